This design comes from an exercise in tuning for small area, a short achievable clock period and few clock cycles on the open sky130 flow, not from production work. The RTL was checked by simulation tests, not by an equivalence proof against the original design. Runs are listed by start time; runs that overlapped did not see each other's results, and the first one shown may already differ from the original design. Not every run is shown, and edits may drop behaviour that the tests do not exercise. Power is estimated from default activity; no workload was simulated.

$ cat config.mk
export PLATFORM = sky130hd
export DESIGN_NAME = kianv_core
export DESIGN_NICKNAME = kianv_core
export VERILOG_FILES = /design/flow/design.v
export SDC_FILE = /design/flow/constraint.sdc
export NUM_CORES = 4
export LEC_CHECK = 0
export CAP_MARGIN = 20
export CORE_MARGIN = 2
export CORE_UTILIZATION = 30
export SLEW_MARGIN = 20
$ cat constraint.sdc
create_clock -name core_clock -period 12.0 [get_ports {clk}]
set_input_delay 2.4000 -clock core_clock [delete_from_list [all_inputs] [get_ports {clk}]]
set_output_delay 2.4000 -clock core_clock [all_outputs]
set_load 0.01 [all_outputs]
$ cat design.v
/*verilator lint_off MULTITOP*/
module mux2 #(
    parameter WIDTH = 32
) (
    input  wire [WIDTH -1:0] d0,
    d1,
    input  wire              s,
    output wire [WIDTH -1:0] y
);
  assign y = s ? d1 : d0;
endmodule
module mux3 #(
    parameter WIDTH = 32
) (
    input  wire [WIDTH -1:0] d0,
    d1,
    d2,
    input  wire [       1:0] s,
    output wire [WIDTH -1:0] y
);
  assign y = s[1] ? d2 : (s[0] ? d1 : d0);
endmodule
module mux4 #(
    parameter WIDTH = 32
) (
    input  wire [WIDTH -1:0] d0,
    d1,
    d2,
    d3,
    input  wire [       1:0] s,
    output wire [WIDTH -1:0] y
);
  wire [WIDTH -1:0] low, high;
  mux2 lowmux (
      d0,
      d1,
      s[0],
      low
  );
  mux2 highmux (
      d2,
      d3,
      s[0],
      high
  );
  mux2 finalmux (
      low,
      high,
      s[1],
      y
  );
endmodule
module mux5 #(
    parameter WIDTH = 32
) (
    input  wire [WIDTH -1:0] d0,
    d1,
    d2,
    d3,
    d4,
    input  wire [       2:0] s,
    output wire [WIDTH -1:0] y
);
  assign y = (s == 0) ? d0 : (s == 1) ? d1 : (s == 2) ? d2 : (s == 3) ? d3 : d4;
endmodule
module latch #(
    parameter WIDTH = 32
) (
    input wire clk,
    input wire [WIDTH -1:0] d,
    output reg [WIDTH -1:0] q
);
  always @(posedge clk) q <= d;
endmodule
module dflop_rsync #(
    parameter WIDTH  = 32,
    parameter PRESET = 0
) (
    input wire resetn,
    input wire clk,
    input wire en,
    input wire [WIDTH -1:0] d,
    output reg [WIDTH -1:0] q
);
  always @(posedge clk)
    if (!resetn) q <= PRESET;
    else if (en) q <= d;
endmodule
module counter #(
    parameter WIDTH = 32
) (
    input wire resetn,
    input wire clk,
    input wire inc,
    output reg [WIDTH -1:0] q
);
  always @(posedge clk)
    if (!resetn) q <= 0;
    else if (inc) q <= q + 1;
endmodule
/*verilator lint_on MULTITOP*/
module extend (
    input  wire [31:7] instr,
    input  wire [ 2:0] immsrc,
    output reg  [31:0] immext
);
  always @(*) begin
    case (immsrc)
      3'b 000: immext = {{20{instr[31]}}, instr[31:20]};
      3'b 001: immext = {{20{instr[31]}}, instr[31:25], instr[11:7]};
      3'b 010: immext = {{20{instr[31]}}, instr[7:7], instr[30:25], instr[11:8], 1'b0};
      3'b 011: immext = {{12{instr[31]}}, instr[19:12], instr[20], instr[30:21], 1'b0};
      3'b 100: immext = {instr[31:12], 12'b0};
      default:       immext = 32'bx;
    endcase
  end
endmodule
module load_alignment (
    input  wire [                 1:0] addr,
    input  wire [$clog2(5)  -1:0] LOADop,
    input  wire [                31:0] data,
    output reg  [                31:0] result
);
  wire is_lb = 0 == LOADop;
  wire is_lbu = 1 == LOADop;
  wire is_lh = 2 == LOADop;
  wire is_lhu = 3 == LOADop;
  wire is_lw = 4 == LOADop;
  always @* begin
    result = 'hx;
    if (is_lb | is_lbu) begin
      result[7:0] =
                  addr[1:0] == 2'b00 ? data[7  :0] :
                  addr[1:0] == 2'b01 ? data[15 :8] :
                  addr[1:0] == 2'b10 ? data[23:16] :
                  addr[1:0] == 2'b11 ? data[31:24] : 8'hx;
      result = {is_lbu ? 24'b0 : {24{result[7]}}, result[7:0]};
    end
    if (is_lh | is_lhu) begin
      result[15:0] = ~addr[1] ? data[15 : 0] : addr[1] ? data[31 : 16] : 16'hx;
      result = {is_lhu ? 16'b0 : {16{result[15]}}, result[15:0]};
    end
    if (is_lw) result = data;
  end
endmodule
module store_alignment (
    input  wire [                 1:0] addr,
    input  wire [$clog2(3) -1:0] STOREop,
    input  wire [                31:0] data,
    output reg  [                31:0] result,
    output reg  [                 3:0] wmask
);
  always @* begin
    wmask  = 0;
    result = 'hx;
    case (STOREop)
      (0): begin
        result[7:0] = addr[1:0] == 2'b00 ? data[7:0] : 8'hx;
        result[15:8] = addr[1:0] == 2'b01 ? data[7:0] : 8'hx;
        result[23:16] = addr[1:0] == 2'b10 ? data[7:0] : 8'hx;
        result[31:24] = addr[1:0] == 2'b11 ? data[7:0] : 8'hx;
        wmask          = addr[1:0] == 2'b00 ? 4'b 0001 :
                    addr[1:0] == 2'b01 ? 4'b 0010 :
                        addr[1:0] == 2'b10 ? 4'b 0100 : 4'b 1000;
      end
      (1): begin
        result[15:0]  = ~addr[1] ? data[15:0] : 16'hx;
        result[31:16] = addr[1] ? data[15:0] : 16'hx;
        wmask         = addr[1] ? 4'b1100 : 4'b0011;
      end
      (2): begin
        result = data;
        wmask  = 4'b1111;
      end
      default: begin
        result = 'hx;
        wmask  = 0;
      end
    endcase
  end
endmodule
module load_decoder (
    input wire [2:0] funct3,
    output reg [$clog2(5) -1:0] LOADop
);
  wire is_lb = funct3 == 3'b000;
  wire is_lh = funct3 == 3'b001;
  wire is_lw = funct3 == 3'b010;
  wire is_lbu = funct3 == 3'b100;
  wire is_lhu = funct3 == 3'b101;
  always @(*) begin
    case (1'b1)
      is_lb: LOADop = 0;
      is_lh: LOADop = 2;
      is_lw: LOADop = 4;
      is_lbu: LOADop = 1;
      is_lhu: LOADop = 3;
      default:
      /*verilator lint_off WIDTH*/
      LOADop = 'hxx;
      /*verilator lint_on WIDTH*/
    endcase
  end
endmodule
/*verilator lint_off WIDTH*/
/*verilator lint_off WIDTHTRUNC*/
/*verilator lint_off UNUSEDSIGNAL*/
module store_decoder (
    input wire [2:0] funct3,
    output reg [$clog2(3) -1:0] STOREop
);
  wire is_sb;
  wire is_sh;
  wire is_sw;
  assign is_sb = funct3[1:0] == 2'b00;
  assign is_sh = funct3[1:0] == 2'b01;
  assign is_sw = funct3[1:0] == 2'b10;
  always @(*) begin
    case (1'b1)
      is_sb:   STOREop = 0;
      is_sh:   STOREop = 1;
      is_sw:   STOREop = 2;
      default: STOREop = 'hxx;
    endcase
  end
endmodule
/*verilator lint_on WIDTH*/
/*verilator lint_on WIDTHTRUNC*/
/*verilator lint_on UNUSEDSIGNAL*/
module alu_decoder (
    input  wire                        imm_bit10,
    input  wire                        op_bit5,
    input  wire [                 2:0] funct3,
    input  wire                        funct7_bit5,
    input  wire [$clog2(6)   -1:0] ALUOp,
    output reg  [$clog2(18) -1:0] ALUControl
);
  wire is_rtype_sub = op_bit5 & funct7_bit5;
  wire is_srl_srli = (op_bit5 && !funct7_bit5) || (!op_bit5 && !imm_bit10);
  always @(*) begin
    case (ALUOp)
      0:                             ALUControl = 0;
      1:                             ALUControl = 1;
      4:                           ALUControl = 9;
      3:                             ALUControl = 10;
      5: begin
        case (funct3)
          3'b000: ALUControl = 12;
          3'b001: ALUControl = 13;
          3'b100: ALUControl = 14;
          3'b101: ALUControl = 15;
          3'b110: ALUControl = 16;
          3'b111: ALUControl = 17;
          default:
          /*verilator lint_off WIDTH*/
          ALUControl = 'hx;
          /*verilator lint_on WIDTH*/
        endcase
      end
      2: begin
        case (funct3)
          3'b000: ALUControl = is_rtype_sub ? 1 : 0;
          3'b100: ALUControl = 2;
          3'b110: ALUControl = 3;
          3'b111: ALUControl = 4;
          3'b010: ALUControl = 8;
          3'b001: ALUControl = 5;
          3'b011: ALUControl = 11;
          3'b101: ALUControl = is_srl_srli ? 6 : 7;
          default:
          /*verilator lint_off WIDTH*/
          ALUControl = 'hx;
          /*verilator lint_on WIDTH*/
        endcase
      end
      default:
  /*verilator lint_off WIDTH*/ ALUControl = 'hx;
      /*verilator lint_on WIDTH*/
    endcase
  end
endmodule
/*verilator lint_off UNUSEDSIGNAL*/
module alu (
    input  wire                        clk,
    input  wire                        resetn,
    input  wire [                31:0] a,
    b,
    input  wire [$clog2(18) -1:0] alucontrol,
    output reg  [                31:0] result,
    input  wire                        alu_valid,
    output wire                        alu_ready,
    output wire                        zero
);
  wire is_beq = alucontrol == 12;
  wire is_bne = alucontrol == 13;
  wire is_blt = alucontrol == 14;
  wire is_bge = alucontrol == 15;
  wire is_bltu = alucontrol == 16;
  wire is_bgeu = alucontrol == 17;
  wire is_slt_slti = alucontrol == 8;
  wire is_sltu_sltiu = alucontrol == 11;
  wire is_sub_ctrl = alucontrol == 1;
  wire is_sum_zero;
  wire is_sub = is_sub_ctrl || is_beq || is_bne || is_blt || is_bge ||
         is_bltu || is_bgeu || is_slt_slti || is_sltu_sltiu;
  wire [31:0] condinv = is_sub ? ~b : b;
  wire [32:0] sum = {1'b1, condinv} + {1'b0, a} + {32'b0, is_sub};
  wire LT = (a[31] ^ b[31]) ? a[31] : sum[32];
  wire LTU = sum[32];
  wire [31:0] sltx_sltux_rslt = {31'b0, is_slt_slti ? LT : LTU};
  wire [63:0] sext_rs1 = {{32{a[31]}}, a};
  /*verilator lint_off UNUSEDSIGNAL*/
  wire [63:0] sra_srai_rslt = sext_rs1 >> b[4:0];
  /*verilator lint_on UNUSEDSIGNAL*/
  assign alu_ready = alu_valid;
  assign is_sum_zero = sum[31:0] == 32'b0;
  always @(*) begin
    case (alucontrol)
      0:   result = sum[31:0];
      1:        result = sum[31:0];
      2:   result = a ^ b;
      3:     result = a | b;
      4:   result = a & b;
      5:   result = a << b[4:0];
      6:   result = a >> b[4:0];
      7:   result = sra_srai_rslt[31:0];
      8:   result = (a[31] == b[31]) ? sltx_sltux_rslt : {31'b0, a[31]};
      11: result = sltx_sltux_rslt;
      10:        result = b;
      9:      result = sum[31:0];
      default: begin
        case (1'b1)
          is_beq:        result = {31'b0, is_sum_zero};
          is_bne:        result = {31'b0, !is_sum_zero};
          is_blt:        result = {31'b0, LT};
          is_bge:        result = {31'b0, !LT};
          is_bltu:       result = {31'b0, LTU};
          is_bgeu:       result = {31'b0, !LTU};
          default:       result = 32'b0;
        endcase
      end
    endcase
  end
  assign zero = result == 32'b0;
endmodule
/*verilator lint_on UNUSEDSIGNAL*/
module register_file #(
    parameter REGISTER_DEPTH = 32,
    parameter REGISTER_WIDTH = 32
) (
    input  wire                      clk,
    input  wire                      we,
    input  wire [               4:0] A1,
    input  wire [               4:0] A2,
    input  wire [               4:0] A3,
    input  wire [REGISTER_WIDTH-1:0] wd,
    output wire [REGISTER_WIDTH-1:0] rd1,
    output wire [REGISTER_WIDTH-1:0] rd2
);
  reg [REGISTER_WIDTH -1:0] bank0[0:REGISTER_DEPTH -1];
  always @(posedge clk) begin
    if (we && A3 != 0) begin
      bank0[A3] <= wd;
    end
  end
  assign rd1 = A1 != 0 ? bank0[A1] : 0;
  assign rd2 = A2 != 0 ? bank0[A2] : 0;
endmodule
/*verilator lint_off UNUSEDSIGNAL*/
/*verilator lint_off UNUSEDPARAM*/
module main_fsm (
    input  wire                        clk,
    input  wire                        resetn,
    input  wire [                 6:0] op,
    input  wire [                 0:0] funct7b1,
    input  wire                        Zero,
    output reg                         AdrSrc,
    output reg                         IRWrite,
    output reg  [$clog2(3)     -1:0] ALUSrcA,
    output reg  [$clog2(3)     -1:0] ALUSrcB,
    output reg  [$clog2(6)   -1:0] ALUOp,
    output reg  [$clog2(5)   -1:0] ResultSrc,
    output reg  [                 2:0] ImmSrc,
    output reg                         PCUpdate,
    output reg                         Branch,
    output reg                         RegWrite,
    output reg                         MemWrite,
    output wire                        ALUOutWrite,
    output reg                         mem_valid,
    output reg  alu_valid,
    input  wire alu_ready,
    input wire mem_ready
);
  localparam  S0 = 0, S1 = 1, S2 = 2, S3 = 3, S4 = 4, S5 = 5,
                S6 = 6, S7 = 7, S8 = 8, S9 = 9, S10 = 10, S11 = 11,
                S12 = 12, S13 = 13, S14 = 14, S15 = 15, S16 = 16, S17 = 17,
                S_LAST = 18;
  reg [$clog2(S_LAST) -1:0] state, next_state;
  localparam      load    = 'b 000_0011,
                    store   = 'b 010_0011,
                    rtype   = 'b 011_0011,
                    itype   = 'b 001_0011,
                    jal     = 'b 110_1111,   
  jalr = 'b110_0111,   
  branch = 'b110_0011, lui = 'b011_0111,   
  aupic = 'b001_0111,   
  system = 'b111_0011;   
  wire is_load = op == load;
  wire is_store = op == store;
  wire is_rtype = op == rtype;
  wire is_itype = op == itype;
  wire is_jal = op == jal;
  wire is_jalr = op == jalr;
  wire is_branch = op == branch;
  wire is_lui = op == lui;
  wire is_aupic = op == aupic;
  wire is_system = 1'b0;
  assign ALUOutWrite = !mem_valid;
  always @(*) begin
    case (1'b1)
      is_rtype:                                 ImmSrc = 3'b xxx;
      is_itype | is_jalr | is_load | is_system: ImmSrc = 3'b 000;
      is_store:                                 ImmSrc = 3'b 001;
      is_branch:                                ImmSrc = 3'b 010;
      is_lui | is_aupic:                        ImmSrc = 3'b 100;
      is_jal:                                   ImmSrc = 3'b 011;
      default:                                  ImmSrc = 3'bxxx;
    endcase
  end
  always @(posedge clk) state <= !resetn ? S0 : next_state;
  always @(*) begin
    next_state = S0;
    case (state)
      S0:      next_state = mem_ready ? S1 : S0;   
      S1:   
            begin
        if (alu_ready) begin
          if (is_load | is_store) next_state = S2;
          if (is_rtype & !funct7b1) next_state = S6;   
          if (is_itype) next_state = S8;
          if (is_jal) next_state = S9;
          if (is_jalr) next_state = S11;
          if (is_branch) next_state = S10;
          if (is_lui) next_state = S12;
          if (is_aupic) next_state = S13;
          if (is_aupic) next_state = S13;
        end else begin
          next_state = S1;
        end
      end
      S2:   
            begin
        if (alu_ready) begin
          if (is_load) next_state = S3;
          if (is_store) next_state = S5;
        end else begin
          next_state = S1;
        end
      end
      S3:      next_state = mem_ready ? S4 : S3;   
      S4:      next_state = S0;   
      S5:      next_state = mem_ready ? S0 : S5;   
      S6:      next_state = alu_ready ? S7 : S6;   
      S7:      next_state = S0;   
      S8:      next_state = alu_ready ? S7 : S8;   
      S9:      next_state = alu_ready ? S7 : S9;   
      S10:     next_state = alu_ready ? S0 : S10;   
      S11:     next_state = alu_ready ? S9 : S11;   
      S12:     next_state = alu_ready ? S7 : S12;   
      S13:     next_state = alu_ready ? S7 : S13;   
      S17:     next_state = S0;   
      default: next_state = S0;
    endcase
  end
  always @(*) begin
    AdrSrc        = 1'b0;
    IRWrite       = 1'b0;
    ALUSrcA       = 0;
    ALUSrcB       = 0;
    ALUOp         = 0;
    ResultSrc     = 'b00;
    PCUpdate      = 1'b0;
    Branch        = 1'b0;
    RegWrite      = 1'b0;
    MemWrite      = 1'b0;
    mem_valid     = 1'b0;
    alu_valid     = 1'b0;
    case (state)
      S0: begin
        mem_valid = 1'b1;
        AdrSrc    = 0;
        IRWrite   = mem_ready;
        ALUSrcA   = 0;
        ALUSrcB   = 2;
        ALUOp     = 0;
        ResultSrc = 2;
        alu_valid = mem_ready;
        PCUpdate  = alu_ready;
      end
      S1: begin
        ALUSrcA   = 1;
        ALUSrcB   = 1;
        ALUOp     = 0;
        alu_valid = 1'b1;
      end
      S2: begin
        ALUSrcA   = 2;
        ALUSrcB   = 1;
        ALUOp     = 0;
        alu_valid = 1'b1;
      end
      S3: begin
        mem_valid = 1'b 1;
        ResultSrc = 'b 00;
        AdrSrc    = 1;
      end
      S4: begin
        mem_valid = 1'b1;
        ResultSrc = 1;
        RegWrite  = 1'b1;
      end
      S5: begin
        mem_valid = 1'b 1;
        ResultSrc = 0;
        AdrSrc    = 1;
        MemWrite  = 1'b 1;
      end
      S6: begin
        ALUSrcA   = 2;
        ALUSrcB   = 0;
        ALUOp     = 2;
        alu_valid = 1'b1;
      end
      S7: begin
        mem_valid = 1'b1;
        ResultSrc = 0;
        RegWrite  = 1'b1;
      end
      S8: begin
        ALUSrcA   = 2;
        ALUSrcB   = 1;
        ALUOp     = 2;
        alu_valid = 1'b1;
      end
      S9: begin
        ALUSrcA   = 1;
        ALUSrcB   = 2;
        ALUOp     = 0;
        ResultSrc = 0;
        PCUpdate  = 1'b1;
        alu_valid = 1'b1;
      end
      S10: begin
        ALUSrcA   = 2;
        ALUSrcB   = 0;
        ALUOp     = 5;
        ResultSrc = 0;
        Branch    = 1'b1;
        alu_valid = 1'b1;
        mem_valid = Zero;
      end
      S11: begin
        ALUSrcA   = 2;
        ALUSrcB   = 1;
        ALUOp     = 0;
        alu_valid = 1'b1;
      end
      S12: begin
        ALUSrcB   = 1;
        ALUOp     = 3;   
        alu_valid = 1'b1;
      end
      S13: begin
        ALUSrcA   = 1;
        ALUSrcB   = 1;
        ALUOp     = 4;   
        alu_valid = 1'b1;
      end
      default: begin
        /*verilator lint_off WIDTH*/
        AdrSrc    = 'b0;
        IRWrite   = 'b0;
        ALUSrcA   = 'b0;
        ALUSrcB   = 'b0;
        ALUOp     = 'b0;
        ResultSrc = 'b0;
        PCUpdate  = 'b0;
        Branch    = 'b0;
        RegWrite  = 'b0;
        MemWrite  = 'b0;
        alu_valid = 1'b0;
        /*verilator lint_on WIDTH*/
      end
    endcase
  end
endmodule
/*verilator lint_on UNUSEDSIGNAL*/
/*verilator lint_on UNUSEDPARAM*/
/*verilator lint_off UNDRIVEN*/
/*verilator lint_off UNUSEDSIGNAL*/
module control_unit (
    input  wire                        clk,
    input  wire                        resetn,
    input  wire [                 6:0] op,
    input  wire [                 2:0] funct3,
    input  wire [                 0:0] funct7b5,
    input  wire [                 0:0] funct7b1,
    input  wire [                 0:0] immb10,
    input  wire                        Zero,
    output wire [$clog2(5)   -1:0] ResultSrc,
    output wire [$clog2(18) -1:0] ALUControl,
    output wire [$clog2(3)     -1:0] ALUSrcA,
    output wire [$clog2(3)     -1:0] ALUSrcB,
    output wire [                 2:0] ImmSrc,
    output wire [$clog2(3) -1:0] STOREop,
    output wire [$clog2(5)  -1:0] LOADop,
    output wire                        RegWrite,
    output wire                        PCWrite,
    output wire                        AdrSrc,
    output wire                        MemWrite,
    output wire                        IRWrite,
    output wire                        ALUOutWrite,
    output wire mem_valid,
    input  wire mem_ready,
    output wire alu_valid,
    input  wire alu_ready
);
  wire [$clog2(6)   -1:0] ALUOp;
  wire PCUpdate;
  wire Branch;
  wire taken_branch = !Zero;
  assign PCWrite = Branch & taken_branch | PCUpdate;
  main_fsm main_fsm_I (
      .clk        (clk),
      .resetn     (resetn),
      .op         (op),
      .funct7b1   (funct7b1),
      .Zero       (Zero),
      .AdrSrc     (AdrSrc),
      .IRWrite    (IRWrite),
      .ALUSrcA    (ALUSrcA),
      .ALUSrcB    (ALUSrcB),
      .ALUOp      (ALUOp),
      .ResultSrc  (ResultSrc),
      .ImmSrc     (ImmSrc),
      .PCUpdate   (PCUpdate),
      .Branch     (Branch),
      .RegWrite   (RegWrite),
      .ALUOutWrite(ALUOutWrite),
      .MemWrite   (MemWrite),
      .mem_valid  (mem_valid),
      .mem_ready  (mem_ready),
      .alu_valid(alu_valid),
      .alu_ready(alu_ready)
  );
  load_decoder load_decoder_I (
      funct3,
      LOADop
  );
  store_decoder store_decoder_I (
      funct3,
      STOREop
  );
  alu_decoder alu_decoder_I (
      immb10,
      op[5],
      funct3,
      funct7b5,
      ALUOp,
      ALUControl
  );
endmodule
/*verilator lint_on UNDRIVEN*/
/*verilator lint_on UNUSEDSIGNAL*/
/*verilator lint_off UNUSEDSIGNAL*/
/*verilator lint_off UNDRIVEN*/
module datapath_unit #(
    parameter RV32E      = 0,
    parameter RESET_ADDR = 0
) (
    input wire clk,
    input wire resetn,
    input  wire [$clog2(5)   -1:0] ResultSrc,
    input  wire [$clog2(18) -1:0] ALUControl,
    input  wire [$clog2(3)     -1:0] ALUSrcA,
    input  wire [$clog2(3)     -1:0] ALUSrcB,
    input  wire [                 2:0] ImmSrc,
    input  wire [$clog2(3) -1:0] STOREop,
    input  wire [$clog2(5)  -1:0] LOADop,
    output wire                        Zero,
    output wire                        immb10,
    input wire RegWrite,
    input wire PCWrite,
    input wire AdrSrc,
    input wire MemWrite,
    input wire IRWrite,
    input wire ALUOutWrite,
    output wire [31:0] Instr,
    output wire [ 3:0] mem_wstrb,
    output wire [31:0] mem_addr,
    output wire [31:0] mem_wdata,
    input  wire [31:0] mem_rdata,
    input  wire        alu_valid,
    output wire        alu_ready,
    output wire [31:0] ProgCounter
);
  wire [31:0] Rd1;
  wire [31:0] Rd2;
  wire [ 4:0] Rs1 = Instr[19:15];
  wire [ 4:0] Rs2 = Instr[24:20];
  wire [ 4:0] Rd = Instr[11:7];
  wire [31:0] WD3;
  register_file #(
      .REGISTER_DEPTH(RV32E ? 16 : 32)
  ) register_file_I (
      .clk(clk),
      .we (RegWrite),
      .A1 (Rs1),
      .A2 (Rs2),
      .A3 (Rd),
      .rd1(Rd1),
      .rd2(Rd2),
      .wd (WD3)
  );
  wire [31:0] ImmExt;
  wire [31:0] PC, OldPC;
  wire [31:0] PCNext;
  wire [31:0] A1, A2;
  wire [31:0] SrcA, SrcB;
  wire [31:0] ALUResult;
  wire [31:0] MULResult;
  wire [31:0] DIVResult;
  wire [31:0] MULExtResult;
  wire [31:0] MULExtResultOut;
  wire [31:0] ALUOut;
  wire [31:0] Result;
  wire [ 3:0] wmask;
  wire [31:0] Data;
  wire [31:0] DataLatched;
  wire [31:0] CSRData;
  wire [ 1:0] mem_addr_align_latch;
  wire [31:0] CSRDataOut;
  assign immb10      = ImmExt[10];
  assign ProgCounter = OldPC;
  assign mem_wstrb   = wmask & {4{MemWrite}};
  assign WD3         = Result;
  assign PCNext      = Result;
  mux2 #(32) Addr_I (
      PC,
      Result,
      AdrSrc,
      mem_addr
  );
  mux3 #(32) Result_I (
      ALUOut,
      DataLatched,
      ALUResult,
      ResultSrc[1:0],
      Result
  );
  dflop_rsync #(32, RESET_ADDR) PC_I (
      resetn,
      clk,
      PCWrite,
      PCNext,
      PC
  );
  dflop_rsync #(32) Instr_I (
      resetn,
      clk,
      IRWrite,
      mem_rdata,
      Instr
  );
  dflop_rsync #(32) OldPC_I (
      resetn,
      clk,
      IRWrite,
      PC,
      OldPC
  );
  dflop_rsync #(32) ALUOut_I (
      resetn,
      clk,
      ALUOutWrite,
      ALUResult,
      ALUOut
  );
  latch #(2) ADDR_I (
      clk,
      mem_addr[1:0],
      mem_addr_align_latch
  );
  latch #(32) A1_I (
      clk,
      Rd1,
      A1
  );
  latch #(32) A2_I (
      clk,
      Rd2,
      A2
  );
  latch #(32) Data_I (
      clk,
      Data,
      DataLatched
  );
  extend extend_I (
      Instr[31:7],
      ImmSrc,
      ImmExt
  );
  store_alignment store_alignment_I (
      mem_addr[1:0],
      STOREop,
      A2,
      mem_wdata,
      wmask
  );
  load_alignment load_alignment_I (
      mem_addr_align_latch,
      LOADop,
      mem_rdata,
      Data
  );
  mux3 #(32) SrcA_I (
      PC,
      OldPC,
      A1   ,
      ALUSrcA,
      SrcA
  );
  mux3 #(32) SrcB_I (
      A2   ,
      ImmExt,
      32'd4,
      ALUSrcB,
      SrcB
  );
  alu alu_I (
      clk,
      resetn,
      SrcA,
      SrcB,
      ALUControl,
      ALUResult,
      alu_valid,
      alu_ready,
      Zero
  );
endmodule
/*verilator lint_on UNUSEDSIGNAL*/
/*verilator lint_on UNDRIVEN*/
/*verilator lint_off UNUSEDSIGNAL*/
module kianv_harris_mc_edition #(
    parameter RESET_ADDR = 0,
    parameter RV32E      = 0
) (
    input  wire        clk,
    input  wire        resetn,
    output wire        mem_valid,
    input  wire        mem_ready,
    output wire [ 3:0] mem_wstrb,
    output wire [31:0] mem_addr,
    output wire [31:0] mem_wdata,
    input  wire [31:0] mem_rdata,
    output wire [31:0] PC
);
  wire [                 31:0] Instr;
  wire [                  6:0] op;
  wire [                  2:0] funct3;
  wire [                  0:0] funct7b5;
  wire [                  0:0] funct7b1;
  wire [                  0:0] immb10;
  wire                         Zero;
  wire [$clog2(5)    -1:0] ResultSrc;
  wire [$clog2(18)  -1:0] ALUControl;
  wire [$clog2(3)      -1:0] ALUSrcA;
  wire [$clog2(3)      -1:0] ALUSrcB;
  wire [                  2:0] ImmSrc;
  wire [$clog2(3)  -1:0] STOREop;
  wire [$clog2(5)   -1:0] LOADop;
  wire                         RegWrite;
  wire                         PCWrite;
  wire                         AdrSrc;
  wire                         MemWrite;
  wire                         IRWrite;
  wire                         ALUOutWrite;
  wire                         alu_valid;
  wire                         alu_ready;
  wire                         mul_valid;
  wire                         mul_ready;
  wire                         div_valid;
  wire                         div_ready;
  assign op       = Instr[6:0];
  assign funct3   = Instr[14:12];
  assign funct7b5 = Instr[30];   
  assign funct7b1 = Instr[25];   
  control_unit control_unit_I (
      .clk        (clk),
      .resetn     (resetn),
      .op         (op),
      .funct3     (funct3),
      .funct7b5   (funct7b5),
      .funct7b1   (funct7b1),
      .immb10     (immb10),
      .Zero       (Zero),
      .ResultSrc  (ResultSrc),
      .ALUControl (ALUControl),
      .ALUSrcA    (ALUSrcA),
      .ALUSrcB    (ALUSrcB),
      .ImmSrc     (ImmSrc),
      .STOREop    (STOREop),
      .LOADop     (LOADop),
      .RegWrite   (RegWrite),
      .PCWrite    (PCWrite),
      .AdrSrc     (AdrSrc),
      .MemWrite   (MemWrite),
      .IRWrite    (IRWrite),
      .ALUOutWrite(ALUOutWrite),
      .mem_valid  (mem_valid),
      .mem_ready  (mem_ready),
      .alu_valid  (alu_valid),
      .alu_ready  (alu_ready)
  );
  datapath_unit #(
      .RESET_ADDR(RESET_ADDR),
      .RV32E     (RV32E)
  ) datapath_unit_I (
      .clk   (clk),
      .resetn(resetn),
      .ResultSrc (ResultSrc),
      .ALUControl(ALUControl),
      .ALUSrcA   (ALUSrcA),
      .ALUSrcB   (ALUSrcB),
      .ImmSrc    (ImmSrc),
      .STOREop   (STOREop),
      .LOADop    (LOADop),
      .Zero      (Zero),
      .immb10    (immb10),
      .RegWrite   (RegWrite),
      .PCWrite    (PCWrite),
      .AdrSrc     (AdrSrc),
      .MemWrite   (MemWrite),
      .IRWrite    (IRWrite),
      .ALUOutWrite(ALUOutWrite),
      .Instr      (Instr),
      .mem_wstrb(mem_wstrb),
      .mem_addr (mem_addr),
      .mem_wdata(mem_wdata),
      .mem_rdata(mem_rdata),
      .alu_valid  (alu_valid),
      .alu_ready  (alu_ready),
      .ProgCounter(PC)
  );
endmodule
/*verilator lint_on UNUSEDSIGNAL*/
module kianv_core (
    input  wire        clk,
    input  wire        resetn,
    output wire        mem_valid,
    input  wire        mem_ready,
    output wire [ 3:0] mem_wstrb,
    output wire [31:0] mem_addr,
    output wire [31:0] mem_wdata,
    input  wire [31:0] mem_rdata
);
  wire [31:0] core_addr;
  assign mem_addr = {core_addr[31:2], 2'b00};
  kianv_harris_mc_edition #(
      .RESET_ADDR(32'h0000_0000),
      .RV32E     (1'b0)
  ) u_core (
      .clk      (clk),
      .resetn   (resetn),
      .mem_valid(mem_valid),
      .mem_ready(mem_ready),
      .mem_wstrb(mem_wstrb),
      .mem_addr (core_addr),
      .mem_wdata(mem_wdata),
      .mem_rdata(mem_rdata),
      .PC       ()
  );
endmodule
$ cat run.sh
#!/bin/bash
# synth_recipe.tcl (not shown) runs the flow's synth.tcl, then flattens the netlist and writes it again
# the make line also repeats each setting of config.mk as NAME=value (left out here)
make -C /OpenROAD-flow-scripts/flow DESIGN_CONFIG=/design/flow/config.mk WORK_HOME=/design/flow/orfs CLKGATE_MAP_FILE= SYNTH_SCRIPT=/design/flow/synth_recipe.tcl finish
==> results.cfg, run 1 <==
[timing]
slew_headroom = 0.210
drv_slew = 0
fin_crit_ns = 11.52
tns_ns = 0
worst_slew_pin_slew_ns = 1.18
clock_skew_ns = 0.0427
clock.fmax_mhz = 86.8
rsz0062_at_grt = no
setup_viol = 0
timing.final.crit_share = 0.960
setup_ws_ns = 0.484
finalHoldViolations = 0

[synthesis]
yosysWarnings = 13
synth-seq-cells = 1254
syn_inst = 4988
async_flop_share = 0
yosys.area.top_type = edfxtp_1
ys_seq_area_frac = 0.530
ys_types = 103
avgSynthCellArea_um2 = 13.4
synth_ff_type = edfxtp_1
netlist.area_leader.share = 0.461
synth_edf_count = 1024
synth.area.top_cells = edfxtp_1 46%, mux4_2 16%, dfxtp_1 6.9%
syn_area_um2 = 66700

[worst_setup_path]
cp.arrival_ns = 9.12
crit_buf_inv = 3
crit_path_top_delay_cell = dfxtp_1
startpoint_type = register
critPathKind = register to output port
crit_fanout = 35
crit_chain = nand2b_1 -> a311oi_4 -> o22ai_1 -> o21ai_0 -> nand2_2 -> xnor2_1 -> ha_1 -> a21oi_1 -> and2_1 -> inv_1 -> a2111oi_4 -> or2_1 -> o21ai_0 -> nand2_1 -> nor3b_1 -> nand2_1 -> o21ai_2 -> buf_4 -> mux2_2 -> clkdlybuf4s50_1
cpPeakStageDelay_ns = 0.99
required_ns = 9.60
crit_path_end_kind = output port
path_delay_family = simple AND/OR/NAND/NOR gates

[clock_network]
clock_sinks = 1254
cts_resized = 0
tritoncts = yes
ctsHoldBuffers = 0
clkLatencyLatePin_ns = 0.80
cts_buffers = 132
postCtsSetupBuffers = 0
cts_root_buffer = clkbuf_16
clk_pin_slew_ns = 0.06
htree_levels = 4
cts_buffer_depth = 3

[route]
viasPerCell = 5.97
routed_wl_um = 262000
wire_per_inst_um = 32.5
postRouteAntennaNets = 0
drtPass1Iterations = 9
vias = 48100
drcViolationCount = 0
dr.first_iter.drc_count = 6947

[pwr]
ir_worst_vdd_uv = 137
leakage_nw = 24.6
p_total_w = 0.0108
pwr_density_cell_nw_per_um2 = 142

[finish]
syn2layout_area_growth_pct = 13.6
utilization = 0.342
fin_cells = 8063
drive_above_1_share = 0.223
nets = 5099
fillCellCount = 21500

[status]
status = timing/DRC/antenna clean

[flow_run]
max-cap-violations = 0

[floorplan]
die_area_um2 = 226000
die_x_um = 476
ios = 104
die_h_um = 476
rows = 173
core_area_um2 = 222000
start_util = 0.301

[placement]
port_buffers = 101
dp_cells = 7808
gp_congestion = 1.04
dp_slack_ns = 1.46
dp_hpwl_um = 166000

[global_routing]
grt_pass1_vias = 46900
antenna_found_initial = 14
grt_overflow = 0
grt_pass1_wl_um = 363000
grt_max_degree = 98
grt_usage = 0.226

[min_path]
hold_path_class = register to register
## kinds of logic (layout without fill, tap and decap cells)
| logic type | Yosys count | count (layout) | synth area share |
|---|---|---|---|
| xor gates and xnor gates | 54 | 54 | 0.00709 |
| buffers and inverters | 535 | 589 | 0.0334 |
| and+or+nand+nor | 1034 | 1034 | 0.0686 |
| AOI/OAI and AO/OA | 1028 | 1028 | 0.106 |
| DFF | 1254 | 1254 | 0.530 |
| adders and majority gates | 97 | 97 | 0.0183 |
| muxes | 985 | 985 | 0.237 |
| other | 1 | 47 | 0.0000562 |
## path summary, 6_finish.rpt
| kind | startpoint | endpoint | slack [ns] | depth (start not counted) |
|---|---|---|---|---|
| max reg2reg | u_core.control_unit_I.main_fsm_I.state[1] | u_core.datapath_unit_I.PC_I.q[9] | 3.50 | 22 |
| min | u_core.datapath_unit_I.ALUOut_I.q[27] | u_core.datapath_unit_I.ALUOut_I.q[27] | 0.45 | 2 |
| min reg2reg | u_core.datapath_unit_I.ALUOut_I.q[27] | u_core.datapath_unit_I.ALUOut_I.q[27] | 0.45 | 2 |
| max | u_core.control_unit_I.main_fsm_I.state[1] | mem_addr[9] | 0.48 | 20 |
## stage by stage
step                cell area (um2)  hold WS (ns)
detailed placement            71400         0.440
global route                  75800         0.473
finish                        75800         0.452
floorplan                     66900         0.428
global placement              71400         0.437
CTS                           75800         0.448
## worst register-to-register path, cell delays in order, from the launching register on
cell and delay, ns:
dfxtp_1 0.99, nand2b_1 0.40, a311oi_4 0.50, nor2_2 0.20
o21ai_4 0.50, inv_4 0.37, a211oi_4 0.50, nor2_1 0.13
fa_1 0.47, a211oi_1 0.41, o21a_1 0.31, or4_1 0.30
and2_1 0.21, o21ai_0 0.19, o311ai_0 0.48, o311ai_1 0.26
a2111oi_2 0.33, o2111ai_1 0.28, o21ba_1 0.29, nor3_1 0.27
a21o_2 0.16, buf_4 0.51, mux2i_1 0.36
## report_power, final
group / switching [W] / internal (W)
logic: 0.00101 / 0.000546
clock network: 0.00180 / 0.00234
registers: 0.000180 / 0.00488
total: 0.00299 / 0.00777
## synthesized netlist by cell type (81+ instances only)
library cell / count
dfxtp_1: 230
o21ai_0: 111
clkbuf_1: 288
nor2_1: 311
nand2_1: 395
ha_1: 96
edfxtp_1: 1024
mux2_2: 138
buf_1: 94
a21oi_1: 325
mux2i_1: 385
inv_1: 81
o22ai_1: 84
mux4_2: 462
nor3_1: 99
## flip-flops by register name, indices dropped and copies added (netlist names)
register                                      cells
u_core.datapath_unit_I.OldPC_I.q                 32
u_core.datapath_unit_I.register_file_I.bank0   1024
u_core.datapath_unit_I.Instr_I.q                 32
u_core.datapath_unit_I.Data_I.q                  32
u_core.datapath_unit_I.ADDR_I.q                   2
u_core.datapath_unit_I.A2_I.q                    32
u_core.datapath_unit_I.PC_I.q                    32
u_core.datapath_unit_I.ALUOut_I.q                32
u_core.control_unit_I.main_fsm_I.state            4
u_core.datapath_unit_I.A1_I.q                    32
## placed cells by master, fill, tap and decap left out, drive strengths merged, types with 32 or more instances in the layout
cell              n
a211o            32
a211oi           71
a21o             45
a21oi           326
a221oi           61
buf             160
clkbuf          172
clkdlybuf4s50   100
clkinv           48
conb             34
dfxtp           230
edfxtp         1024
ha               96
inv              95
mux2            138
mux2i           385
mux4            462
nand2           395
nand3            72
nor2            312
nor3            101
o211ai           35
o21ai           120
o221ai           65
o22ai            84
xnor2            46
## final cells by class
type / count / area, um2 / share of cell area
repair buffers: 260 / 2250 / 0.0297
well taps: 2975 / 3720 / 0.0491
inverters: 87 / 329 / 0.00434
diodes: 13 / 32.5 / 0.000429
clock inverters: 70 / 737 / 0.00972
clock buffers: 172 / 3610 / 0.0476
multi-input cells: 3232 / 29700 / 0.392
flip-flops and latches: 1254 / 35400 / 0.467
## metal layers
layer | wire, um | global-route usage
met5 | 0 | 0
met4 | 16900 | 0.129
met3 | 25500 | 0.0449
met2 | 120000 | 0.357
met1 | 99600 | 0.290
Testbench counts, summed over its fixed seeds: cycles 136,540.
==> run 2, diff against run 1 <==
==> design.v (replaced) <==
module kianv_core (
    input  wire        clk,
    input  wire        resetn,
    output wire        mem_valid,
    input  wire        mem_ready,
    output wire [ 3:0] mem_wstrb,
    output wire [31:0] mem_addr,
    output wire [31:0] mem_wdata,
    input  wire [31:0] mem_rdata
);
  reg st_fetch, st_exec, st_mem;
  reg mispred;   
  reg [31:2] fa;   
  reg [31:2] pc4;   
  reg [31:0] imm;   
  reg        alt;   
  reg        use_b;   
  reg        do_sub;   
  reg        r_add, r_sll, r_slt, r_sltu, r_xor, r_sr, r_or, r_and;   
  reg        r_imm, r_fa, r_pc4;   
  reg        x_wr;   
  reg        x_br;   
  reg        x_tgt;   
  reg        x_jalr;   
  reg        x_mem;   
  reg        br_eq, br_lt, br_ltu, br_inv;   
  reg [4:0] rd;
  reg [2:0] f3;
  reg       is_store, ld_rd;
  reg [31:0] ra, rb;   
  reg  [31:0] x       [1:31];
  wire        rf_we;
  wire [31:0] rf_wd;
  genvar gi;
  generate
    for (gi = 1; gi < 32; gi = gi + 1) begin : g_rf
      always @(posedge clk) if (rf_we && rd == gi) x[gi] <= rf_wd;
    end
  endgenerate
  wire [ 4:0] rs1 = mem_rdata[19:15];
  wire [ 4:0] rs2 = mem_rdata[24:20];
  wire [31:0] rs1v = (rs1 == 5'd0) ? 32'd0 : x[rs1];
  wire [31:0] rs2v = (rs2 == 5'd0) ? 32'd0 : x[rs2];
  wire [31:0] i = mem_rdata;
  wire [ 4:0] opc = i[6:2];
  wire d_lui = opc == 5'b01101;
  wire d_auipc = opc == 5'b00101;
  wire d_jal = opc == 5'b11011;
  wire d_jalr = opc == 5'b11001;
  wire d_br = opc == 5'b11000;
  wire d_load = opc == 5'b00000;
  wire d_store = opc == 5'b01000;
  wire d_opimm = opc == 5'b00100;
  wire d_op = opc == 5'b01100;
  wire d_alu = d_op | d_opimm;
  wire [2:0] d_f3 = i[14:12];
  wire d_rdnz = i[11:7] != 5'd0;
  wire go_exec = st_fetch & mem_ready & ~mispred;
  wire [31:2] d_immt = i[3] ? {{12{i[31]}}, i[19:12], i[20], i[30:22]} :
                       i[2] ? {i[31:12], 10'd0} :
                              {{20{i[31]}}, i[7], i[30:25], i[11:9]};
  always @(posedge clk) begin
    imm    <= d_lui ? {i[31:12], 12'd0} :
              d_store ? {{21{i[31]}}, i[30:25], i[11:7]} : {{21{i[31]}}, i[30:20]};
    alt    <= i[30];
    use_b  <= d_op | d_br;
    do_sub <= d_br | (d_alu & (d_f3 == 3'b010 || d_f3 == 3'b011)) | (d_op & i[30] & d_f3 == 3'b000);
    r_add  <= d_alu & (d_f3 == 3'b000);
    r_sll  <= d_alu & (d_f3 == 3'b001);
    r_slt  <= d_alu & (d_f3 == 3'b010);
    r_sltu <= d_alu & (d_f3 == 3'b011);
    r_xor  <= d_alu & (d_f3 == 3'b100);
    r_sr   <= d_alu & (d_f3 == 3'b101);
    r_or   <= d_alu & (d_f3 == 3'b110);
    r_and  <= d_alu & (d_f3 == 3'b111);
    r_imm  <= d_lui;
    r_fa   <= d_auipc;
    r_pc4  <= d_jal | d_jalr;
    br_eq  <= ~d_f3[2];
    br_lt  <= d_f3[2] & ~d_f3[1];
    br_ltu <= d_f3[2] & d_f3[1];
    br_inv <= d_f3[0];
    x_wr   <= go_exec & d_rdnz & (d_alu | d_lui | d_auipc | d_jal | d_jalr);
    x_br   <= go_exec & d_br;
    x_tgt  <= go_exec & (d_br | d_jal);
    x_jalr <= go_exec & d_jalr;
    x_mem  <= go_exec & (d_load | d_store);
  end
  always @(posedge clk) begin
    if (st_fetch) begin
      rd       <= i[11:7];
      f3       <= d_f3;
      is_store <= d_store;
      ld_rd    <= d_rdnz & d_load;
      rb       <= rs2v;
    end
  end
  wire [31:0] opb = use_b ? rb : imm;
  wire [32:0] sum = {1'b0, ra} + {1'b0, do_sub ? ~opb : opb} + {32'd0, do_sub};
  wire ltu = ~sum[32];
  wire lt = (ra[31] ^ opb[31]) ? ra[31] : sum[31];
  wire eq = sum[31:0] == 32'd0;
  reg [31:0] ra_rev, sr_rev;
  wire [31:0] sh_in = r_sll ? ra_rev : ra;
  wire [63:0] sh_ext = {{32{alt & r_sr & ra[31]}}, sh_in};
  wire [63:0] sh_out = sh_ext >> opb[4:0];
  wire [31:0] sr = sh_out[31:0];
  integer k;
  always @(*) begin
    for (k = 0; k < 32; k = k + 1) begin
      ra_rev[k] = ra[31-k];
      sr_rev[k] = sr[31-k];
    end
  end
  wire [31:0] result = ({32{r_add}} & sum[31:0]) |
                       ({32{r_sll}} & sr_rev) |
                       {31'd0, (r_slt & lt) | (r_sltu & ltu)} |
                       ({32{r_xor}} & (ra ^ opb)) |
                       ({32{r_sr}} & sr) |
                       ({32{r_or}} & (ra | opb)) |
                       ({32{r_and}} & (ra & opb)) |
                       ({32{r_imm}} & imm) |
                       ({32{r_fa}} & {fa, 2'b00}) |
                       ({32{r_pc4}} & {pc4, 2'b00});
  wire        cond = ((br_eq & eq) | (br_lt & lt) | (br_ltu & ltu)) ^ br_inv;
  wire [15:0] ld_h = ra[1] ? mem_rdata[31:16] : mem_rdata[15:0];
  wire [ 7:0] ld_b = ra[0] ? ld_h[15:8] : ld_h[7:0];
  wire [31:0] ld_val = f3[1] ? mem_rdata :
                       f3[0] ? {{16{~f3[2] & ld_h[15]}}, ld_h} :
                               {{24{~f3[2] & ld_b[7]}}, ld_b};
  assign rf_we = x_wr | (st_mem & mem_ready & ld_rd);
  assign rf_wd = st_mem ? ld_val : result;
  always @(posedge clk) begin
    if (!resetn) begin
      st_fetch <= 1'b1;
      st_exec  <= 1'b0;
      st_mem   <= 1'b0;
      mispred  <= 1'b0;
      fa       <= 30'd0;
    end else begin
      st_fetch <= (st_fetch & ~go_exec) | (st_exec & ~x_mem) | (st_mem & mem_ready);
      st_exec  <= go_exec;
      st_mem   <= (st_exec & x_mem) | (st_mem & ~mem_ready);
      if (st_exec) mispred <= x_br & ~cond;
      else if (st_fetch & mem_ready) mispred <= 1'b0;
      if (st_fetch & mem_ready) fa <= mispred ? pc4 : fa + d_immt;
      else if (st_exec) fa <= x_jalr ? sum[31:2] : x_tgt ? fa : pc4;
    end
  end
  always @(posedge clk) begin
    if (st_fetch & ~mispred) pc4 <= fa + 30'd1;
  end
  always @(posedge clk) begin
    if (st_fetch) ra <= rs1v;
    else if (st_exec) ra <= sum[31:0];
  end
  wire [3:0] strb = f3[1] ? 4'b1111 : f3[0] ? (ra[1] ? 4'b1100 : 4'b0011) : (4'b0001 << ra[1:0]);
  assign mem_valid = ~(x_mem | x_jalr);
  assign mem_addr  = {st_mem ? ra[31:2] : (st_exec & ~x_tgt) ? pc4 : fa, 2'b00};
  assign mem_wstrb = (st_mem & is_store) ? strb : 4'b0000;
  assign mem_wdata = f3[1] ? rb : f3[0] ? {2{rb[15:0]}} : {4{rb[7:0]}};
endmodule
==> flow/run.sh (new file) <==
#!/bin/bash
set -euo pipefail
W=$(pwd)
cp config.mk config_own.mk
echo "export SETUP_SLACK_MARGIN = 7.5" >> config_own.mk
sed "s#DESIGN_CONFIG=[^ ]*#DESIGN_CONFIG=$W/config_own.mk#" standard.sh > standard_own.sh
grep -q "config_own.mk" standard_own.sh
bash standard_own.sh synth > synth.log 2>&1
bash standard_own.sh > layout.log 2>&1
==> standard.sh (new file) <==
#!/bin/bash
# synth_recipe.tcl (not shown) runs the flow's synth.tcl, then flattens the netlist and writes it again
# the make line also repeats each setting of config.mk as NAME=value (left out here)
make -C /OpenROAD-flow-scripts/flow DESIGN_CONFIG=/design/flow/config.mk WORK_HOME=/design/flow/orfs CLKGATE_MAP_FILE= SYNTH_SCRIPT=/design/flow/synth_recipe.tcl "${@:-finish}"
--- a/config.mk
+++ b/config.mk
@@ -9,3 +9,3 @@
 export CORE_MARGIN = 2
-export CORE_UTILIZATION = 30
+export CORE_UTILIZATION = 40
 export SLEW_MARGIN = 20
removed: run.sh
==> results.cfg, run 2 <==
[finish]
fin_cells = 7280
final_common_cell = edfxtp_1
largest_register_ffs = 992
fillCellCount = 12400
seq_area_um2 = 34700
regMostFlops = x
final_cell_mix = 1096 x edfxtp_1, 460 x a22oi_1, 325 x buf_4
multiInputGateArea_um2 = 25900
utilization = 0.512
drive_above_1_share = 0.246
nets = 5410
syn2layout_area_growth_pct = 26.8

[synthesis]
netlist.area_leader.share = 0.559
synth_edf_count = 1096
yosysMostFrequentCell = edfxtp_1
ys_seq_area_frac = 0.589
ys_types = 81
async_flop_share = 0
synth_ff_type = edfxtp_1
synth.area.top_cells = edfxtp_1 56%, a22oi_1 5.9%, a221oi_1 3.4%
syn_area_um2 = 58900
ys_top_cells_by_count = 1096 x edfxtp_1, 462 x a22oi_1, 313 x a21oi_1, 312 x clkbuf_1, 259 x nand2_1
yosys.area.top_type = edfxtp_1
avgSynthCellArea_um2 = 12.2
syn_inst = 4822
synth-seq-cells = 1185
yosysWarnings = 34

[timing]
fin_hold_ws_ns = 0.479
setup_viol = 0
slew_headroom = 0.139
finalHoldViolations = 0
clock_skew_ns = 0.0507
timing.final.crit_share = 0.409
worst_slew_pin_slew_ns = 1.29
rsz0062_at_grt = yes
drv_slew = 0
clock.fmax_mhz = 204
fin_crit_ns = 4.90
tns_ns = 0

[global_routing]
grt_usage = 0.435
grt_pass1_vias = 51900
antenna_found_initial = 32
grt_pass1_wl_um = 447000
grt_max_degree = 47
grt_overflow = 0

[worst_setup_path]
required_ns = 12.68
reg2reg_slack_ns = 7.33
r2r-end = x[18][20]
critPathKind = input port to register
crit_fanout = 6
cp.arrival_ns = 5.58
crit_chain = buf_6 -> buf_12 -> a22o_1 -> ha_2 -> fa_2 -> a21o_1 -> a21oi_2 -> o21bai_2 -> a2111oi_4 -> o31ai_4 -> a31oi_4 -> a211oi_2 -> or3_4 -> a21o_1 -> a21oi_2 -> xnor2_1 -> o2bb2ai_1
crit_path_top_delay_cell = a2111oi_4
startpoint_type = input port
rr_worst_depth = 15
cpPeakStageDelay_ns = 0.40
crit_path_end_kind = register
r2r_start = use_b

[pwr]
pwr_density_cell_nw_per_um2 = 160
p_clk_frac = 0.334
leakage_nw = 25.7
ir_worst_vdd_uv = 165
power_frac_comb = 0.251
switching_share = 0.339
seq_power_share = 0.415
intPower_w = 0.00790
p_switching_w = 0.00404

[min_path]
hold_path_class = register to register
holdPathStages = 2
hp-start = x_br
hold-path-endpoint = mispred

[route]
drcViolationCount = 0
vias = 57100
postRouteAntennaNets = 0
routed_wl_um = 341000
dr.first_iter.drc_count = 14000
wire_per_inst_um = 46.9
drtPass1Iterations = 22
viasPerCell = 7.85

[flow_run]
max-cap-violations = 0

[placement]
dp_hpwl_um = 180000
gp_congestion = 1.05
dp_cells = 6668
port_buffers = 101

[clock_network]
clock_sinks = 1185
cts_buffer_depth = 3
clkLatencyLatePin_ns = 0.82
clk_pin_slew_ns = 0.06
tritoncts = yes
cts_buffers = 131
ctsHoldBuffers = 0
cts_root_buffer = clkbuf_16
htree_levels = 4

[floorplan]
core_area_um2 = 146000
start_util = 0.404
rows = 140
die_h_um = 388
ios = 104
die_x_um = 388
die_area_um2 = 150000

[status]
status = timing/DRC/antenna clean
==> run 2: changes by cell type in the layout (fill, tap and decap cells not counted), sizes merged, moves of 141 or more <==
cell | before | now
a22oi | 9 | 462
buf | 160 | 587
mux2i | 385 | 136
a221oi | 61 | 231
mux4 | 462 | 29
dfxtp | 230 | 89
a22o | 16 | 206
==> run 2: layer usage <==
layer	global-route usage	share of wire	vias up
met5	0.0214	0.0012	-
met4	0.355	0.12	33
met3	0.244	0.19	2398
met2	0.585	0.38	6906
met1	0.499	0.31	27300
li1	-	-	20500
==> run 2: worst max path at each step <==
stage	from	end	slack, ns	depth (start not counted)
global route	mem_rdata[22]	fa[30]	7.00	17
global placement	mem_rdata[3]	fa[30]	5.45	17
detailed placement	mem_rdata[3]	fa[30]	5.40	17
finish	mem_rdata[22]	fa[30]	7.10	17
floorplan	mem_rdata[3]	fa[30]	6.49	17
CTS	mem_rdata[22]	fa[30]	7.04	17
==> run 2: final cells by class <==
cell class	instances	share of cell area
flip-flops and latches	1185	0.465
well taps	1917	0.0321
diodes	21	0.000704
clock buffers	165	0.0462
clock inverters	64	0.00933
inverters	119	0.00613
repair buffers	641	0.0933
multi-input cells	3168	0.347
==> run 2: power groups by stage <==
stage               clock network [W]  registers, W  logic, W
finish                        0.00399       0.00495   0.00300
global route                  0.00414       0.00492   0.00301
CTS                           0.00398       0.00491   0.00262
detailed placement                  0       0.00501   0.00219
global placement                    0       0.00502   0.00218
floorplan                           0       0.00482   0.00116
==> run 2: timing repair <==
action / 4_1_cts / 5_1_grt
pin swaps: 138 / 113
gates cloned: 34 / 7
setup endpoints to repair: 1335 / 965
setup buffers: 229 / 91
gates resized for setup: 773 / 265
==> run 2: logic make-up after synthesis <==
group           synth area share
compound gates             0.211
buf+inv                   0.0319
mux                       0.0380
other cells            0.0000637
xor+xnor                  0.0182
flops                      0.589
fa+ha+maj                 0.0277
simple gates              0.0838
==> run 2: worst max-delay path, delay by kind of cell <==
family / cells / cell delay (ns)
compound gates: 11 / 1.96
fa+ha+maj: 2 / 0.52
simple gates: 1 / 0.34
buf+inv: 2 / 0.25
xor+xnor: 1 / 0.08
==> run 2: stage by stage <==
step / worst slack (ns) / instance area [um2] / total power (W)
floorplan: 6.49 / 59300 / 0.00598
global placement: 5.45 / 63400 / 0.00720
detailed placement: 5.40 / 63400 / 0.00720
CTS: 7.04 / 72800 / 0.0115
global route: 7.00 / 74600 / 0.0121
finish: 7.10 / 74700 / 0.0119
Testbench counts for the RTL of run 2, summed over its fixed seeds: cycles 85,442.
==> run 3, diff against run 2 <==
==> design.v (replaced) <==
module kianv_core (
    input  wire        clk,
    input  wire        resetn,
    output wire        mem_valid,
    input  wire        mem_ready,
    output wire [ 3:0] mem_wstrb,
    output wire [31:0] mem_addr,
    output wire [31:0] mem_wdata,
    input  wire [31:0] mem_rdata
);
  reg st_fetch, st_exec, st_mem;
  reg [31:2] ma;   
  reg [31:2] pc;   
  reg [ 3:0] ws;   
  reg [ 1:0] a_lo;   
  reg [31:0] imm;
  reg        alt;   
  reg        use_b;   
  reg        do_sub;   
  reg        r_add, r_sll, r_slt, r_sltu, r_xor, r_sr, r_or, r_and;   
  reg        r_imm, r_tadd, r_link;   
  reg        x_wr;   
  reg        x_noreq;   
  reg        x_br;   
  reg        x_jal;   
  reg        x_sum;   
  reg        x_mem;   
  reg        x_store;   
  reg        br_eq, br_lt, br_ltu, br_inv;   
  reg [4:0] rd;
  reg [2:0] f3;
  reg       ld_rd;
  reg       w_b, w_h, w_w;   
  reg [31:0] ra, rb;   
  reg  [31:0] x       [1:31];
  wire        rf_we;
  wire [31:0] rf_wd;
  genvar gi;
  generate
    for (gi = 1; gi < 32; gi = gi + 1) begin : g_rf
      always @(posedge clk) if (rf_we && rd == gi) x[gi] <= rf_wd;
    end
  endgenerate
  wire [ 4:0] rs1 = mem_rdata[19:15];
  wire [ 4:0] rs2 = mem_rdata[24:20];
  wire [31:0] rs1v = (rs1 == 5'd0) ? 32'd0 : x[rs1];
  wire [31:0] rs2v = (rs2 == 5'd0) ? 32'd0 : x[rs2];
  wire [31:0] i = mem_rdata;
  wire [ 4:0] opc = i[6:2];
  wire d_lui = opc == 5'b01101;
  wire d_auipc = opc == 5'b00101;
  wire d_jal = opc == 5'b11011;
  wire d_jalr = opc == 5'b11001;
  wire d_br = opc == 5'b11000;
  wire d_load = opc == 5'b00000;
  wire d_store = opc == 5'b01000;
  wire d_opimm = opc == 5'b00100;
  wire d_op = opc == 5'b01100;
  wire d_alu = d_op | d_opimm;
  wire [2:0] d_f3 = i[14:12];
  wire d_rdnz = i[11:7] != 5'd0;
  wire go_exec = st_fetch & mem_ready;
  reg [31:0] d_imm;
  always @(*) begin
    if (d_lui | d_auipc) d_imm = {i[31:12], 12'd0};
    else if (d_jal) d_imm = {{12{i[31]}}, i[19:12], i[20], i[30:21], 1'b0};
    else if (d_br) d_imm = {{20{i[31]}}, i[7], i[30:25], i[11:8], 1'b0};
    else if (d_store) d_imm = {{21{i[31]}}, i[30:25], i[11:7]};
    else d_imm = {{21{i[31]}}, i[30:20]};
  end
  always @(posedge clk) begin
    imm     <= d_imm;
    alt     <= i[30];
    use_b   <= d_op | d_br;
    do_sub  <= d_br | (d_alu & (d_f3 == 3'b010 || d_f3 == 3'b011)) | (d_op & i[30] & d_f3 == 3'b000);
    r_add   <= d_alu & (d_f3 == 3'b000);
    r_sll   <= d_alu & (d_f3 == 3'b001);
    r_slt   <= d_alu & (d_f3 == 3'b010);
    r_sltu  <= d_alu & (d_f3 == 3'b011);
    r_xor   <= d_alu & (d_f3 == 3'b100);
    r_sr    <= d_alu & (d_f3 == 3'b101);
    r_or    <= d_alu & (d_f3 == 3'b110);
    r_and   <= d_alu & (d_f3 == 3'b111);
    r_imm   <= d_lui;
    r_tadd  <= d_auipc;
    r_link  <= d_jal | d_jalr;
    br_eq   <= ~d_f3[2];
    br_lt   <= d_f3[2] & ~d_f3[1];
    br_ltu  <= d_f3[2] & d_f3[1];
    br_inv  <= d_f3[0];
    x_wr    <= go_exec & d_rdnz & (d_alu | d_lui | d_auipc | d_jal | d_jalr);
    x_noreq <= go_exec & (d_br | d_jal | d_jalr | d_load | d_store);
    x_br    <= go_exec & d_br;
    x_jal   <= go_exec & d_jal;
    x_sum   <= go_exec & (d_jalr | d_load | d_store);
    x_mem   <= go_exec & (d_load | d_store);
    x_store <= go_exec & d_store;
  end
  always @(posedge clk) begin
    if (st_fetch) begin
      rd    <= i[11:7];
      f3    <= d_f3;
      ld_rd <= d_rdnz & d_load;
      w_b   <= d_f3[1:0] == 2'b00;
      w_h   <= d_f3[1:0] == 2'b01;
      w_w   <= d_f3[1];
      rb    <= rs2v;
    end
  end
  always @(posedge clk) ra <= rs1v;
  wire [31:0] opb = use_b ? rb : imm;
  wire [32:0] sum = {1'b0, ra} + {1'b0, do_sub ? ~opb : opb} + {32'd0, do_sub};
  wire ltu = ~sum[32];
  wire lt = (ra[31] ^ opb[31]) ? ra[31] : sum[31];
  wire eq = ra == rb;
  wire [31:2] tadd = pc + imm[31:2];
  reg [31:0] ra_rev, sr_rev;
  wire [31:0] sh_in = r_sll ? ra_rev : ra;
  wire [63:0] sh_ext = {{32{alt & r_sr & ra[31]}}, sh_in};
  wire [63:0] sh_out = sh_ext >> opb[4:0];
  wire [31:0] sr = sh_out[31:0];
  integer k;
  always @(*) begin
    for (k = 0; k < 32; k = k + 1) begin
      ra_rev[k] = ra[31-k];
      sr_rev[k] = sr[31-k];
    end
  end
  wire [31:0] result = ({32{r_add}} & sum[31:0]) |
                       ({32{r_sll}} & sr_rev) |
                       {31'd0, (r_slt & lt) | (r_sltu & ltu)} |
                       ({32{r_xor}} & (ra ^ opb)) |
                       ({32{r_sr}} & sr) |
                       ({32{r_or}} & (ra | opb)) |
                       ({32{r_and}} & (ra & opb)) |
                       ({32{r_imm}} & imm) |
                       ({32{r_tadd}} & {tadd, imm[1:0]}) |
                       ({32{r_link}} & {ma, 2'b00});
  wire        cond = ((br_eq & eq) | (br_lt & lt) | (br_ltu & ltu)) ^ br_inv;
  wire        to_tadd = x_jal | (x_br & cond);
  wire [15:0] ld_h = a_lo[1] ? mem_rdata[31:16] : mem_rdata[15:0];
  wire [ 7:0] ld_b = a_lo[0] ? ld_h[15:8] : ld_h[7:0];
  wire [31:0] ld_val = f3[1] ? mem_rdata :
                       f3[0] ? {{16{~f3[2] & ld_h[15]}}, ld_h} :
                               {{24{~f3[2] & ld_b[7]}}, ld_b};
  assign rf_we = x_wr | (st_mem & mem_ready & ld_rd);
  assign rf_wd = st_mem ? ld_val : result;
  wire [3:0] strb = f3[1] ? 4'b1111 : f3[0] ? (sum[1] ? 4'b1100 : 4'b0011) : (4'b0001 << sum[1:0]);
  always @(posedge clk) begin
    if (!resetn) begin
      st_fetch <= 1'b1;
      st_exec  <= 1'b0;
      st_mem   <= 1'b0;
      ma       <= 30'd0;
      ws       <= 4'd0;
    end else begin
      st_fetch <= (st_fetch & ~mem_ready) | (st_exec & ~x_mem) | (st_mem & mem_ready);
      st_exec  <= go_exec;
      st_mem   <= (st_exec & x_mem) | (st_mem & ~mem_ready);
      if (go_exec) ma <= ma + 30'd1;
      else if (x_sum) ma <= sum[31:2];
      else if (to_tadd) ma <= tadd;
      else if (st_mem & mem_ready) ma <= pc + 30'd1;
      if (x_store) ws <= strb;
      else if (mem_ready) ws <= 4'd0;
    end
  end
  always @(posedge clk) begin
    if (go_exec) pc <= ma;
    if (x_mem) a_lo <= sum[1:0];
  end
  assign mem_valid = ~x_noreq;
  assign mem_addr  = {ma, 2'b00};
  assign mem_wstrb = ws;
  assign mem_wdata[7:0]   = rb[7:0];
  assign mem_wdata[15:8]  = w_b ? rb[7:0] : rb[15:8];
  assign mem_wdata[23:16] = w_w ? rb[23:16] : rb[7:0];
  assign mem_wdata[31:24] = w_w ? rb[31:24] : w_h ? rb[15:8] : rb[7:0];
endmodule
--- a/config.mk
+++ b/config.mk
@@ -8,4 +8,9 @@
 export CAP_MARGIN = 20
+export CELL_PAD_IN_SITES_DETAIL_PLACEMENT = 1
+export CELL_PAD_IN_SITES_GLOBAL_PLACEMENT = 2
 export CORE_MARGIN = 2
 export CORE_UTILIZATION = 40
+export CTS_CLUSTER_DIAMETER = 100
+export CTS_CLUSTER_SIZE = 20
+export PLACE_DENSITY = 0.55
 export SLEW_MARGIN = 20
==> results.cfg, run 3 <==
[worst_setup_path]
critPathKind = input port to register
crit_path_end_kind = register
startpoint = mem_rdata[17]
r2r_start = use_b
cp.arrival_ns = 5.26
required_ns = 12.63
r2r-end = x[31][3]
startpoint_type = input port
crit_end = ra[28]
rr_worst_depth = 13
crit_fanout = 32
reg2reg_slack_ns = 7.47

[clock_network]
clkLatencyLatePin_ns = 0.75
cts_buffer_depth = 3
clk_pin_slew_ns = 0.09
clock_sinks = 1193
cts_buffers = 73
tritoncts = yes
htree_levels = 3
ctsHoldBuffers = 0
cts_root_buffer = clkbuf_16

[floorplan]
die_x_um = 388
core_area_um2 = 146000
start_util = 0.404
die_area_um2 = 150000
die_h_um = 388
rows = 140
ios = 104

[synthesis]
synthXorXnorAreaFrac = 0.0219
ys_types = 85
avgSynthCellArea_um2 = 12.2
synth_ff_type = edfxtp_1
yosysWarnings = 34
synth-adder-area-share = 0.0274
synthSimpleGateAreaFrac = 0.0864
yosysMostFrequentCell = edfxtp_1
synth_edf_count = 1067
synth-seq-cells = 1193
netlist.area_leader.share = 0.544
ys_seq_area_frac = 0.587
yosys.area.top_type = edfxtp_1
synth.area.top_cells = edfxtp_1 54%, a22oi_1 4.7%, dfxtp_1 4.3%
synth_compound_area_frac = 0.209
ys_top_cells_by_count = 1067 x edfxtp_1, 371 x a22oi_1, 282 x nand2_1, 281 x a221oi_1, 281 x nor2_1
synth_top_family_by_area = compound AO/OA/AOI/OAI gates
syn_area_um2 = 58900
muxShareOfSynthArea = 0.0385
async_flop_share = 0
syn_inst = 4813

[pwr]
switching_share = 0.323
intPower_w = 0.00658
leakage_nw = 23.3
seq_power_share = 0.496
ir_worst_vdd_uv = 151
p_switching_w = 0.00314
pwr_density_cell_nw_per_um2 = 140
power_frac_comb = 0.219
p_clk_frac = 0.285
p_total_w = 0.00973

[placement]
postPlaceCellArea_um2 = 63200
gp_congestion = 0.981
port_buffers = 101
dp_slack_ns = 5.37
dp_hpwl_um = 203000

[timing]
slew_headroom = 0.151
clock_skew_ns = 0.0503
rsz0062_at_grt = yes
finalHoldViolations = 0
tns_ns = 0
drv_slew = 0
clock.fmax_mhz = 216
setup_viol = 0
setup_ws_ns = 7.37
worst_slew_pin_slew_ns = 1.26
fin_crit_ns = 4.63
timing.final.crit_share = 0.386

[route]
wire_per_inst_um = 50.2
postRouteAntennaNets = 0
drtPass1Iterations = 10
viasPerCell = 7.61
dr.first_iter.drc_count = 9853
vias = 53400
drcViolationCount = 0
routed_wl_um = 352000

[finish]
final_common_cell = edfxtp_1
design_area_um2 = 69500
drive_above_1_share = 0.178
final_cell_mix = 1067 x edfxtp_1, 369 x a22oi_1, 274 x nand2_1
regMostFlops = x
largest_register_ffs = 992
nets = 5200
syn2layout_area_growth_pct = 18.1

[global_routing]
grt_pass1_wl_um = 463000
antenna_found_initial = 18
grt_max_degree = 65
grt_pass1_vias = 51000
grt_usage = 0.455
grt_overflow = 0

[min_path]
hold_path_class = register to register

[status]
status = timing/DRC/antenna clean

[flow_run]
max-cap-violations = 0
## run 3: cell count changes after synthesis, sizes merged, moves of 37 or more
cell    delta
dfxtp     +37
nor2      +55
a221oi    +50
a22o      +39
a22oi     -91
clkbuf    -37
## run 3: metal layers
| layer | part of all wire | GRT usage | vias to the layer above |
|---|---|---|---|
| li1 | - | - | 20000 |
| met1 | 0.35 | 0.552 | 27100 |
| met2 | 0.43 | 0.680 | 4873 |
| met3 | 0.13 | 0.144 | 1417 |
| met4 | 0.091 | 0.334 | 4 |
| met5 | 0.000071 | 0 | - |
## run 3: how the worst min path moves through the flow
stage	from	to	slack, ns	depth (start not counted)
2_1_floorplan	st_exec	st_mem	0.46	2
3_3_place_gp	st_exec	st_mem	0.48	2
4_1_cts	st_exec	st_mem	0.50	2
3_5_place_dp	st_exec	st_mem	0.48	2
5_1_grt	ws[0]	ws[0]	0.53	2
6_report	ws[0]	ws[0]	0.51	2
## run 3: layout make-up
| class | instances | area, um2 |
|---|---|---|
| antenna | 7 | 17.5 |
| multi-input combinational | 3180 | 24800 |
| sequential | 1193 | 34600 |
| fill | 14800 | 76400 |
| inverter | 104 | 390 |
| clock inverter | 16 | 274 |
| tap | 1917 | 2400 |
| clock buffer | 115 | 2020 |
| timing repair buffer | 485 | 5010 |
## run 3: what timing repair did
item | in CTS | in global routing
endpoints found under the setup margin | 1464 | 1021
setup buffers | 149 | 45
gates resized for setup | 246 | 157
cloned | 17 | 2
pin swaps | 59 | 29
## run 3: stage by stage
| stage | util | hold WS, ns | cells |
|---|---|---|---|
| final | 0.477 | 0.508 | 7017 |
| after global routing | 0.476 | 0.529 | 7011 |
| after CTS | 0.469 | 0.505 | 6962 |
| after detailed placement | 0.433 | 0.485 | 6665 |
| after global placement | 0.433 | 0.481 | 6662 |
| after floorplan | - | 0.462 | 4814 |
## run 3: kinds of logic (layout without fill, tap and decap cells)
kind of cell	after synthesis	after routing
AOI/OAI and AO/OA	1644	1650
xor gates and xnor gates	147	147
adders and majority gates	128	128
buffers and inverters	449	720
DFF	1193	1193
muxes	181	181
other	1	9
and+or+nand+nor	1070	1072
## run 3: critical path, stage by stage
cell             delay (ns)
clkdlybuf4s15_2        0.45
or3b_2                 0.62
nor2_4                 0.11
buf_4                  0.80
a22o_1                 0.28
a221oi_1               0.08
nand4_1                0.16
nor3_1                 0.08
nor2_1                 0.23
## run 3: power by group through the flow
stage / Combinational [W] / Sequential [W] / Clock (W)
6_report: 0.00213 / 0.00482 / 0.00277
5_1_grt: 0.00217 / 0.00481 / 0.00290
4_1_cts: 0.00196 / 0.00480 / 0.00278
3_5_place_dp: 0.00166 / 0.00496 / 0
2_1_floorplan: 0.000897 / 0.00479 / 0
3_3_place_gp: 0.00165 / 0.00496 / 0
Testbench counts for the RTL of run 3, summed over its fixed seeds: cycles 87,793.
==> run 4, diff against run 3 <==
==> design.v (replaced) <==
module kianv_core (
    input  wire        clk,
    input  wire        resetn,
    output wire        mem_valid,
    input  wire        mem_ready,
    output wire [ 3:0] mem_wstrb,
    output wire [31:0] mem_addr,
    output wire [31:0] mem_wdata,
    input  wire [31:0] mem_rdata
);
  reg s_d, s_e, s_fw, s_fwd, s_fwm, s_mq;
  reg        bv;   
  reg [31:2] ma;   
  reg [ 3:0] ws;   
  reg [ 1:0] a_lo;   
  reg [31:2] ir;   
  reg [31:2] pc;   
  reg [31:2] tgt;   
  reg        alt;   
  reg        cin;   
  reg r_add, r_sll, r_slt, r_sltu, r_xor, r_sr, r_or, r_and;   
  reg r_imm, r_tgt, r_link;   
  reg c_wr;   
  reg c_br, c_jal, c_jalr, c_mem, c_store, c_ld;
  reg br_eq, br_lt, br_ltu, br_inv;   
  reg [4:0] rd;
  reg [2:0] f3;
  reg [31:0] ra;   
  reg [31:0] obx;   
  reg [31:0] rb;   
  reg  [31:0] x       [1:31];
  wire        rf_we;
  wire [31:0] rf_wd;
  genvar gi;
  generate
    for (gi = 1; gi < 32; gi = gi + 1) begin : g_rf
      always @(posedge clk) if (rf_we && rd == gi) x[gi] <= rf_wd;
    end
  endgenerate
  wire [ 4:0] rs1 = ir[19:15];
  wire [ 4:0] rs2 = ir[24:20];
  wire [31:0] rs1v = (rs1 == 5'd0) ? 32'd0 : x[rs1];
  wire [31:0] rs2v = (rs2 == 5'd0) ? 32'd0 : x[rs2];
  wire [31:0] i = {ir, 2'b11};
  wire [ 4:0] opc = i[6:2];
  wire d_lui = opc == 5'b01101;
  wire d_auipc = opc == 5'b00101;
  wire d_jal = opc == 5'b11011;
  wire d_jalr = opc == 5'b11001;
  wire d_br = opc == 5'b11000;
  wire d_load = opc == 5'b00000;
  wire d_store = opc == 5'b01000;
  wire d_opimm = opc == 5'b00100;
  wire d_op = opc == 5'b01100;
  wire d_alu = d_op | d_opimm;
  wire [2:0] d_f3 = i[14:12];
  wire d_rdnz = i[11:7] != 5'd0;
  wire d_sll = d_alu & (d_f3 == 3'b001);
  wire d_sub = d_br | (d_alu & (d_f3 == 3'b010 || d_f3 == 3'b011)) | (d_op & i[30] & d_f3 == 3'b000);
  wire [31:0] d_imm = d_lui ? {i[31:12], 12'd0} :
                      d_store ? {{21{i[31]}}, i[30:25], i[11:7]} : {{21{i[31]}}, i[30:20]};
  wire [31:2] d_pimm = d_jal ? {{12{i[31]}}, i[19:12], i[20], i[30:22]} :
                       d_br ? {{20{i[31]}}, i[7], i[30:25], i[11:9]} : {i[31:12], 10'd0};
  wire [31:2] d_tgt = pc + d_pimm;
  wire [31:0] d_ob = (d_op | d_br) ? rs2v : d_imm;
  reg  [31:0] rs1v_rev;
  integer k;
  always @(*) for (k = 0; k < 32; k = k + 1) rs1v_rev[k] = rs1v[31-k];
  always @(posedge clk) begin
    if (s_d) begin
      ra      <= d_sll ? rs1v_rev : rs1v;
      obx     <= d_sub ? ~d_ob : d_ob;
      rb      <= ~d_store ? rs2v : d_f3[1] ? rs2v : d_f3[0] ? {2{rs2v[15:0]}} : {4{rs2v[7:0]}};
      tgt     <= d_tgt;
      alt     <= i[30];
      cin     <= d_sub;
      r_add   <= d_alu & (d_f3 == 3'b000);
      r_sll   <= d_sll;
      r_slt   <= d_alu & (d_f3 == 3'b010);
      r_sltu  <= d_alu & (d_f3 == 3'b011);
      r_xor   <= d_alu & (d_f3 == 3'b100);
      r_sr    <= d_alu & (d_f3 == 3'b101);
      r_or    <= d_alu & (d_f3 == 3'b110);
      r_and   <= d_alu & (d_f3 == 3'b111);
      r_imm   <= d_lui;
      r_tgt   <= d_auipc;
      r_link  <= d_jal | d_jalr;
      c_wr    <= d_rdnz & (d_alu | d_lui | d_auipc | d_jal | d_jalr);
      c_br    <= d_br;
      c_jal   <= d_jal;
      c_jalr  <= d_jalr;
      c_mem   <= d_load | d_store;
      c_store <= d_store;
      c_ld    <= d_rdnz & d_load;
      br_eq   <= ~d_f3[2];
      br_lt   <= d_f3[2] & ~d_f3[1];
      br_ltu  <= d_f3[2] & d_f3[1];
      br_inv  <= d_f3[0];
      rd      <= i[11:7];
      f3      <= d_f3;
    end
  end
  wire [32:0] sum = {1'b0, ra} + {1'b0, obx} + {32'd0, cin};
  wire ltu = ~sum[32];
  wire lt = (ra[31] ^ ~obx[31]) ? ra[31] : sum[31];
  wire eq = ra == rb;
  wire [63:0] sh_ext = {{32{alt & r_sr & ra[31]}}, ra};
  wire [63:0] sh_out = sh_ext >> obx[4:0];
  wire [31:0] sr = sh_out[31:0];
  reg  [31:0] sr_rev;
  always @(*) for (k = 0; k < 32; k = k + 1) sr_rev[k] = sr[31-k];
  wire [31:2] pc4 = pc + 30'd1;
  wire [31:0] result = ({32{r_add}} & sum[31:0]) |
                       ({32{r_sll}} & sr_rev) |
                       {31'd0, (r_slt & lt) | (r_sltu & ltu)} |
                       ({32{r_xor}} & (ra ^ obx)) |
                       ({32{r_sr}} & sr) |
                       ({32{r_or}} & (ra | obx)) |
                       ({32{r_and}} & (ra & obx)) |
                       ({32{r_imm}} & obx) |
                       ({32{r_tgt}} & {tgt, 2'b00}) |
                       ({32{r_link}} & {pc4, 2'b00});
  wire cond = ((br_eq & eq) | (br_lt & lt) | (br_ltu & ltu)) ^ br_inv;
  wire taken = c_br & cond;
  wire [3:0] strb = f3[1] ? 4'b1111 : f3[0] ? (sum[1] ? 4'b1100 : 4'b0011) : (4'b0001 << sum[1:0]);
  wire [15:0] ld_h = a_lo[1] ? mem_rdata[31:16] : mem_rdata[15:0];
  wire [ 7:0] ld_b = a_lo[0] ? ld_h[15:8] : ld_h[7:0];
  wire [31:0] ld_val = f3[1] ? mem_rdata :
                       f3[0] ? {{16{~f3[2] & ld_h[15]}}, ld_h} :
                               {{24{~f3[2] & ld_b[7]}}, ld_b};
  assign rf_we = (s_e & c_wr) | (s_mq & mem_ready & c_ld);
  assign rf_wd = s_mq ? ld_val : result;
  wire jmp_rdata = mem_rdata[6:4] == 3'b110 && mem_rdata[2];
  wire jmp_ir = ir[6:4] == 3'b110 && ir[2];
  wire e_seq = ~c_jal & ~c_jalr & ~c_mem & ~taken;
  wire to_d_resp = mem_ready & (s_fw | (s_e & e_seq));
  wire to_d_ir = mem_ready & s_mq;
  wire to_mq = mem_ready & ((s_e & c_mem) | s_fwm);
  wire to_tgt = mem_ready & ((s_e & taken) | s_fwd);
  reg [31:2] ma_n;
  reg        bv_n;
  always @(*) begin
    ma_n = ma;
    bv_n = bv;
    if (s_d & d_jal) begin
      ma_n = d_tgt;
      bv_n = 1'b1;
    end else if ((s_e & c_jalr) | to_mq) begin
      ma_n = sum[31:2];
      bv_n = 1'b1;
    end else if (mem_ready & s_mq) begin
      ma_n = pc4;
      bv_n = ~jmp_ir;
    end else if (mem_ready & s_fwd) begin
      ma_n = tgt;
      bv_n = 1'b1;
    end else if (mem_ready & (s_fw | s_e)) begin
      ma_n = ma + 30'd1;
      bv_n = ~jmp_rdata;
    end
  end
  wire br_redirect = s_e & mem_ready & taken;
  always @(posedge clk) begin
    if (!resetn) begin
      s_d   <= 1'b0;
      s_e   <= 1'b0;
      s_fw  <= 1'b1;
      s_fwd <= 1'b0;
      s_fwm <= 1'b0;
      s_mq  <= 1'b0;
      bv    <= 1'b1;
      ma    <= 30'd0;
      ws    <= 4'd0;
    end else begin
      s_d   <= to_d_resp | to_d_ir;
      s_e   <= s_d;
      s_fw  <= (s_fw & ~mem_ready) | (s_e & (c_jal | c_jalr | (e_seq & ~mem_ready))) | to_tgt;
      s_fwd <= (s_fwd & ~mem_ready) | (s_e & taken & ~mem_ready);
      s_fwm <= (s_fwm & ~mem_ready) | (s_e & c_mem & ~mem_ready);
      s_mq  <= (s_mq & ~mem_ready) | to_mq;
      ma    <= br_redirect ? tgt : ma_n;
      bv    <= br_redirect | bv_n;
      if (to_mq & c_store) ws <= strb;
      else if (mem_ready) ws <= 4'd0;
    end
  end
  always @(posedge clk) begin
    if (mem_ready & ~s_mq) begin
      ir <= mem_rdata[31:2];
      pc <= ma;
    end
    if (to_mq) a_lo <= sum[1:0];
  end
  assign mem_valid = bv;
  assign mem_addr  = {ma, 2'b00};
  assign mem_wstrb = ws;
  assign mem_wdata = rb;
endmodule
==> results.cfg, run 4 <==
[timing]
timing.final.crit_share = 0.389
setup_ws_ns = 7.34
finalHoldViolations = 0
fin_crit_ns = 4.66
drv_slew = 0
worst_slew_pin_slew_ns = 1.41
tns_ns = 0
setup_viol = 0
fin_hold_ws_ns = 0.493
clock_skew_ns = 0.0358
rsz0062_at_grt = yes
clock.fmax_mhz = 214
slew_headroom = 0.0507

[synthesis]
synthXorXnorAreaFrac = 0.0239
ys_seq_area_frac = 0.601
synth.area.top_cells = edfxtp_1 59%, a22oi_1 4.5%, a221oi_1 4.4%
ys_top_cells_by_count = 1211 x edfxtp_1, 369 x a22oi_1, 353 x a21oi_1, 313 x a221oi_1, 299 x nand2_1
synth_edf_count = 1211
synth-seq-cells = 1252
async_flop_share = 0
netlist.area_leader.share = 0.588
synth_ff_type = edfxtp_1
syn_area_um2 = 61900
syn_inst = 4977
yosys.area.top_type = edfxtp_1
synthSimpleGateAreaFrac = 0.0848
synth_compound_area_frac = 0.215
muxShareOfSynthArea = 0.0249
yosysMostFrequentCell = edfxtp_1
synth_top_family_by_area = compound AO/OA/AOI/OAI gates
ys_types = 78
synth-adder-area-share = 0.0205
avgSynthCellArea_um2 = 12.4
yosysWarnings = 34

[route]
drtPass1Iterations = 7
viasPerCell = 7.63
routed_wl_um = 362000
wire_per_inst_um = 50.4
postRouteAntennaNets = 0
drcViolationCount = 0
dr.first_iter.drc_count = 9796
vias = 54800

[clock_network]
htree_levels = 3
cts_root_buffer = clkbuf_16
ctsHoldBuffers = 0
tritoncts = yes
cts_buffer_depth = 3
clkLatencyLatePin_ns = 0.75
clock_sinks = 1252
cts_buffers = 75
clk_pin_slew_ns = 0.10

[global_routing]
grt_overflow = 0
antenna_found_initial = 23
grt_pass1_vias = 52200
grt_usage = 0.443
grt_max_degree = 73
grt_pass1_wl_um = 473000

[pwr]
p_switching_w = 0.00277
p_clk_frac = 0.297
ir_worst_vdd_uv = 141
leakage_nw = 22.7
pwr_density_cell_nw_per_um2 = 131
intPower_w = 0.00652
seq_power_share = 0.540
switching_share = 0.298
power_frac_comb = 0.163

[worst_setup_path]
crit_fanout = 42
cpPeakStageDelay_ns = 0.95
cp.arrival_ns = 5.26
crit_path_end_kind = register
critPathKind = register to register
startpoint_type = register
crit_top_cell = buf_4
crit_chain = buf_4 -> nand3b_1 -> nor2_4 -> buf_4 -> a22o_1 -> a221oi_1 -> nand4_1 -> nor3_1 -> a21oi_1 -> mux2_2
crit_path_top_delay_cell = a21oi_1
required_ns = 12.59

[finish]
final_common_cell = edfxtp_1
nets = 5242
utilization = 0.461
fin_cells = 7185
largest_register_ffs = 992
final_cell_mix = 1211 x edfxtp_1, 360 x a22oi_1, 305 x a221oi_1
syn2layout_area_growth_pct = 14.7
drive_above_1_share = 0.156
regMostFlops = x

[floorplan]
start_util = 0.402
core_area_um2 = 154000
rows = 144
die_area_um2 = 158000
ios = 104
die_x_um = 397
die_h_um = 397

[status]
status = timing/DRC/antenna clean

[min_path]
hold_path_class = register to register

[placement]
dp_cells = 6949
dp_slack_ns = 5.84
dp_hpwl_um = 228000
port_buffers = 101
gp_congestion = 0.990

[flow_run]
max-cap-violations = 0
==> run 4: kinds of logic (layout without fill, tap and decap cells) <==
| group | after synthesis | count (layout) |
|---|---|---|
| xor+xnor | 169 | 169 |
| buf+inv | 468 | 611 |
| fa+ha+maj | 99 | 99 |
| other cells | 1 | 15 |
| flops | 1252 | 1252 |
| simple gates | 1072 | 1074 |
| compound gates | 1804 | 1809 |
| mux | 112 | 112 |
==> run 4: final timing paths <==
kind                              from    end  slack (ns)  cells past startpoint
worst max-delay path            ir[15]  ra[3]        7.34                     10
worst min-delay path             c_jal    s_d        0.49                      1
worst max register to register  ir[15]  ra[3]        7.34                     10
worst min register to register   c_jal    s_d        0.49                      1
==> run 4: cell type report <==
class                           count  area, um2
Inverter                           95        408
Timing Repair inverter              1       5.00
Timing Repair Buffer              418       3920
Tap cell                         2044       2560
Clock inverter                     15        194
Antenna cell                       13       32.5
Clock buffer                       82       1920
Fill cell                       15700      82900
Multi-Input combinational cell   3265      24700
Sequential cell                  1252      37200
==> run 4: repair_timing <==
action	in CTS	in global routing
resized for setup	128	130
pin swaps	36	53
setup buffers	71	33
gates cloned	13	7
endpoints found under the setup margin	1639	631
==> run 4: per-stage QoR <==
| stage | total power [W] | area [um2] |
|---|---|---|
| floorplan | 0.00572 | 62000 |
| global placement | 0.00644 | 66400 |
| detailed placement | 0.00645 | 66400 |
| CTS | 0.00916 | 69900 |
| global route | 0.00944 | 70900 |
| finish | 0.00929 | 71000 |
==> run 4: worst max-delay path, delay by kind of cell, from the launching register on <==
family,cells,cell delay (ns)
AND/OR/NAND/NOR,4,1.37
flip-flops,1,0.33
multiplexers,1,0.38
buffers and inverters,2,1.16
AO/OA/AOI/OAI,3,1.26
==> run 4: power by group through the flow <==
stage	Combinational, W	Sequential [W]	Clock, W
after global placement	0.00132	0.00513	0
after global routing	0.00154	0.00502	0.00289
after CTS	0.00140	0.00502	0.00275
after floorplan	0.000644	0.00508	0
after detailed placement	0.00132	0.00513	0
final	0.00151	0.00502	0.00276
==> run 4: per-layer routing <==
| metal | vias up | global-route usage | routed length (um) |
|---|---|---|---|
| met2 | 4802 | 0.668 | 156000 |
| met4 | 12 | 0.338 | 34600 |
| li1 | 20600 | - | - |
| met1 | 28000 | 0.538 | 127000 |
| met3 | 1354 | 0.127 | 43900 |
| met5 | - | 0 | 239 |
Testbench counts for the RTL of run 4, summed over its fixed seeds: cycles 83,311.
==> run 5, diff against run 4 <==
--- a/design.v
+++ b/design.v
@@ -10,3 +10,3 @@
 );
-  reg s_d, s_e, s_fw, s_fwd, s_fwm, s_mq;
+  reg s_d, s_e, s_fw, s_fwd, s_fwn, s_fwm, s_mq;
   reg        bv;   
@@ -23,3 +23,3 @@
   reg c_wr;   
-  reg c_br, c_jal, c_jalr, c_mem, c_store, c_ld;
+  reg c_br, c_bwd, c_jal, c_jalr, c_mem, c_store, c_ld;
   reg br_eq, br_lt, br_ltu, br_inv;   
@@ -58,2 +58,3 @@
   wire d_sll = d_alu & (d_f3 == 3'b001);
+  wire d_bwd = d_br & i[31];
   wire d_sub = d_br | (d_alu & (d_f3 == 3'b010 || d_f3 == 3'b011)) | (d_op & i[30] & d_f3 == 3'b000);
@@ -74,26 +75,5 @@
       tgt     <= d_tgt;
-      alt     <= i[30];
       cin     <= d_sub;
-      r_add   <= d_alu & (d_f3 == 3'b000);
-      r_sll   <= d_sll;
-      r_slt   <= d_alu & (d_f3 == 3'b010);
-      r_sltu  <= d_alu & (d_f3 == 3'b011);
-      r_xor   <= d_alu & (d_f3 == 3'b100);
-      r_sr    <= d_alu & (d_f3 == 3'b101);
-      r_or    <= d_alu & (d_f3 == 3'b110);
-      r_and   <= d_alu & (d_f3 == 3'b111);
-      r_imm   <= d_lui;
-      r_tgt   <= d_auipc;
-      r_link  <= d_jal | d_jalr;
-      c_wr    <= d_rdnz & (d_alu | d_lui | d_auipc | d_jal | d_jalr);
-      c_br    <= d_br;
-      c_jal   <= d_jal;
-      c_jalr  <= d_jalr;
-      c_mem   <= d_load | d_store;
       c_store <= d_store;
       c_ld    <= d_rdnz & d_load;
-      br_eq   <= ~d_f3[2];
-      br_lt   <= d_f3[2] & ~d_f3[1];
-      br_ltu  <= d_f3[2] & d_f3[1];
-      br_inv  <= d_f3[0];
       rd      <= i[11:7];
@@ -101,2 +81,26 @@
     end
+  end
+  always @(posedge clk) begin
+    alt    <= i[30];
+    r_add  <= d_alu & (d_f3 == 3'b000);
+    r_sll  <= d_sll;
+    r_slt  <= d_alu & (d_f3 == 3'b010);
+    r_sltu <= d_alu & (d_f3 == 3'b011);
+    r_xor  <= d_alu & (d_f3 == 3'b100);
+    r_sr   <= d_alu & (d_f3 == 3'b101);
+    r_or   <= d_alu & (d_f3 == 3'b110);
+    r_and  <= d_alu & (d_f3 == 3'b111);
+    r_imm  <= d_lui;
+    r_tgt  <= d_auipc;
+    r_link <= d_jal | d_jalr;
+    c_wr   <= d_rdnz & (d_alu | d_lui | d_auipc | d_jal | d_jalr);
+    c_br   <= d_br;
+    c_bwd  <= d_bwd;
+    c_jal  <= d_jal;
+    c_jalr <= d_jalr;
+    c_mem  <= d_load | d_store;
+    br_eq  <= ~d_f3[2];
+    br_lt  <= d_f3[2] & ~d_f3[1];
+    br_ltu <= d_f3[2] & d_f3[1];
+    br_inv <= d_f3[0];
   end
@@ -123,3 +127,4 @@
   wire cond = ((br_eq & eq) | (br_lt & lt) | (br_ltu & ltu)) ^ br_inv;
-  wire taken = c_br & cond;
+  wire ftaken = c_br & ~c_bwd & cond;   
+  wire bnt = c_br & c_bwd & ~cond;   
   wire [3:0] strb = f3[1] ? 4'b1111 : f3[0] ? (sum[1] ? 4'b1100 : 4'b0011) : (4'b0001 << sum[1:0]);
@@ -132,5 +137,5 @@
   assign rf_wd = s_mq ? ld_val : result;
-  wire jmp_rdata = mem_rdata[6:4] == 3'b110 && mem_rdata[2];
-  wire jmp_ir = ir[6:4] == 3'b110 && ir[2];
-  wire e_seq = ~c_jal & ~c_jalr & ~c_mem & ~taken;
+  wire jmp_rdata = mem_rdata[6:4] == 3'b110 && (mem_rdata[2] || (mem_rdata[3] == 1'b0 && mem_rdata[31]));
+  wire jmp_ir = ir[6:4] == 3'b110 && (ir[2] || (ir[3] == 1'b0 && ir[31]));
+  wire e_seq = ~c_jal & ~c_jalr & ~c_mem & ~(c_br & c_bwd) & ~ftaken;
   wire to_d_resp = mem_ready & (s_fw | (s_e & e_seq));
@@ -138,3 +143,3 @@
   wire to_mq = mem_ready & ((s_e & c_mem) | s_fwm);
-  wire to_tgt = mem_ready & ((s_e & taken) | s_fwd);
+  wire to_tgt = mem_ready & ((s_e & ftaken) | s_fwd);
   reg [31:2] ma_n;
@@ -144,3 +149,3 @@
     bv_n = bv;
-    if (s_d & d_jal) begin
+    if (s_d & (d_jal | d_bwd)) begin
       ma_n = d_tgt;
@@ -156,2 +161,5 @@
       bv_n = 1'b1;
+    end else if (mem_ready & s_fwn) begin
+      ma_n = pc4;
+      bv_n = 1'b1;
     end else if (mem_ready & (s_fw | s_e)) begin
@@ -161,3 +169,3 @@
   end
-  wire br_redirect = s_e & mem_ready & taken;
+  wire br_redirect = s_e & mem_ready & ftaken;
   always @(posedge clk) begin
@@ -168,2 +176,3 @@
       s_fwd <= 1'b0;
+      s_fwn <= 1'b0;
       s_fwm <= 1'b0;
@@ -176,4 +185,6 @@
       s_e   <= s_d;
-      s_fw  <= (s_fw & ~mem_ready) | (s_e & (c_jal | c_jalr | (e_seq & ~mem_ready))) | to_tgt;
-      s_fwd <= (s_fwd & ~mem_ready) | (s_e & taken & ~mem_ready);
+      s_fw  <= (s_fw & ~mem_ready) | (s_e & (c_jal | c_jalr | (c_br & c_bwd & cond) | (e_seq & ~mem_ready))) |
+               to_tgt | (s_fwn & mem_ready);
+      s_fwd <= (s_fwd & ~mem_ready) | (s_e & ftaken & ~mem_ready);
+      s_fwn <= (s_fwn & ~mem_ready) | (s_e & bnt);
       s_fwm <= (s_fwm & ~mem_ready) | (s_e & c_mem & ~mem_ready);
--- a/flow/run.sh
+++ b/flow/run.sh
@@ -4,3 +4,6 @@
 cp config.mk config_own.mk
-echo "export SETUP_SLACK_MARGIN = 7.5" >> config_own.mk
+cat >> config_own.mk <<'EOC'
+export SETUP_SLACK_MARGIN = 7.5
+export BUFFER_PORTS_ARGS = -buffer_cell sky130_fd_sc_hd__buf_2
+EOC
 sed "s#DESIGN_CONFIG=[^ ]*#DESIGN_CONFIG=$W/config_own.mk#" standard.sh > standard_own.sh
--- a/config.mk
+++ b/config.mk
@@ -11,6 +11,6 @@
 export CORE_MARGIN = 2
-export CORE_UTILIZATION = 40
+export CORE_UTILIZATION = 50
 export CTS_CLUSTER_DIAMETER = 100
 export CTS_CLUSTER_SIZE = 20
-export PLACE_DENSITY = 0.55
+export PLACE_DENSITY = 0.62
 export SLEW_MARGIN = 20
==> results.cfg, run 5 <==
[synthesis]
synthXorXnorAreaFrac = 0.0243
syn_area_um2 = 61700
synth-adder-area-share = 0.0206
synth_top_family_by_area = compound AO/OA/AOI/OAI gates
synth-seq-cells = 1255
syn_inst = 4987
synth_ff_type = edfxtp_1
netlist.area_leader.share = 0.580
ys_types = 82
yosysWarnings = 34
synth_edf_count = 1191
ys_seq_area_frac = 0.600
muxShareOfSynthArea = 0.0262
synthSimpleGateAreaFrac = 0.0862
avgSynthCellArea_um2 = 12.4
yosys.area.top_type = edfxtp_1
ys_top_cells_by_count = 1191 x edfxtp_1, 374 x a22oi_1, 311 x a221oi_1, 310 x clkbuf_1, 283 x nand2_1
async_flop_share = 0
synth.area.top_cells = edfxtp_1 58%, a22oi_1 4.5%, a221oi_1 4.4%
yosysMostFrequentCell = edfxtp_1
synth_compound_area_frac = 0.213

[worst_setup_path]
crit_end = obx[7]
required_ns = 12.47
crit_fanout = 44
crit_path_end_kind = register
cp.arrival_ns = 5.27
startpoint = ir[20]
r2r_start = ir[20]
path_delay_family = simple AND/OR/NAND/NOR gates
crit_path_top_delay_cell = nor2_4
crit_chain = buf_4 -> nand3b_1 -> nor2_4 -> buf_4 -> a22o_1 -> a221oi_1 -> nand4_1 -> nor3_2 -> a21oi_1 -> a21oi_1 -> xnor2_1
reg2reg_slack_ns = 7.20
startpoint_type = register
r2r-end = obx[7]
rr_worst_depth = 11
crit_buf_inv = 2
cpPeakStageDelay_ns = 0.75
worstSetupPathDepth = 11
critPathKind = register to register

[floorplan]
die_h_um = 355
die_area_um2 = 126000
start_util = 0.505
ios = 104
die_x_um = 355
core_area_um2 = 122000
rows = 128

[timing]
timing.final.crit_share = 0.400
drv_slew = 0
tns_ns = 0
rsz0062_at_grt = yes
finalHoldViolations = 0
worst_slew_pin_slew_ns = 1.26
clock_skew_ns = 0.0372
setup_viol = 0
fin_crit_ns = 4.80
clock.fmax_mhz = 208
slew_headroom = 0.159

[flow_run]
max-cap-violations = 0

[route]
viasPerCell = 8.25
wl_met3_um = 49700
postRouteAntennaNets = 0
vias = 55700
wl_met2_um = 139000
dr.first_iter.drc_count = 11900
wire_per_inst_um = 49.0
top_layer = met5
drtPass1Iterations = 10
drcViolationCount = 0
wl_met1_um = 108000
routed_wl_um = 331000

[clock_network]
clkLatencyLatePin_ns = 0.73
clk_pin_slew_ns = 0.10
tritoncts = yes
ctsHoldBuffers = 0
cts_buffer_depth = 3
htree_levels = 3
cts_root_buffer = clkbuf_16
cts_buffers = 74
clock_sinks = 1255

[placement]
gp_congestion = 1.03
port_buffers = 101
dp_hpwl_um = 199000

[finish]
largest_register_ffs = 992
regMostFlops = x
syn2layout_area_growth_pct = 11.9
final_cell_mix = 1191 x edfxtp_1, 367 x a22oi_1, 309 x a221oi_1
utilization = 0.565
drive_above_1_share = 0.162
nets = 5218
final_common_cell = edfxtp_1
seq_area_um2 = 37100
fillCellCount = 12100
multiInputGateArea_um2 = 24300

[min_path]
hold_path_class = register to register

[global_routing]
grt_pass1_wl_um = 443000
grt_max_degree = 57
grt_pass1_vias = 53600
grt_overflow = 0
antenna_found_initial = 18
grt_usage = 0.512

[status]
status = timing/DRC/antenna clean

[pwr]
pwr_density_cell_nw_per_um2 = 129
leakage_nw = 23.0
ir_worst_vdd_uv = 197
==> run 5: cell families after synthesis <==
kind of cell	Yosys count
flip-flops	1255
AND/OR/NAND/NOR	1109
AO/OA/AOI/OAI	1761
buffers and inverters	471
other	1
XOR/XNOR	171
adder cells (fa/ha/maj)	99
multiplexers	120
==> run 5: worst register-to-register path, stage by stage (launching register included) <==
cell and delay [ns]:
edfxtp_1 0.34, buf_4 0.44, nand3b_1 0.56, nor2_4 0.75, buf_4 0.66, a22o_1 0.25, a221oi_1 0.07, nand4_1 0.17
nor3_2 0.13, a21oi_1 0.61, a21oi_1 0.20, xnor2_1 0.39
==> run 5: worst min path at each step <==
stage / from / endpoint / slack (ns) / cells past startpoint
floorplan: ir[12] / br_inv / 0.36 / 0
global placement: ws[2] / ws[2] / 0.44 / 2
detailed placement: ws[2] / ws[2] / 0.44 / 2
CTS: ws[2] / ws[2] / 0.46 / 2
global route: ws[1] / ws[1] / 0.51 / 2
finish: ws[2] / ws[2] / 0.46 / 2
==> run 5: power breakdown <==
group          internal, W  switching, W
registers          0.00486     0.0000916
logic             0.000364      0.000903
clock network      0.00117       0.00155
total              0.00639       0.00254
==> run 5: routing by layer <==
layer,vias up,track usage
met5,-,0
met2,5805,0.744
met3,1810,0.195
li1,20500,-
met4,27,0.416
met1,27600,0.605
==> run 5: metrics by stage <==
stage | power (W) | setup WS (ns) | hold slack (ns) | instance area [um2] | cells
2_1_floorplan | 0.00557 | 7.32 | 0.363 | 62000 | 4988
3_3_place_gp | 0.00612 | 6.37 | 0.436 | 65000 | 6522
3_5_place_dp | 0.00613 | 6.24 | 0.440 | 65000 | 6522
4_1_cts | 0.00877 | 7.49 | 0.462 | 68000 | 6682
5_1_grt | 0.00904 | 7.31 | 0.508 | 69000 | 6735
6_report | 0.00893 | 7.20 | 0.462 | 69100 | 6750
==> run 5: final cells by class <==
type	count	share of cell area
diodes	15	0.000543
multi-input cells	3263	0.352
flip-flops and latches	1255	0.536
clock buffers	90	0.0280
well taps	1625	0.0294
repair buffers	386	0.0451
clock inverters	12	0.00257
inverters	104	0.00596
==> run 5: timing repair <==
| action | CTS | global route |
|---|---|---|
| endpoints found under the hold margin | 0 | 0 |
| cloned | 5 | 8 |
| endpoints found under the setup margin | 875 | 826 |
| resized for setup | 69 | 121 |
| pin swaps | 13 | 48 |
| setup buffers | 53 | 40 |
Testbench counts for the RTL of run 5, summed over its fixed seeds: cycles 82,429.
==> run 6, diff against run 5 <==
--- a/design.v
+++ b/design.v
@@ -30,5 +30,7 @@
   reg [31:0] rb;   
+  reg [31:0] wd;   
   reg  [31:0] x       [1:31];
-  wire        rf_we;
-  wire [31:0] rf_wd;
+  reg         wb_we;   
+  reg  [ 4:0] wb_rd;
+  reg  [31:0] wb;
   genvar gi;
@@ -36,3 +38,3 @@
     for (gi = 1; gi < 32; gi = gi + 1) begin : g_rf
-      always @(posedge clk) if (rf_we && rd == gi) x[gi] <= rf_wd;
+      always @(posedge clk) if (wb_we && wb_rd == gi) x[gi] <= wb;
     end
@@ -41,4 +43,4 @@
   wire [ 4:0] rs2 = ir[24:20];
-  wire [31:0] rs1v = (rs1 == 5'd0) ? 32'd0 : x[rs1];
-  wire [31:0] rs2v = (rs2 == 5'd0) ? 32'd0 : x[rs2];
+  wire [31:0] rs1v = (wb_we && wb_rd == rs1) ? wb : (rs1 == 5'd0) ? 32'd0 : x[rs1];
+  wire [31:0] rs2v = (wb_we && wb_rd == rs2) ? wb : (rs2 == 5'd0) ? 32'd0 : x[rs2];
   wire [31:0] i = {ir, 2'b11};
@@ -70,8 +72,12 @@
   always @(posedge clk) begin
+    ra  <= d_sll ? rs1v_rev : rs1v;
+    obx <= d_sub ? ~d_ob : d_ob;
+    cin <= d_sub;
+    tgt <= d_tgt;
+  end
+  wire [31:0] d_wd = ~d_store ? rs2v : d_f3[1] ? rs2v : d_f3[0] ? {2{rs2v[15:0]}} : {4{rs2v[7:0]}};
+  always @(posedge clk) wd <= s_d ? d_wd : c_store ? rb : 32'd0;
+  always @(posedge clk) begin
     if (s_d) begin
-      ra      <= d_sll ? rs1v_rev : rs1v;
-      obx     <= d_sub ? ~d_ob : d_ob;
-      rb      <= ~d_store ? rs2v : d_f3[1] ? rs2v : d_f3[0] ? {2{rs2v[15:0]}} : {4{rs2v[7:0]}};
-      tgt     <= d_tgt;
-      cin     <= d_sub;
+      rb      <= d_wd;
       c_store <= d_store;
@@ -106,6 +112,33 @@
   end
-  wire [32:0] sum = {1'b0, ra} + {1'b0, obx} + {32'd0, cin};
-  wire ltu = ~sum[32];
-  wire lt = (ra[31] ^ ~obx[31]) ? ra[31] : sum[31];
-  wire eq = ra == rb;
+  wire [31:0] sum = ra + obx + {31'd0, cin};
+  wire [31:0] cb = ~obx;
+  wire [31*6-1:0] lt_t, eq_t;
+  genvar gm, gn;
+  generate
+    for (gn = 0; gn < 31; gn = gn + 1) begin : g_cmp0
+      assign lt_t[gn] = ~ra[gn] & cb[gn];
+      assign eq_t[gn] = ~(ra[gn] ^ cb[gn]);
+    end
+    for (gm = 1; gm < 6; gm = gm + 1) begin : g_cmpl
+      for (gn = 0; gn < 31; gn = gn + 1) begin : g_cmpb
+        if ((gn % (1 << gm)) == 0 && gn + (1 << (gm - 1)) < 31) begin : g_pair
+          assign lt_t[31*gm+gn] = lt_t[31*(gm-1)+gn+(1<<(gm-1))] |
+                                  (eq_t[31*(gm-1)+gn+(1<<(gm-1))] & lt_t[31*(gm-1)+gn]);
+          assign eq_t[31*gm+gn] = eq_t[31*(gm-1)+gn+(1<<(gm-1))] & eq_t[31*(gm-1)+gn];
+        end else if ((gn % (1 << gm)) == 0) begin : g_pass
+          assign lt_t[31*gm+gn] = lt_t[31*(gm-1)+gn];
+          assign eq_t[31*gm+gn] = eq_t[31*(gm-1)+gn];
+        end else begin : g_unused
+          assign lt_t[31*gm+gn] = 1'b0;
+          assign eq_t[31*gm+gn] = 1'b0;
+        end
+      end
+    end
+  endgenerate
+  wire lt_lo = lt_t[31*5];   
+  wire eq_lo = eq_t[31*5];
+  wire eq_hi = ~(ra[31] ^ cb[31]);
+  wire ltu = (~ra[31] & cb[31]) | (eq_hi & lt_lo);
+  wire lt = (ra[31] & ~cb[31]) | (eq_hi & lt_lo);
+  wire eq = eq_hi & eq_lo;
   wire [63:0] sh_ext = {{32{alt & r_sr & ra[31]}}, ra};
@@ -135,4 +168,7 @@
                                {{24{~f3[2] & ld_b[7]}}, ld_b};
-  assign rf_we = (s_e & c_wr) | (s_mq & mem_ready & c_ld);
-  assign rf_wd = s_mq ? ld_val : result;
+  always @(posedge clk) begin
+    wb_we <= (s_e & c_wr) | (s_mq & mem_ready & c_ld);
+    wb_rd <= rd;
+    wb    <= s_mq ? ld_val : result;
+  end
   wire jmp_rdata = mem_rdata[6:4] == 3'b110 && (mem_rdata[2] || (mem_rdata[3] == 1'b0 && mem_rdata[31]));
@@ -207,3 +243,3 @@
   assign mem_wstrb = ws;
-  assign mem_wdata = rb;
+  assign mem_wdata = wd;
 endmodule
--- a/flow/run.sh
+++ b/flow/run.sh
@@ -5,3 +5,3 @@
 cat >> config_own.mk <<'EOC'
-export SETUP_SLACK_MARGIN = 7.5
+export SETUP_SLACK_MARGIN = 8.5
 export BUFFER_PORTS_ARGS = -buffer_cell sky130_fd_sc_hd__buf_2
==> results.cfg, run 6 <==
[timing]
rsz0062_at_grt = yes
finalHoldViolations = 0
fin_crit_ns = 3.78
clock_skew_ns = 0.0610
worst_slew_pin_slew_ns = 1.36
tns_ns = 0
slew_headroom = 0.0896
drv_slew = 0
timing.final.crit_share = 0.315
clock.fmax_mhz = 264
setup_viol = 0

[min_path]
hold_path_class = register to register
holdPathStages = 0
hold-path-endpoint = wb_rd[4]
hp-start = rd[4]

[finish]
largest_register_ffs = 992
drive_above_1_share = 0.214
fillCellCount = 12600
final_common_cell = edfxtp_1
fin_cells = 7394
regMostFlops = x
final_cell_mix = 1096 x edfxtp_1, 833 x a22oi_1, 398 x nand2_1
syn2layout_area_growth_pct = 17.3
nets = 5817

[worst_setup_path]
crit_chain = nor3b_4 -> and3_4 -> nor2_4 -> buf_8 -> buf_6 -> a21o_1 -> ha_4 -> and4_1 -> a221o_2 -> o41ai_4 -> buf_4 -> o311ai_4 -> mux2i_1 -> o31ai_1 -> a31oi_1
critPathKind = register to register
startpoint = ir[4]
cpPeakStageDelay_ns = 0.45
cp.arrival_ns = 4.40
r2r_start = ir[4]
rr_worst_depth = 15
crit_path_top_delay_cell = edfxtp_1
crit_fanout = 8
r2r-end = ma[30]
reg2reg_slack_ns = 8.22
crit_path_end_kind = register
startpoint_type = register
required_ns = 12.62

[pwr]
pwr_density_cell_nw_per_um2 = 134
leakage_nw = 26.0
p_total_w = 0.0100
ir_worst_vdd_uv = 147

[route]
wire_per_inst_um = 47.5
drcViolationCount = 0
viasPerCell = 8.13
postRouteAntennaNets = 0
wl_met2_um = 134000
wl_met1_um = 124000
top_layer = met5
wl_met3_um = 66900
vias = 60100
routed_wl_um = 351000
dr.first_iter.drc_count = 13800
drtPass1Iterations = 13

[placement]
gp_congestion = 1.05
port_buffers = 101
dp_hpwl_um = 211000
dp_cells = 7029

[global_routing]
grt_pass1_wl_um = 468000
grt_overflow = 0
grt_max_degree = 77
grt_pass1_vias = 56700
grt_usage = 0.519
antenna_found_initial = 27

[clock_network]
cts_buffer_depth = 3
cts_buffers = 78
clk_pin_slew_ns = 0.09
cts_root_buffer = clkbuf_16
clock_sinks = 1325
clkLatencyLatePin_ns = 0.76
ctsHoldBuffers = 0
tritoncts = yes
htree_levels = 3

[floorplan]
die_h_um = 362
ios = 104
core_area_um2 = 127000
die_x_um = 362
start_util = 0.503
rows = 131
die_area_um2 = 131000

[synthesis]
synth-seq-cells = 1325
ys_seq_area_frac = 0.586
synth.area.top_cells = edfxtp_1 51%, a22oi_1 9.8%, dfxtp_1 7.2%
async_flop_share = 0
yosysMostFrequentCell = edfxtp_1
yosysWarnings = 34
synth_edf_count = 1096
ys_top_cells_by_count = 1096 x edfxtp_1, 833 x a22oi_1, 412 x nand2_1, 382 x a21oi_1, 229 x dfxtp_1
syn_area_um2 = 64000
avgSynthCellArea_um2 = 11.7
syn_inst = 5481
synth_ff_type = edfxtp_1
netlist.area_leader.share = 0.514
yosys.area.top_type = edfxtp_1
ys_types = 94

[flow_run]
max-cap-violations = 0

[status]
status = timing/DRC/antenna clean
## run 6: changes by cell type after synthesis, moves of 44 or more
| cell | change |
|---|---|
| a21oi_1 | +100 |
| a221oi_1 | -266 |
| a22o_1 | -222 |
| a22oi_1 | +459 |
| and3_1 | +82 |
| buf_2 | +112 |
| clkbuf_1 | -82 |
| dfxtp_1 | +165 |
| edfxtp_1 | -95 |
| mux2_2 | -44 |
| mux2i_1 | +66 |
| nand2_1 | +129 |
| nor2_1 | -74 |
## run 6: critical path: cells and delay by family (launching register included)
kind | cells | cell delay [ns]
buf+inv | 3 | 0.49
compound gates | 6 | 1.45
fa+ha+maj | 1 | 0.23
mux | 1 | 0.16
flops | 1 | 0.45
simple gates | 4 | 0.86
## run 6: power by group
group	internal (W)	total (W)	switching, W
clock network	0.00122	0.00289	0.00166
logic	0.000632	0.00190	0.00126
registers	0.00508	0.00526	0.000186
## run 6: how the worst max path moves through the flow
stage / slack (ns) / cells after the start / endpoint
finish: 8.22 / 15 / ma[30]
global route: 8.14 / 17 / ma[26]
CTS: 8.31 / 1 / mem_wdata[4]
detailed placement: 6.66 / 9 / ma[28]
global placement: 6.75 / 9 / ma[28]
floorplan: 7.97 / 11 / ma[31]
## run 6: cell type report
type / instances / area (um2) / area share
sequential: 1325 / 37800 / 0.503
clock buffer: 97 / 2030 / 0.0271
tap: 1662 / 2080 / 0.0277
timing repair buffer: 538 / 5260 / 0.0700
antenna: 19 / 47.5 / 0.000633
clock inverter: 12 / 214 / 0.00285
inverter: 120 / 490 / 0.00653
multi-input combinational: 3621 / 27200 / 0.362
## run 6: timing repair
action                     in CTS  in global routing
gates cloned                    6                  4
resized for setup             631                256
pin swaps                      92                 87
setup endpoints to repair     280                224
buffers inserted              169                 58
## run 6: per-layer routing
layer | up-vias | track usage
li1 | 22100 | -
met1 | 29700 | 0.687
met2 | 6671 | 0.669
met3 | 1631 | 0.266
met4 | 29 | 0.307
met5 | - | 0.0163
## run 6: cell families after synthesis
group,synth area share
AO/OA/AOI/OAI,0.205
XOR/XNOR,0.0200
adder cells (fa/ha/maj),0.0195
buffers and inverters,0.0353
flip-flops,0.586
multiplexers,0.0280
other,0.0000586
AND/OR/NAND/NOR,0.106
## run 6: per-stage QoR
| step | worst slack [ns] | instance area, um2 | hold WS [ns] | util |
|---|---|---|---|---|
| floorplan | 7.97 | 64100 | 0.323 | - |
| global placement | 6.75 | 67000 | 0.326 | 0.526 |
| detailed placement | 6.66 | 67000 | 0.329 | 0.526 |
| CTS | 8.31 | 73300 | 0.346 | 0.575 |
| global route | 8.14 | 75000 | 0.358 | 0.589 |
| finish | 8.22 | 75100 | 0.347 | 0.589 |
Testbench counts for the RTL of run 6, summed over its fixed seeds: cycles 82,429.
==> run 7, diff against run 6 <==
--- a/design.v
+++ b/design.v
@@ -30,3 +30,2 @@
   reg [31:0] rb;   
-  reg [31:0] wd;   
   reg  [31:0] x       [1:31];
@@ -77,7 +76,5 @@
   end
-  wire [31:0] d_wd = ~d_store ? rs2v : d_f3[1] ? rs2v : d_f3[0] ? {2{rs2v[15:0]}} : {4{rs2v[7:0]}};
-  always @(posedge clk) wd <= s_d ? d_wd : c_store ? rb : 32'd0;
   always @(posedge clk) begin
     if (s_d) begin
-      rb      <= d_wd;
+      rb      <= ~d_store ? rs2v : d_f3[1] ? rs2v : d_f3[0] ? {2{rs2v[15:0]}} : {4{rs2v[7:0]}};
       c_store <= d_store;
@@ -243,3 +240,3 @@
   assign mem_wstrb = ws;
-  assign mem_wdata = wd;
+  assign mem_wdata = rb;
 endmodule
==> results.cfg, run 7 <==
[status]
status = timing/DRC/antenna clean

[floorplan]
ios = 104
core_area_um2 = 125000
die_x_um = 358
die_area_um2 = 128000
start_util = 0.502
die_h_um = 358
rows = 130

[worst_setup_path]
critPathKind = register to register
required_ns = 12.56
cp.arrival_ns = 4.74
crit_fanout = 17
startpoint_type = register
crit_path_end_kind = register
startpoint = ir[18]
r2r_start = ir[18]

[global_routing]
grt_overflow = 0
grt_pass1_wl_um = 481000
grt_max_degree = 45
antenna_found_initial = 40
grt_pass1_vias = 56900
grt_usage = 0.552

[placement]
port_buffers = 101
postPlaceCellArea_um2 = 65800
gp_congestion = 1.03
dp_hpwl_um = 211000

[route]
wire_per_inst_um = 50.0
viasPerCell = 8.28
vias = 60200
wl_met1_um = 112000
drcViolationCount = 0
top_layer = met5
postRouteAntennaNets = 0
drtPass1Iterations = 10
dr.first_iter.drc_count = 12700
wl_met2_um = 149000
wl_met3_um = 59900
routed_wl_um = 364000

[synthesis]
yosys.area.top_type = edfxtp_1
synth_edf_count = 1096
yosysMostFrequentCell = edfxtp_1
synth-seq-cells = 1293
syn_inst = 5352
ys_seq_area_frac = 0.587
yosysWarnings = 34
netlist.area_leader.share = 0.524
ys_top_cells_by_count = 1096 x edfxtp_1, 821 x a22oi_1, 399 x a21oi_1, 359 x nand2_1, 270 x clkbuf_1
ys_types = 90
synth.area.top_cells = edfxtp_1 52%, a22oi_1 9.8%, dfxtp_1 6.3%
avgSynthCellArea_um2 = 11.7
async_flop_share = 0
synth_ff_type = edfxtp_1
syn_area_um2 = 62800

[clock_network]
cts_root_buffer = clkbuf_16
clock_sinks = 1293
tritoncts = yes
htree_levels = 3
cts_buffer_depth = 3
cts_buffers = 76
clkLatencyLatePin_ns = 0.77
clk_pin_slew_ns = 0.10
ctsHoldBuffers = 0

[timing]
slew_headroom = 0.0898
setup_viol = 0
finalHoldViolations = 0
timing.final.crit_share = 0.348
tns_ns = 0
rsz0062_at_grt = yes
fin_crit_ns = 4.18
fin_hold_ws_ns = 0.349
drv_slew = 0
clock_skew_ns = 0.0479
clock.fmax_mhz = 239
worst_slew_pin_slew_ns = 1.37

[finish]
nets = 5689
regMostFlops = x
largest_register_ffs = 992
seq_area_um2 = 37000
design_area_um2 = 73900
multiInputGateArea_um2 = 27100
drive_above_1_share = 0.213
fillCellCount = 12400
final_cell_mix = 1096 x edfxtp_1, 821 x a22oi_1, 350 x nand2_1
final_common_cell = edfxtp_1
syn2layout_area_growth_pct = 17.7

[pwr]
pwr_density_cell_nw_per_um2 = 134
ir_worst_vdd_uv = 155
leakage_nw = 25.1

[flow_run]
max-cap-violations = 0

[min_path]
hold_path_class = register to register
hp-start = rd[2]
[run 7: cell count changes in the layout (fill, tap and decap cells not counted), moves of 18 or more]
cell / change
dfxtp_4: -19
a22o_1: -20
xor2_1: -20
nor2_1: +26
nand2_1: -48
and3_1: -28
nand4_1: +18
[run 7: cell type report]
class	instances	area share
sequential	1293	0.501
multi-input combinational	3546	0.367
timing repair buffer	526	0.0666
tap	1650	0.0279
clock buffer	107	0.0273
inverter	113	0.00618
clock inverter	13	0.00286
antenna	31	0.00105
[run 7: final timing paths]
check / to / slack (ns) / cells after the start
worst max-delay path: ra[6] / 7.82 / 12
worst min-delay path: wb_rd[2] / 0.35 / 0
worst max register to register: ra[6] / 7.82 / 12
worst min register to register: wb_rd[2] / 0.35 / 0
[run 7: worst max-delay path, stage by stage (launching register included)]
cell      delay (ns)
edfxtp_1        0.53
buf_4           0.21
nand2b_4        0.21
nor2_4          0.07
buf_4           0.30
buf_6           0.31
a22oi_1         0.22
and4_1          0.22
nand4_1         0.09
nor3_2          0.37
nor3_2          0.19
a21oi_2         1.00
mux2i_1         0.18
[run 7: metrics by stage]
stage	util	setup WS [ns]	instances	total power, W
3_3_place_gp	0.526	6.60	6875	0.00671
2_1_floorplan	-	7.92	5353	0.00597
4_1_cts	0.573	8.10	7169	0.00958
3_5_place_dp	0.526	6.51	6876	0.00672
6_report	0.591	7.82	7279	0.00993
5_1_grt	0.590	8.03	7252	0.0100
[run 7: cells by family after synthesis]
kind of cell	count (synthesis)	share of synthesized area
xor+xnor	148	0.0206
buf+inv	520	0.0330
simple gates	1318	0.106
flops	1293	0.587
other cells	1	0.0000597
compound gates	1829	0.203
mux	145	0.0297
fa+ha+maj	98	0.0199
[run 7: repair_timing]
| action | 4_1_cts | 5_1_grt |
|---|---|---|
| cloned | 8 | 6 |
| pin swaps | 92 | 98 |
| endpoints found under the setup margin | 279 | 211 |
| resized for setup | 540 | 264 |
| endpoints found under the hold margin | 0 | 0 |
| setup buffers | 165 | 72 |
[run 7: routing by layer]
metal	track usage	vias to the layer above
met4	0.508	40
met3	0.262	2381
met5	0.0126	-
met2	0.770	6766
met1	0.620	29400
li1	-	21700
[run 7: where the power goes]
group	internal [W]	leakage [nW]	switching (W)
clock network	0.00120	1.06	0.00164
registers	0.00496	11.8	0.000186
logic	0.000636	12.3	0.00131
total	0.00680	25.1	0.00313
Testbench counts for the RTL of run 7, summed over its fixed seeds: cycles 82,429.

-- separate check: timing with driven ports --
No port has a modelled driver above. Below, the same layouts with a new extraction and two added sets of constraints. Step 1 (the two cells are an assumption about what drives the block):
set clk [get_ports {clk}]
set_driving_cell -lib_cell sky130_fd_sc_hd__clkbuf_16 $clk
set_driving_cell -lib_cell sky130_fd_sc_hd__buf_2 [delete_from_list [all_inputs] $clk]
Step 2 also shifts input and output timing later by t, the mid clock arrival at the registers, as if the neighbouring blocks saw the same clock. Slacks: no drivers / after step 1 / after step 2; pairs: no drivers / after step 1.
run	t (ns)	setup slack, ns	worst hold slack (ns)	cell pins on the clock port's net
run 1	0.873	0.484 / 0.395 / 1.268	0.452 / 0.452 / 0.452	1
run 2	0.879	7.097 / 7.096 / 6.262	0.479 / 0.479 / 0.479	1
run 3	0.803	7.373 / 7.402 / 6.598	0.508 / 0.508 / 0.508	1
run 4	0.812	7.337 / 7.337 / 6.711	0.493 / 0.493 / 0.493	1
run 5	0.792	7.201 / 7.201 / 6.701	0.462 / 0.462 / 0.462	1
run 6	0.824	8.218 / 8.194 / 7.694	0.347 / 0.347 / 0.347	1
run 7	0.828	7.821 / 7.821 / 7.562	0.349 / 0.349 / 0.349	1
After both steps setup and hold are still met in every run listed. For run 2, which loses most, drivers alone change the setup slack by -0.001 ns; drivers and shift together by -0.835 ns.
